Context: an optimization exercise on an open-source flow, tuned for small area and a short achievable clock period. The choices shown serve that exercise and are no tape-out recipe.
At most, simulation tests tie the RTL to the original design; equivalence was not proved.
Order is by start time. A run may have started before the one above it ended, and the first run may already hold edits.
The series may have gaps, and a smaller design here may also do less where the tests do not look.
Function not checked in runs 1 to 5: the RTL went through the layout flow alone.
No activity file was given, so power comes from the tool's default toggle rates.

### design/flow/config.mk
export PLATFORM = sky130hd
export DESIGN_NAME = fifo_ecc72
export DESIGN_NICKNAME = fifo_ecc72
export VERILOG_FILES = /design/flow/design.v
export SDC_FILE = /design/flow/constraint.sdc
export NUM_CORES = 4
export LEC_CHECK = 0
export CAP_MARGIN = 20
export CORE_MARGIN = 2
export CORE_UTILIZATION = 40
export SLEW_MARGIN = 20
### design/flow/constraint.sdc
create_clock -name core_clock -period 7.0 [get_ports {clk}]
set_input_delay 1.4000 -clock core_clock [delete_from_list [all_inputs] [get_ports {clk}]]
set_output_delay 1.4000 -clock core_clock [all_outputs]
set_load 0.01 [all_outputs]
### design/flow/design.v
module FIFO36E2
#(
    parameter  [64:1] CASCADE_ORDER           = "NONE",
    parameter         CLOCK_DOMAINS           = "INDEPENDENT",
    parameter         EN_ECC_PIPE             = "FALSE",
    parameter         EN_ECC_READ             = "FALSE",
    parameter         EN_ECC_WRITE            = "FALSE",
    parameter         FIRST_WORD_FALL_THROUGH = "FALSE",
    parameter  [71:0] INIT                    = 72'h0,
    parameter   [0:0] IS_RSTREG_INVERTED      = 1'b0,
    parameter   [0:0] IS_RST_INVERTED         = 1'b0,
    parameter   [0:0] IS_RDCLK_INVERTED       = 1'b0,
    parameter   [0:0] IS_RDEN_INVERTED        = 1'b0,
    parameter   [0:0] IS_WRCLK_INVERTED       = 1'b0,
    parameter   [0:0] IS_WREN_INVERTED        = 1'b0,
    parameter integer PROG_EMPTY_THRESH       = 256,
    parameter integer PROG_FULL_THRESH        = 256,
    parameter         RDCOUNT_TYPE            = "RAW_PNTR",
    parameter integer READ_WIDTH              = 4,
    parameter         REGISTER_MODE           = "UNREGISTERED",
    parameter         RSTREG_PRIORITY         = "RSTREG",
    parameter         SLEEP_ASYNC             = "FALSE",
    parameter  [71:0] SRVAL                   = 72'h0,
    parameter         WRCOUNT_TYPE            = "RAW_PNTR",
    parameter integer WRITE_WIDTH             = 4
)
(
    input  [63:0] CASDIN,         
    input   [7:0] CASDINP,        
    input         CASDOMUX,      
    input         CASDOMUXEN,     
    output [63:0] CASDOUT,        
    output  [7:0] CASDOUTP,       
    output        CASNXTEMPTY,    
    input         CASNXTRDEN,     
    input         CASOREGIMUX,   
    input         CASOREGIMUXEN,  
    input         CASPRVEMPTY,    
    output        CASPRVRDEN,     
    input         INJECTDBITERR,  
    input         INJECTSBITERR,  
    output  [7:0] ECCPARITY,
    output        DBITERR,
    output        SBITERR,
    input         RST,
    input         RSTREG,
    input         SLEEP,
    input         RDCLK,
    input         RDEN,
    input         REGCE,
    output [63:0] DOUT,
    output  [7:0] DOUTP,
    output        EMPTY,
    output        FULL,
    output        PROGEMPTY,
    output        PROGFULL,
    output [13:0] RDCOUNT,
    output        RDERR,
    output        RDRSTBUSY,
    output [13:0] WRCOUNT,
    output        WRERR,
    output        WRRSTBUSY,
    input         WRCLK,
    input         WREN,
    input  [63:0] DIN,
    input   [7:0] DINP
);
    /*verilator lint_off WIDTH*/
    localparam [0:0] _CLOCK_DOMAINS   = (CLOCK_DOMAINS == "COMMON" ) ? 1'b1 : 1'b0;
    localparam [0:0] _EN_ECC_PIPE     = (EN_ECC_PIPE   == "TRUE"   ) ? 1'b1 : 1'b0;
    localparam [0:0] _EN_ECC_READ     = (EN_ECC_READ   == "TRUE"   ) ? 1'b1 : 1'b0;
    localparam [0:0] _EN_ECC_WRITE    = (EN_ECC_WRITE  == "TRUE"   ) ? 1'b1 : 1'b0;
    localparam [0:0] _RSTREG_PRIORITY = (RSTREG_PRIORITY == "REGCE") ? 1'b1 : 1'b0;
    localparam [0:0] _FWFT_MODE       = (FIRST_WORD_FALL_THROUGH == "TRUE") ? 1'b1 : 1'b0;
    localparam [4:0] _CASCADE_ORDER   = (CASCADE_ORDER == "PARALLEL") ? 5'b10001
                                      : (CASCADE_ORDER == "FIRST"   ) ? 5'b00010
                                      : (CASCADE_ORDER == "MIDDLE"  ) ? 5'b00100
                                      : (CASCADE_ORDER == "LAST"    ) ? 5'b01000
                                      : 5'b00000;
    localparam [1:0] _REGISTER_MODE   = (REGISTER_MODE == "UNREGISTERED") ? 2'b00
                                      : (REGISTER_MODE == "DO_PIPELINED") ? 2'b01
                                      : (REGISTER_MODE == "REGISTERED"  ) ? 2'b10
                                      : 2'b00;
    localparam [2:0] _RDCOUNT_TYPE    = (RDCOUNT_TYPE == "SYNC_PNTR"         ) ? 3'b001
                                      : (RDCOUNT_TYPE == "SIMPLE_DATACOUNT"  ) ? 3'b010
                                      : (RDCOUNT_TYPE == "EXTENDED_DATACOUNT") ? 3'b100
                                      : 3'b000;
    localparam [2:0] _WRCOUNT_TYPE    = (WRCOUNT_TYPE == "SYNC_PNTR"         ) ? 3'b001
                                      : (WRCOUNT_TYPE == "SIMPLE_DATACOUNT"  ) ? 3'b010
                                      : (WRCOUNT_TYPE == "EXTENDED_DATACOUNT") ? 3'b100
                                      : 3'b000;
    /*verilator lint_on WIDTH*/
    localparam integer _DEPTH_LOG2    = 5;
    localparam integer _DEPTH         = 1 << _DEPTH_LOG2;
    localparam integer _PW            = _DEPTH_LOG2 + 5;
    localparam [_PW:0] _FULL_SPAN     = 1 << _PW;
    localparam        _RD_ADDR_INC    = (READ_WIDTH ==  4) ? 2
                                      : (READ_WIDTH ==  9) ? 4
                                      : (READ_WIDTH == 18) ? 8
                                      : (READ_WIDTH == 36) ? 16
                                      : (READ_WIDTH == 72) ? 32
                                      : 2;
    localparam        _WR_ADDR_INC    = (WRITE_WIDTH ==  4) ? 2
                                      : (WRITE_WIDTH ==  9) ? 4
                                      : (WRITE_WIDTH == 18) ? 8
                                      : (WRITE_WIDTH == 36) ? 16
                                      : (WRITE_WIDTH == 72) ? 32
                                      : 2;
    localparam [13:0] _WR_ADDR_MSK    = (WRITE_WIDTH ==  4) ? 14'b11111111111110
                                      : (WRITE_WIDTH ==  9) ? 14'b11111111111100
                                      : (WRITE_WIDTH == 18) ? 14'b11111111111000
                                      : (WRITE_WIDTH == 36) ? 14'b11111111110000
                                      : (WRITE_WIDTH == 72) ? 14'b11111111100000
                                      : 14'b11111111111110;
    localparam  [7:0] _INITP          = (READ_WIDTH <= 9)  ? {8{INIT[    8]}}
                                      : (READ_WIDTH == 18) ? {4{INIT[17:16]}}
                                      : (READ_WIDTH == 36) ? {2{INIT[35:32]}}
                                      :                      {1{INIT[71:64]}};
    localparam [63:0] _INIT           = (READ_WIDTH <= 9)  ? {8{INIT[ 7: 0]}}
                                      : (READ_WIDTH == 18) ? {4{INIT[15: 0]}}
                                      : (READ_WIDTH == 36) ? {2{INIT[31: 0]}}
                                      :                      {1{INIT[63: 0]}};
    localparam  [7:0] _SRVALP         = (READ_WIDTH <= 9)  ? {8{SRVAL[    8]}}
                                      : (READ_WIDTH == 18) ? {4{SRVAL[17:16]}}
                                      : (READ_WIDTH == 36) ? {2{SRVAL[35:32]}}
                                      :                      {1{SRVAL[71:64]}};
    localparam [63:0] _SRVAL          = (READ_WIDTH <= 9)  ? {8{SRVAL[ 7: 0]}}
                                      : (READ_WIDTH == 18) ? {4{SRVAL[15: 0]}}
                                      : (READ_WIDTH == 36) ? {2{SRVAL[31: 0]}}
                                      :                      {1{SRVAL[63: 0]}};
    localparam        pipe_dly        = { 31'b0, _EN_ECC_PIPE }
                                      + { 31'b0, _REGISTER_MODE[1] }
                                      + { 31'b0, _FWFT_MODE };
    localparam wr_adj      = (_RD_ADDR_INC >= _WR_ADDR_INC) ? _RD_ADDR_INC / _WR_ADDR_INC
                           : 1;
    localparam rdcount_adj = (_RDCOUNT_TYPE[2]) ? pipe_dly
                           : 0;
    localparam wrcount_adj = (((_WR_ADDR_INC >= _RD_ADDR_INC) && (pipe_dly == 0)) ||
                              ((_WR_ADDR_INC >= pipe_dly * _RD_ADDR_INC) && (pipe_dly > 0))) ? 1
                           : ((pipe_dly > 1) || (_FWFT_MODE)) ? pipe_dly * wr_adj
                           : 0;
    function [7:0] fn_ecc
    (
        input        encode,
        input [63:0] d_i,
        input  [7:0] dp_i
    );
    begin
        fn_ecc[0] = ^{ dp_i[0] & ~encode, d_i & 64'b1010101_1010101010101010101010101010101_101010101010101_1010101_101_1 };
        fn_ecc[1] = ^{ dp_i[1] & ~encode, d_i & 64'b1100110_1100110011001100110011001100110_110011001100110_1100110_110_1 };
        fn_ecc[2] = ^{ dp_i[2] & ~encode, d_i & 64'b1111000_1111000011110000111100001111000_111100001111000_1111000_111_0 };
        fn_ecc[3] = ^{ dp_i[3] & ~encode, d_i & 64'b0000000_1111111100000000111111110000000_111111110000000_1111111_000_0 };
        fn_ecc[4] = ^{ dp_i[4] & ~encode, d_i & 64'b0000000_1111111111111111000000000000000_111111111111111_0000000_000_0 };
        fn_ecc[5] = ^{ dp_i[5] & ~encode, d_i & 64'b0000000_1111111111111111111111111111111_000000000000000_0000000_000_0 };
        fn_ecc[6] = ^{ dp_i[6] & ~encode, d_i & 64'b1111111_0000000000000000000000000000000_000000000000000_0000000_000_0 };
        fn_ecc[7] = (encode) ? ^{ fn_ecc[6:0], d_i } : ^{ dp_i[7:0], d_i };
    end
    endfunction
    function [71:0] fn_cor_bit
    (
        input  [6:0] error_bit,
        input [63:0] d_i,
        input  [7:0] dp_i
    );
    reg [71:0] _d;
    begin
        _d = { d_i[63:57], dp_i[6], d_i[56:26], dp_i[5], d_i[25:11], dp_i[4],
               d_i[10:4], dp_i[3], d_i[3:1], dp_i[2], d_i[0], dp_i[1:0], dp_i[7] };
        _d[error_bit] = ~_d[error_bit];
        fn_cor_bit = { _d[0], _d[64], _d[32], _d[16], _d[8], _d[4], _d[2], _d[1],
                       _d[71:65], _d[63:33], _d[31:17], _d[15:9], _d[7:5], _d[3] };
    end
    endfunction
    wire        _w_GSR = 1'b0;
    wire        _w_RDCLK;
    wire        _w_WRCLK;
    assign _w_RDCLK = (IS_RDCLK_INVERTED[0]) ? ~RDCLK : RDCLK;
    assign _w_WRCLK = (IS_WRCLK_INVERTED[0]) ? ~WRCLK : WRCLK;
    wire        _w_RST    = RST ^ IS_RST_INVERTED[0];
    wire        _w_RSTREG = (!_REGISTER_MODE[0]) ? _w_RDRST
                          : (!_RSTREG_PRIORITY) ? RSTREG ^ IS_RSTREG_INVERTED[0]
                          : (RSTREG ^ IS_RSTREG_INVERTED[0]) & REGCE;
    reg         _r_WRRST;
    reg   [1:0] _r_WRRST_busy;
    reg   [2:0] _r_WRRST_done;
    wire        _w_RDRST;
    reg   [1:0] _r_RDRST_cdc;
    reg   [2:0] _r_RDRST_busy;
    reg   [2:0] _r_RDRST_done;
    always @ (posedge _w_WRCLK) begin : P_WR_RESET
        if (_w_RST & ~WRRSTBUSY) begin
            _r_WRRST <= 1'b1;
        end
        else begin
            if (_CLOCK_DOMAINS) begin
                if (_r_WRRST) _r_WRRST <= 1'b0;
            end
            else begin
                if (_r_WRRST_done[2]) _r_WRRST <= 1'b0;
            end
        end
    end
generate
    if (_CLOCK_DOMAINS) begin
        assign _w_RDRST  = _r_WRRST;
        assign RDRSTBUSY = _r_WRRST;
        assign WRRSTBUSY = _r_WRRST;
    end
    else begin
        always @ (posedge _w_RDCLK) begin : P_RD_RESET_CDC
            if (_w_GSR) begin
                _r_RDRST_cdc <= 2'b00;
            end
            else begin
                _r_RDRST_cdc <= { _r_RDRST_cdc[0], _r_WRRST };
            end
        end
        always @ (posedge _w_RDCLK) begin : P_RD_RESET_DONE
            if (_w_GSR | ~_r_RDRST_cdc[1]) begin
                _r_RDRST_done <= 3'b000;
            end
            else begin
                _r_RDRST_done <= { _r_RDRST_done[1:0], _r_RDRST_cdc[1] };
            end
        end
        always @ (posedge _w_RDCLK) begin : P_RD_RESET_BUSY
            if (_w_GSR) begin
                _r_RDRST_busy <= 3'b000;
            end
            else begin
                _r_RDRST_busy <= { _r_RDRST_busy[1:0], _r_RDRST_cdc[1] };
            end
        end
        always @ (posedge _w_WRCLK) begin : P_WR_RESET_DONE
            if (_w_GSR | _r_WRRST_done[2]) begin
                _r_WRRST_done <= 3'b000;
            end
            else if (_r_WRRST) begin
                _r_WRRST_done <= { _r_WRRST_done[1:0], _r_RDRST_done[2] };
            end
        end
        always @ (posedge _w_WRCLK) begin : P_WR_RESET_BUSY
            if (_w_GSR) begin
                _r_WRRST_busy <= 2'b00;
            end
            else begin
                _r_WRRST_busy <= { _r_WRRST_busy[0], _r_RDRST_busy[2] };
            end
        end
        assign _w_RDRST  = _r_RDRST_cdc[1];
        assign RDRSTBUSY = _r_RDRST_cdc[1];
        assign WRRSTBUSY = _r_WRRST | _r_WRRST_busy[1];
    end
endgenerate
    reg   [1:0] _r_SLEEP_RD;  
    wire        _w_SLEEP_RD;
    reg   [1:0] _r_SLEEP_WR;  
    wire        _w_SLEEP_WR;
    always @ (posedge _w_RDCLK) begin : P_SLEEP_RD_CLK
        if (_w_GSR) begin
            _r_SLEEP_RD <= 2'b0;
        end
        else begin
            _r_SLEEP_RD <= { _r_SLEEP_RD[0], SLEEP };
        end
    end
    assign _w_SLEEP_RD = |{ _r_SLEEP_RD, SLEEP };
    always @ (posedge _w_WRCLK) begin : P_SLEEP_WR_CLK
        if (_w_GSR) begin
            _r_SLEEP_WR <= 2'b0;
        end
        else begin
            _r_SLEEP_WR <= { _r_SLEEP_WR[0], SLEEP };
        end
    end
    assign _w_SLEEP_WR = |{ _r_SLEEP_WR, SLEEP };
    wire        _w_RDEN = (|_CASCADE_ORDER[2:1])               
                        ? CASNXTRDEN & ~_w_SLEEP_RD            
                        : RDEN ^ IS_RDEN_INVERTED[0];          
    wire        _w_WREN = (|_CASCADE_ORDER[3:2])               
                        ? ~(CASPRVEMPTY | FULL | _w_SLEEP_WR)  
                        : WREN ^ IS_WREN_INVERTED[0];          
    wire  [7:0] _w_DINP = (|_CASCADE_ORDER[3:2])               
                        ? CASDINP                              
                        : DINP;                                
    wire [63:0] _w_DIN  = (|_CASCADE_ORDER[3:2])               
                        ? CASDIN                               
                        : DIN;                                 
    assign CASDOUT      = (|_CASCADE_ORDER[2:0])               
                        ? DOUT                                 
                        : 64'b0;                               
    assign CASDOUTP     = (|_CASCADE_ORDER[2:0])               
                        ? DOUTP                                
                        : 8'b0;                                
    assign CASNXTEMPTY  = (|_CASCADE_ORDER[2:1])               
                        ? EMPTY | _w_SLEEP_RD                  
                        : 1'b0;                                
    assign CASPRVRDEN   = (|_CASCADE_ORDER[3:2])               
                        ? ~(CASPRVEMPTY | FULL | _w_SLEEP_WR)  
                        : 1'b0;                                
    reg         _r_CASDOMUX;
    reg         _r_CASOREGIMUX;
    always @ (posedge _w_RDCLK) begin
        if (_w_GSR) begin
            _r_CASDOMUX    <= 1'b0;
            _r_CASOREGIMUX <= 1'b0;
        end
        else begin
            _r_CASDOMUX    <= (|_CASCADE_ORDER[4:2]) ? CASDOMUX    : 1'b0;
            _r_CASOREGIMUX <= (|_CASCADE_ORDER[4:2]) ? CASOREGIMUX : 1'b0;
        end
    end
    /*verilator lint_off MULTIDRIVEN*/
    reg   [7:0] _mem_blk_p [0:_DEPTH-1];  
    reg  [63:0] _mem_blk   [0:_DEPTH-1];  
    /*verilator lint_on MULTIDRIVEN*/
    wire        _w_wr_ena = _w_WREN & ~FULL & ~WRRSTBUSY;
    reg   [7:0] _r_ecc_reg_p1;
    reg  [_PW-1:0] _r_wr_addr_p0;
    reg  [_PW-1:0] _r_wr_addr_p1;
    wire [_PW-1:0] _w_wr_addr_nxt_p0;
    reg  [_PW-1:0] _r_rd_addr_cc1;
    reg  [_PW-1:0] _r_rd_addr_cc2;
    reg  [_PW-1:0] _r_rd_addr_cc3;
    wire [_PW-1:0] _w_rd_addr_cc;
    always @ (posedge _w_WRCLK) begin : P_FIFO_WRITE
        reg [63:0] _v_data;  
        reg  [7:0] _v_ecc;   
        reg  [_DEPTH_LOG2-1:0] _v_word;  
        reg  [5:0] _v_bit;   
        if (_w_GSR) begin
            _r_ecc_reg_p1  <= 8'h00;
            _r_wr_addr_p0  <= 14'd0;
            _r_wr_addr_p1  <= 14'd0;
            _r_rd_addr_cc1 <= 14'd0;
            _r_rd_addr_cc2 <= 14'd0;
            _r_rd_addr_cc3 <= 14'd0;
        end
        else if (WRRSTBUSY) begin
            _r_wr_addr_p0  <= 14'd0;
            _r_wr_addr_p1  <= 14'd0;
            _r_rd_addr_cc1 <= 14'd0;
            _r_rd_addr_cc2 <= 14'd0;
            _r_rd_addr_cc3 <= 14'd0;
        end
        else begin
            if (_w_wr_ena) begin
                if (_w_SLEEP_WR) begin
                    $display("Error: WRITE on port B attempted while in SLEEP mode");
                    _r_ecc_reg_p1 <= 8'h00;
                end
                else begin
                    if (_EN_ECC_WRITE) begin
                        if (INJECTDBITERR) begin
                            _v_data = _w_DIN ^ 64'h4000000040000000;
                        end
                        else if (INJECTSBITERR) begin
                            _v_data = _w_DIN ^ 64'h0000000040000000;
                        end
                        else begin
                            _v_data = _w_DIN;
                        end
                        _v_ecc         = fn_ecc(1'b1, _w_DIN, _w_DINP);
                        _r_ecc_reg_p1 <= _v_ecc;
                    end
                    else begin
                        _v_data        = _w_DIN;
                        _v_ecc         = _w_DINP;
                        _r_ecc_reg_p1 <= 8'h00;
                    end
                    _v_word = _r_wr_addr_p0[_PW-1:5];
                    _v_bit  = { _r_wr_addr_p0[4:0], 1'b0 };
                    if (WRITE_WIDTH == 4) begin
                        _mem_blk  [_v_word][_v_bit+:4]      <= _v_data[3:0];
                    end
                    else if (WRITE_WIDTH == 9) begin
                        _mem_blk_p[_v_word][_v_bit[5:3]]    <= _v_ecc[0];
                        _mem_blk  [_v_word][_v_bit+:8]      <= _v_data[7:0];
                    end
                    else if (WRITE_WIDTH == 18) begin
                        _mem_blk_p[_v_word][_v_bit[5:3]+:2] <= _v_ecc[1:0];
                        _mem_blk  [_v_word][_v_bit+:16]     <= _v_data[15:0];
                    end
                    else if (WRITE_WIDTH == 36) begin
                        _mem_blk_p[_v_word][_v_bit[5:3]+:4] <= _v_ecc[3:0];
                        _mem_blk  [_v_word][_v_bit+:32]     <= _v_data[31:0];
                    end
                    else if (WRITE_WIDTH == 72) begin
                        _mem_blk_p[_v_word]                 <= _v_ecc;
                        _mem_blk  [_v_word]                 <= _v_data;
                    end
                end
            end
            _r_wr_addr_p0 <= _w_wr_addr_nxt_p0;
            if (!_CLOCK_DOMAINS) begin
                _r_wr_addr_p1  <= _r_wr_addr_p0;
                _r_rd_addr_cc1 <= _r_rd_addr_p1;
                _r_rd_addr_cc2 <= _r_rd_addr_cc1;
                _r_rd_addr_cc3 <= _r_rd_addr_cc2;
            end
        end
    end
    assign _w_wr_addr_nxt_p0 = (_w_wr_ena) ? _r_wr_addr_p0 + _WR_ADDR_INC[_PW-1:0] : _r_wr_addr_p0;
    assign _w_rd_addr_cc     = (_CLOCK_DOMAINS) ? _r_rd_addr_p0 : _r_rd_addr_cc3;
    assign ECCPARITY         = _r_ecc_reg_p1;
    reg  [13:0] _r_wr_count;
    always @ (posedge _w_WRCLK) begin
        reg [_PW:0] v_wr_count;
        if (_w_GSR || WRRSTBUSY) begin
            _r_wr_count <= 14'd0;
        end
        else begin
            v_wr_count = { 1'b0, _r_wr_addr_p0 - _w_rd_addr_cc };
            if (v_wr_count == 0) v_wr_count[_PW] = FULL;
            v_wr_count = v_wr_count / _WR_ADDR_INC;
            if (_WRCOUNT_TYPE[2])
                _r_wr_count <= { 3'b0, v_wr_count } + wrcount_adj[13:0];
            else
                _r_wr_count <= { 3'b0, v_wr_count };
        end
    end
    assign WRCOUNT = (_WRCOUNT_TYPE[0]) ? _w_wr_addr_cc / _WR_ADDR_INC
                   : (|_WRCOUNT_TYPE[2:1]) ? _r_wr_count
                   : _r_wr_addr_p0 / _WR_ADDR_INC;
    wire        _w_rd_ena;
  assign _w_rd_ena = (_w_RDEN ||
                        ((fill_lat || fill_reg || fill_ecc) && ~_w_SLEEP_RD)) &&
                        ~ram_empty && ~_w_RDRST;
    reg  [_PW-1:0] _r_rd_addr_p0;
    reg  [_PW-1:0] _r_rd_addr_p1;
    wire [_PW-1:0] _w_rd_addr_nxt_p0;
    reg  [_PW-1:0] _r_wr_addr_cc1;
    reg  [_PW-1:0] _r_wr_addr_cc2;
    reg  [_PW-1:0] _r_wr_addr_cc3;
    wire [_PW-1:0] _w_wr_addr_cc;
    reg   [7:0] _r_rd_ecc_p1;
    reg  [63:0] _r_rd_data_p1;
    reg         _r_sbiterr_p1;
    reg         _r_dbiterr_p1;
    always @ (posedge _w_RDCLK) begin : P_FIFO_READ_P1
        reg [63:0] _v_data;  
        reg  [7:0] _v_ecc;   
        reg  [7:0] _v_synd;  
        reg        _v_sbit;  
        reg        _v_dbit;  
        reg  [_DEPTH_LOG2-1:0] _v_word;  
        reg  [5:0] _v_bit;   
        if (_w_GSR) begin
            _r_rd_addr_p0  <= 14'd0;
            _r_rd_addr_p1  <= 14'd0;
            _r_wr_addr_cc1 <= 14'd0;
            _r_wr_addr_cc2 <= 14'd0;
            _r_wr_addr_cc3 <= 14'd0;
            _r_rd_ecc_p1   <= _INITP;
            _r_rd_data_p1  <= _INIT;
            first_read     <= 1'b0;
            rdcount_en     <= 1'b0;
        end
        else if (_w_RDRST) begin
            _r_rd_addr_p0  <= 14'd0;
            _r_rd_addr_p1  <= 14'd0;
            _r_wr_addr_cc1 <= 14'd0;
            _r_wr_addr_cc2 <= 14'd0;
            _r_wr_addr_cc3 <= 14'd0;
            _r_rd_ecc_p1   <= _SRVALP;
            _r_rd_data_p1  <= _SRVAL;
            _r_sbiterr_p1  <= 1'b0;
            _r_dbiterr_p1  <= 1'b0;
            first_read     <= 1'b0;
            rdcount_en     <= 1'b0;
        end
        else begin
            if (_w_rd_ena) begin
                if (_w_SLEEP_RD) begin
                    $display("Error: READ on port A attempted while in SLEEP mode");
                    _r_rd_ecc_p1  <= 8'h00;
                    _r_rd_data_p1 <= 64'hDEADDEAD;
                end
                else begin
                    _v_word = _r_rd_addr_p0[_PW-1:5];
                    _v_bit  = { _r_rd_addr_p0[4:0], 1'b0 };
                    if (READ_WIDTH == 4) begin
                        _v_ecc  =   8'b0;
                        _v_data = { 60'b0, _mem_blk  [_v_word][_v_bit+:4] };
                    end
                    else if (READ_WIDTH == 9) begin
                        _v_ecc  = { 7'b0,  _mem_blk_p[_v_word][_v_bit[5:3]] };
                        _v_data = { 56'b0, _mem_blk  [_v_word][_v_bit+:8] };
                    end
                    else if (READ_WIDTH == 18) begin
                        _v_ecc  = { 6'b0,  _mem_blk_p[_v_word][_v_bit[5:3]+:2] };
                        _v_data = { 48'b0, _mem_blk  [_v_word][_v_bit+:16] };
                    end
                    else if (READ_WIDTH == 36) begin
                        _v_ecc  = { 4'b0,  _mem_blk_p[_v_word][_v_bit[5:3]+:4] };
                        _v_data = { 32'b0, _mem_blk  [_v_word][_v_bit+:32] };
                    end
                    else if (READ_WIDTH == 72) begin
                        _v_ecc  =          _mem_blk_p[_v_word];
                        _v_data =          _mem_blk  [_v_word];
                    end
                    if (_EN_ECC_READ) begin
                        _v_synd = fn_ecc(1'b0, _v_data, _v_ecc);
                        _v_sbit = (|_v_synd) &  _v_synd[7];
                        _v_dbit = (|_v_synd) & ~_v_synd[7];
                        if (_v_sbit) begin
                            { _r_rd_ecc_p1, _r_rd_data_p1 } <= fn_cor_bit(_v_synd[6:0], _v_data, _v_ecc);
                        end
                        else begin
                            { _r_rd_ecc_p1, _r_rd_data_p1 } <= { _v_ecc, _v_data };
                        end
                        _r_sbiterr_p1 <= _v_sbit;
                        _r_dbiterr_p1 <= _v_dbit;
                    end
                    else begin
                        _r_rd_ecc_p1  <= _v_ecc;
                        _r_rd_data_p1 <= _v_data;
                        _r_sbiterr_p1 <= 1'b0;
                        _r_dbiterr_p1 <= 1'b0;
                    end
                    first_read <= 1'b1;
                    rdcount_en <= 1'b1;
                end
            end
            else if (_w_RDEN) begin
                rdcount_en <= 1'b1;
            end
            _r_rd_addr_p0 <= _w_rd_addr_nxt_p0;
            if (!_CLOCK_DOMAINS) begin
                _r_rd_addr_p1  <= _r_rd_addr_p0;
                _r_wr_addr_cc1 <= _r_wr_addr_p1;
                _r_wr_addr_cc2 <= _r_wr_addr_cc1;
                _r_wr_addr_cc3 <= _r_wr_addr_cc2;
            end
        end
    end
    assign _w_rd_addr_nxt_p0 = (_w_rd_ena) ? _r_rd_addr_p0 + _RD_ADDR_INC[_PW-1:0] : _r_rd_addr_p0;
    assign _w_wr_addr_cc     = (_CLOCK_DOMAINS) ? _r_wr_addr_p0 : _r_wr_addr_cc3;
    reg   [7:0] _r_rd_ecc_p2;
    reg  [63:0] _r_rd_data_p2;
    reg         _r_sbiterr_p2;
    reg         _r_dbiterr_p2;
    always @ (posedge _w_RDCLK) begin : P_DATA_PIPE_P2
        if (_w_GSR) begin
            _r_rd_ecc_p2  <= _INITP;
            _r_rd_data_p2 <= _INIT;
            _r_sbiterr_p2 <= 1'b0;
            _r_dbiterr_p2 <= 1'b0;
        end
        else if (_w_RDRST) begin
            _r_rd_ecc_p2  <= _SRVALP;
            _r_rd_data_p2 <= _SRVAL;
            _r_sbiterr_p2 <= 1'b0;
            _r_dbiterr_p2 <= 1'b0;
        end
        else if (WREN_ecc) begin
            _r_rd_ecc_p2  <= _r_rd_ecc_p1;
            _r_rd_data_p2 <= _r_rd_data_p1;
            _r_sbiterr_p2 <= _r_sbiterr_p1;
            _r_dbiterr_p2 <= _r_dbiterr_p1;
        end
    end
    reg   [7:0] _r_rd_ecc_p3;
    reg  [63:0] _r_rd_data_p3;
    reg         _r_sbiterr_p3;
    reg         _r_dbiterr_p3;
    always @ (posedge _w_RDCLK) begin : P_DATA_PIPE_P3
        if (_w_GSR) begin
            _r_rd_ecc_p3  <= _INITP;
            _r_rd_data_p3 <= _INIT;
        end
        else if (_w_RSTREG) begin
            _r_rd_ecc_p3  <= _SRVALP;
            _r_rd_data_p3 <= _SRVAL;
        end
        else if (REGCE_A_int) begin
            if (_r_CASOREGIMUX) begin
                _r_rd_ecc_p3  <= CASDINP;
                _r_rd_data_p3 <= CASDIN;
            end
            else begin
                _r_rd_ecc_p3  <= (_EN_ECC_PIPE) ? _r_rd_ecc_p2  : _r_rd_ecc_p1;
                _r_rd_data_p3 <= (_EN_ECC_PIPE) ? _r_rd_data_p2 : _r_rd_data_p1;
            end
        end
    end
    assign DOUTP = (_r_CASDOMUX) ? CASDINP
                 : (|_REGISTER_MODE) ? _r_rd_ecc_p3
                 : (_EN_ECC_PIPE) ? _r_rd_ecc_p2
                 : _r_rd_ecc_p1;
    assign DOUT  = (_r_CASDOMUX) ? CASDIN
                 : (|_REGISTER_MODE) ? _r_rd_data_p3
                 : (_EN_ECC_PIPE) ? _r_rd_data_p2
                 : _r_rd_data_p1;
    always @ (posedge _w_RDCLK) begin : P_ECC_PIPE_P3
        if (_w_GSR) begin
            _r_sbiterr_p3 <= 1'b0;
            _r_dbiterr_p3 <= 1'b0;
        end
        else if (_w_RDRST) begin
            _r_sbiterr_p3 <= 1'b0;
            _r_dbiterr_p3 <= 1'b0;
        end
        else if (REGCE_A_int) begin
            _r_sbiterr_p3 <= (_EN_ECC_PIPE) ? _r_sbiterr_p2 : _r_sbiterr_p1;
            _r_dbiterr_p3 <= (_EN_ECC_PIPE) ? _r_dbiterr_p2 : _r_dbiterr_p1;
        end
    end
    assign SBITERR = (|_REGISTER_MODE) ? _r_sbiterr_p3
                   : (_EN_ECC_PIPE) ? _r_sbiterr_p2
                   : _r_sbiterr_p1;
    assign DBITERR = (|_REGISTER_MODE) ? _r_dbiterr_p3
                   : (_EN_ECC_PIPE) ? _r_dbiterr_p2
                   : _r_dbiterr_p1;
    reg  [13:0] _r_rd_count;
generate
    if ((_WR_ADDR_INC == _RD_ADDR_INC) && (_CLOCK_DOMAINS) && (_RDCOUNT_TYPE[2])) begin : EXT_RD_COUNT
        always @ (posedge _w_RDCLK) begin
            if (_w_GSR) begin
                _r_rd_count <= 14'd0;
            end
            else if (_w_RDRST) begin
                _r_rd_count <= 14'd0;
            end
            else begin
                case ({ EMPTY, _w_RDEN, _w_wr_ena })
                    3'b000 : _r_rd_count <= _r_rd_count;
                    3'b001 : _r_rd_count <= _r_rd_count + 14'd1;
                    3'b010 : _r_rd_count <= _r_rd_count - 14'd1;
                    3'b011 : _r_rd_count <= _r_rd_count;
                    3'b100 : _r_rd_count <= _r_rd_count;
                    3'b101 : _r_rd_count <= _r_rd_count + 14'd1;
                    3'b110 : _r_rd_count <= _r_rd_count;
                    3'b111 : _r_rd_count <= _r_rd_count;
                endcase
            end
        end
    end
    else begin
        always @ (posedge _w_RDCLK) begin
            reg [_PW:0] v_rd_count;
            if (_w_GSR) begin
                _r_rd_count <= 14'd0;
            end
            else if (_w_RDRST) begin
                _r_rd_count <= 14'd0;
            end
            else if (rdcount_en) begin
                v_rd_count = { 1'b0, _w_wr_addr_cc - _r_rd_addr_p0 };
                if (v_rd_count == 0) v_rd_count[_PW] = FULL;
                v_rd_count = v_rd_count / _RD_ADDR_INC;
                _r_rd_count <= { 3'b0, v_rd_count } + rdcount_adj[13:0];
            end
        end
    end
endgenerate
assign RDCOUNT = (_RDCOUNT_TYPE[0]) ? _w_rd_addr_cc / _RD_ADDR_INC
               : (|_RDCOUNT_TYPE[2:1]) ? _r_rd_count
               : _r_rd_addr_p0 / _RD_ADDR_INC;
  wire RDEN_lat;
  wire WREN_lat;
  wire RDEN_reg;
  reg  fill_lat;
  reg  fill_reg;
  wire WREN_ecc;
  wire RDEN_ecc;
  reg  fill_ecc;
  wire REGCE_A_int;
  wire prog_empty;
  reg prog_empty_cc;
  reg  ram_full_c;
  wire ram_empty;
  reg  ram_empty_i;
  reg  ram_empty_c;
  reg  o_lat_empty;
  reg  o_reg_empty;
  reg  o_ecc_empty;
  wire o_stages_empty;
  wire prog_full;
  reg  prog_full_reg;
  reg  r_RDERR;
  reg  r_WRERR;
  reg first_read;
  reg rdcount_en;
  wire [_PW-1:0] full_count;
  wire [_PW-1:0] next_full_count;
  wire [_PW-1:0] full_count_masked;
  wire [_PW:0] m_full;
  wire [_PW:0] m_full_raw;
  wire [_PW:0] prog_full_val;
  wire [_PW-1:0] prog_empty_val;
  reg ram_full_i;
  wire ram_one_from_full_i;
  wire ram_two_from_full_i;
  wire ram_one_from_full;
  wire ram_two_from_full;
  wire ram_one_read_from_not_full;
  wire [_PW-1:0] empty_count;
  wire [_PW-1:0] next_empty_count;
  wire ram_one_read_from_empty_i;
  wire ram_one_read_from_empty;
  wire ram_one_write_from_not_empty;
  wire ram_one_write_from_not_empty_i;
   assign REGCE_A_int = (_REGISTER_MODE[0]) ? RDEN_reg : REGCE;
   assign RDEN_lat = _w_RDEN || ((fill_reg || fill_ecc || fill_lat) && ~_w_SLEEP_RD);
   assign WREN_lat = _w_rd_ena;
   assign RDEN_ecc = (_w_RDEN || fill_reg) && (_EN_ECC_PIPE);
   assign WREN_ecc = (_w_RDEN || fill_reg || fill_ecc) && ~o_lat_empty &&
                       (_EN_ECC_PIPE) && first_read;
   assign RDEN_reg = _w_RDEN || fill_reg ;
    assign o_stages_empty =
         (pipe_dly == 0) ? ram_empty :
         (pipe_dly == 1) ? o_lat_empty :
         (pipe_dly == 3) ? o_reg_empty :  
        ((pipe_dly == 2) && (!_EN_ECC_PIPE)) ?
          o_reg_empty :  
          o_ecc_empty ;  
   always @ (posedge _w_RDCLK) begin
      if (_w_GSR || _w_RDRST) begin
         o_lat_empty <= 1'b1;
         end
      else if (RDEN_lat) begin
         o_lat_empty <= ram_empty;
      end
      else if (WREN_lat == 1) begin
         o_lat_empty <= 1'b0;
         end
      end
generate
    if (pipe_dly > 0) begin : G_FILL_LAT
   always @ (negedge _w_RDCLK) begin
      if (_w_GSR || _w_RDRST || _w_SLEEP_RD) begin
         fill_lat  <= 0;
         end
      else if (o_lat_empty) begin
         if (pipe_dly>0) begin
            fill_lat  <= ~ram_empty;
         end
      end
      else begin
         fill_lat  <= 0;
         end
      end
    end
    else begin : G_NO_FILL_LAT
        assign fill_lat = 1'b0;
    end
endgenerate
    always @ (posedge _w_RDCLK) begin
        if (_w_GSR) begin
            o_reg_empty <= 1'b1;
        end
        else if (_w_RDRST) begin
            o_reg_empty <= 1'b1;
        end
        else if (RDEN_reg) begin
            o_reg_empty <= (_EN_ECC_PIPE) ? o_ecc_empty : o_lat_empty;
        end
    end
generate
    if (pipe_dly > 0) begin : G_FILL_REG
   always @ (negedge _w_RDCLK) begin
      if (_w_GSR || _w_RDRST || _w_SLEEP_RD) begin
          fill_reg <= 0;
          end
      else if ((o_lat_empty == 0) && (o_reg_empty == 1) &&
               (!_EN_ECC_PIPE) &&
               (pipe_dly==2)) begin
          fill_reg <= 1;
          end
      else if ((o_ecc_empty == 0) && (o_reg_empty == 1) &&
               (pipe_dly==3)) begin
          fill_reg <= first_read;
          end
      else begin
          fill_reg <= 0;
          end
      end
    end
    else begin : G_NO_FILL_REG
        assign fill_reg = 1'b0;
    end
endgenerate
   always @ (posedge _w_RDCLK) begin
      if (_w_GSR || _w_RDRST) begin
          o_ecc_empty <= 1;
         end
      else if (RDEN_ecc || WREN_ecc) begin
          o_ecc_empty <= o_lat_empty;
         end
      end
generate
    if (pipe_dly > 0) begin : G_FILL_ECC
   always @ (negedge _w_RDCLK) begin
      if (_w_GSR || _w_RDRST || _w_SLEEP_RD) begin
          fill_ecc <= 0;
      end
      else if ((o_lat_empty == 0) && (o_ecc_empty == 1) && first_read &&
               (_EN_ECC_PIPE & (_REGISTER_MODE[1] | _FWFT_MODE))) begin
          fill_ecc <= 1;
      end
      else begin
          fill_ecc <= 0;
      end
   end
    end
    else begin : G_NO_FILL_ECC
        assign fill_ecc = 1'b0;
    end
endgenerate
    always @ (posedge _w_RDCLK) begin : READ_ERROR
        if (_w_GSR)
            r_RDERR <= 1'b0;
        else
            r_RDERR <= _w_RDEN & (EMPTY | _w_RDRST);
    end
    assign RDERR = r_RDERR;
    always @ (posedge _w_WRCLK) begin : WRITE_ERROR
        if (_w_GSR)
            r_WRERR <= 1'b0;
        else
            r_WRERR <= _w_WREN & (FULL | WRRSTBUSY);
    end
    assign WRERR = r_WRERR;
   assign prog_full = ((full_count_masked <= prog_full_val[_PW-1:0]) && ((full_count > 14'd0) || FULL));
   assign prog_full_val = _FULL_SPAN - (PROG_FULL_THRESH[_PW:0] * _WR_ADDR_INC) + m_full;
   assign m_full = (pipe_dly == 0) ? 15'd0 : (((m_full_raw - 15'd1) / _WR_ADDR_INC) + 15'd1) * _WR_ADDR_INC;
   assign m_full_raw = pipe_dly[_PW:0] * _RD_ADDR_INC;
   assign prog_empty_val = (PROG_EMPTY_THRESH[_PW-1:0] - pipe_dly[_PW-1:0] + 14'd1) * _RD_ADDR_INC;
   assign full_count_masked = full_count & _WR_ADDR_MSK;
   assign full_count        = _w_rd_addr_cc - _r_wr_addr_p0;
   assign next_full_count   = _w_rd_addr_nxt_p0 - _w_wr_addr_nxt_p0;
   assign FULL = (_CLOCK_DOMAINS) ? ram_full_c : ram_full_i;
   assign ram_one_from_full_i = ((full_count < 2*_WR_ADDR_INC) && (full_count > 14'd0));
   assign ram_two_from_full_i = ((full_count < 3*_WR_ADDR_INC) && (full_count > 14'd0));
   assign ram_one_from_full = (next_full_count < _WR_ADDR_INC) && ~ram_full_c;
   assign ram_two_from_full = (next_full_count < 2*_WR_ADDR_INC) && ~ram_full_c;
   assign ram_one_read_from_not_full = (next_full_count >= _WR_ADDR_INC) && ram_full_c;
   always @ (posedge _w_WRCLK) begin
      if (_w_GSR || WRRSTBUSY) begin
         ram_full_c <= 1'b0;
         end
      else if (_w_wr_ena &&
               (_w_rd_ena && (_RD_ADDR_INC < _WR_ADDR_INC)) &&
               ram_one_from_full) begin
         ram_full_c <= 1'b1;
         end
      else if (_w_wr_ena && ~_w_rd_ena && ram_one_from_full) begin
         ram_full_c <= 1'b1;
         end
      else if (_w_rd_ena && ram_one_read_from_not_full) begin
         ram_full_c <= 1'b0;
         end
      else begin
         ram_full_c <= ram_full_c;
         end
      end
   always @ (posedge _w_WRCLK) begin
      if (_w_GSR || WRRSTBUSY) begin
         ram_full_i <= 1'b0;
         end
      else if (_w_wr_ena && ram_two_from_full_i && ~ram_full_i) begin
         ram_full_i <= 1'b1;
         end
      else if (~ram_one_from_full_i) begin
         ram_full_i <= 1'b0;
         end
      else begin
         ram_full_i <= ram_full_i;
         end
      end
   assign PROGFULL = prog_full_reg;
   always @ (posedge _w_WRCLK) begin
      if (_w_GSR || WRRSTBUSY) begin
         prog_full_reg <= 1'b0;
         end
      else begin
         prog_full_reg <= prog_full;
         end
      end
   assign empty_count      = _w_wr_addr_cc - _r_rd_addr_p0;
   assign next_empty_count = _w_wr_addr_nxt_p0 - _w_rd_addr_nxt_p0;
   assign EMPTY = o_stages_empty;
   assign ram_empty = (_CLOCK_DOMAINS) ? ram_empty_c : ram_empty_i;
   assign ram_one_read_from_empty_i = (empty_count < 2*_RD_ADDR_INC) && (empty_count >= _RD_ADDR_INC) && ~ram_empty;
   assign ram_one_read_from_empty = (next_empty_count < _RD_ADDR_INC) && ~ram_empty;
   assign ram_one_write_from_not_empty = (next_empty_count >= _RD_ADDR_INC) && ram_empty;
   assign ram_one_write_from_not_empty_i = (_RD_ADDR_INC < _WR_ADDR_INC) ? EMPTY : ((empty_count + _WR_ADDR_INC) >= _RD_ADDR_INC);
   assign prog_empty = ((empty_count < prog_empty_val) || (_CLOCK_DOMAINS && ram_empty)) && (~FULL | ~_CLOCK_DOMAINS);
   always @ (posedge _w_RDCLK) begin
      if (_w_GSR || _w_RDRST)
         ram_empty_c <= 1'b1;
      else if (~_w_wr_ena &&
               _w_rd_ena  &&
               (ram_one_read_from_empty || ram_empty_c))
         ram_empty_c <= 1'b1;
      else if (_w_wr_ena &&
              (_w_rd_ena && (_RD_ADDR_INC > _WR_ADDR_INC)) &&
              (ram_one_read_from_empty || ram_empty_c))
         ram_empty_c <= 1'b1;
      else if ( _w_wr_ena && (ram_one_write_from_not_empty && ram_empty_c))
         ram_empty_c <= 1'b0;
      else
         ram_empty_c <= ram_empty_c;
      end
   always @ (posedge _w_RDCLK) begin
      if (_w_GSR || _w_RDRST)
         ram_empty_i <= 1'b1;
      else if (_w_rd_ena && ram_one_read_from_empty_i)  
         ram_empty_i <= 1'b1;
      else if (empty_count < _RD_ADDR_INC)
         ram_empty_i <= 1'b1;
      else
         ram_empty_i <= 1'b0;
      end
   assign PROGEMPTY = prog_empty_cc;
   always @ (posedge _w_RDCLK) begin
      if (_w_GSR || _w_RDRST)
         prog_empty_cc <= 1'b1;
      else
         prog_empty_cc <= prog_empty;
      end
endmodule
module fifo_ecc72 (
    input         clk,
    input         RST,
    input         WREN,
    input  [63:0] DIN,
    input   [7:0] DINP,
    output        FULL,
    output        PROGFULL,
    output [13:0] WRCOUNT,
    output        WRERR,
    output        WRRSTBUSY,
    input         RDEN,
    output [63:0] DOUT,
    output  [7:0] DOUTP,
    output        EMPTY,
    output        PROGEMPTY,
    output [13:0] RDCOUNT,
    output        RDERR,
    output        RDRSTBUSY,
    output        SBITERR,
    output        DBITERR
);
    FIFO36E2 #(
        .CASCADE_ORDER           ("NONE"),
        .CLOCK_DOMAINS           ("COMMON"),
        .EN_ECC_PIPE             ("FALSE"),
        .EN_ECC_READ             ("TRUE"),
        .EN_ECC_WRITE            ("FALSE"),
        .FIRST_WORD_FALL_THROUGH ("FALSE"),
        .PROG_EMPTY_THRESH       (4),
        .PROG_FULL_THRESH        (24),
        .RDCOUNT_TYPE            ("SIMPLE_DATACOUNT"),
        .READ_WIDTH              (72),
        .REGISTER_MODE           ("UNREGISTERED"),
        .WRCOUNT_TYPE            ("SIMPLE_DATACOUNT"),
        .WRITE_WIDTH             (72)
    ) u_fifo (
        .CASDIN        (64'b0),
        .CASDINP       (8'b0),
        .CASDOMUX      (1'b0),
        .CASDOMUXEN    (1'b0),
        .CASDOUT       (),
        .CASDOUTP      (),
        .CASNXTEMPTY   (),
        .CASNXTRDEN    (1'b0),
        .CASOREGIMUX   (1'b0),
        .CASOREGIMUXEN (1'b0),
        .CASPRVEMPTY   (1'b0),
        .CASPRVRDEN    (),
        .INJECTDBITERR (1'b0),
        .INJECTSBITERR (1'b0),
        .ECCPARITY     (),
        .DBITERR       (DBITERR),
        .SBITERR       (SBITERR),
        .RST           (RST),
        .RSTREG        (1'b0),
        .SLEEP         (1'b0),
        .RDCLK         (clk),
        .RDEN          (RDEN),
        .REGCE         (1'b1),
        .DOUT          (DOUT),
        .DOUTP         (DOUTP),
        .EMPTY         (EMPTY),
        .FULL          (FULL),
        .PROGEMPTY     (PROGEMPTY),
        .PROGFULL      (PROGFULL),
        .RDCOUNT       (RDCOUNT),
        .RDERR         (RDERR),
        .RDRSTBUSY     (RDRSTBUSY),
        .WRCOUNT       (WRCOUNT),
        .WRERR         (WRERR),
        .WRRSTBUSY     (WRRSTBUSY),
        .WRCLK         (clk),
        .WREN          (WREN),
        .DIN           (DIN),
        .DINP          (DINP)
    );
endmodule
### design/flow/run.sh
#!/bin/bash
# synth_recipe.tcl (not shown) runs the flow's synth.tcl, then flattens the netlist and writes it again
# the make line also repeats each setting of config.mk as NAME=value (left out here)
make -C /OpenROAD-flow-scripts/flow DESIGN_CONFIG=/design/flow/config.mk WORK_HOME=/design/flow/orfs CLKGATE_MAP_FILE= SYNTH_SCRIPT=/design/flow/synth_recipe.tcl finish
==> flow_summary.ini, run 1 <==
[cts]
clock_path_buffers = 3
worst_skew_pair.late_latency_ns = 0.87
root_buffer = sky130_fd_sc_hd__clkbuf_16
clk_pin_slew_worst_paths_ns = 0.06
post_cts_resize_count = 0
numClockSinks = 2408
postCtsSetupRepairBufs = 0
tritoncts = built
ctsHoldBuffers = 0
numCtsBuffers = 237
cts.htree.levels = 4

[finish]
largest_register = u_fifo._mem_blk
area_delta_synth_final_pct = 15.12
share_of_post_route_cells_with_drive_strength_above_1_pct = 23.78
nets_final = 5351
finish.cell_count_without_fillers = 8639
fill_cells = 20100
largest_register_ffs = 2048
biggestRegsByFlops = u_fifo._mem_blk x2048, u_fifo._mem_blk_p x256, u_fifo._r_rd_data_p1 x64

[detailed_routing]
per_cell_routed_wire_length_um = 33.57
drt_iter0_drc = 6814
drc = 0
route.antenna.remaining_nets = 0
detail_route.first_pass.iterations = 5
vias = 51610
drt-total-wl_mm = 290.0
post_drt_via_cell_ratio = 5.975

[yosys]
synth-async-reset-ratio_pct = 0
yosys.cell_types.count = 99
synth.avg_cell_area_um2 = 20.04
synthDominantAreaCellType = sky130_fd_sc_hd__edfxtp_1
synthDominantCellAreaShare_pct = 71.57
synth.cells.most_frequent = sky130_fd_sc_hd__edfxtp_1, sky130_fd_sc_hd__mux4_2, sky130_fd_sc_hd__mux2i_1
seq_area_frac_synth_pct = 73.72
post-synth-top-count-cell = sky130_fd_sc_hd__edfxtp_1
synth_seq_cells = 2408
synth_top_cells_by_area = sky130_fd_sc_hd__edfxtp_1, sky130_fd_sc_hd__mux4_2, sky130_fd_sc_hd__mux2i_1, sky130_fd_sc_hd__dfxtp_1, sky130_fd_sc_hd__a22oi_1
synthCells = 4825
synth-main-ff-cell = sky130_fd_sc_hd__edfxtp_1
synth_warnings = 4
post_synth_instance_area_um2 = 96680
post_synth_edffs = 2304

[worst_hold_path]
hold_path.class = flop to flop

[floorplanning]
die_x_um = 495.6
fp-row-count = 180
core-area_um2 = 240500
design.portCount = 186
start_util_pct = 40.19
die-area_um2 = 245600
die_h_um = 495.6

[placed_design]
dp_hpwl_mm = 162.5
place_congestion = 0.9091
place.port_buffers = 169
placed_cells_incl_taps = 8193

[global_route]
first_pass_grt_wire_length_mm = 401.2
grt_pass1_vias = 50290
antenna_found_initial = 29
global_route.usage.total_pct = 23.28
maximum_number_of_pins_on_one_net_before_global_route_repair = 82
grt-ovfl-total = 0

[timing]
finalHoldViolations = 0
clock.fmax_mhz = 147.0
tightest_slew_ns = 1.211
report.final.setup_viol = 0
timing.setup.tns_ns = 0
clock-skew-final_ns = 0.02925
period_minus_slack_ns = 6.803
max-slew-margin-rel_pct = 19.27
rsz0062_at_grt = no
post-route-period-util_pct = 97.19
final-max-slew-violation-count = 0

[critical_path]
worst_ep_arrival_time_ns = 7.53
max_stage_delay_ns = 0.68
critical-path-top-cell-by-count = sky130_fd_sc_hd__buf_4
critical_path.endpoint_type = flop
path_cells = buf_12, buf_4, buf_4, mux4_2, a2111oi_0, a22o_1, xnor2_1, xnor3_1, xnor2_4, xor3_1, buf_4, nand3_1, nor3_1, nand3b_1, a21oi_1, nand3_1, o211ai_1, o311ai_1
startpoint_type = flop
worstPathMaxFanout = 20
timing.setup.critical_path_class = flop to flop
critical-path-slowest-cell = sky130_fd_sc_hd__a22o_1
cp.required_ns = 7.73

[status]
run_status = complete, no violations

[flow_run]
max-cap-violations = 0
## per-stage QoR
stage / hold slack, ns / util [%] / setup slack, ns / cell area [um^2]
after floorplan: 0.4726 / - / 0.1613 / 96730
after global placement: 0.4424 / 43.09 / 0.2761 / 103600
after detailed placement: 0.4496 / 43.11 / 0.3139 / 103700
after CTS: 0.4581 / 46.27 / 0.2859 / 111300
after global routing: 0.4757 / 46.26 / 0.03818 / 111300
final: 0.4556 / 46.27 / 0.1968 / 111300
## layout make-up
cell class,instances,area [um^2],area share [%]
antenna,5,12.51,0.01124
multi-input combinational,2092,23480,21.10
tap,3185,3985,3.581
inverter,47,180.2,0.1619
clock buffer,284,6225,5.593
sequential,2408,71290,64.06
clock inverter,153,1365,1.227
timing repair buffer,465,4756,4.273
## worst max-delay path, delay by kind of cell (launching register included)
kind | cells | cell delay, ns
buffers and inverters | 4 | 1.13
AOI/OAI and AO/OA | 5 | 2.32
and+or+nand+nor | 4 | 0.79
DFF | 1 | 0.52
muxes | 1 | 0.55
xor gates and xnor gates | 4 | 1.31
## cells in the final DEF (no fill, tap or decap), types with 17 or more instances in the layout
cell type                            n
sky130_fd_sc_hd__edfxtp_1         2304
sky130_fd_sc_hd__mux4_2            489
sky130_fd_sc_hd__mux2i_1           313
sky130_fd_sc_hd__clkbuf_16         240
sky130_fd_sc_hd__buf_4             221
sky130_fd_sc_hd__nand2_1           162
sky130_fd_sc_hd__clkdlybuf4s50_1   149
sky130_fd_sc_hd__nor2_1            121
sky130_fd_sc_hd__dfxtp_1            98
sky130_fd_sc_hd__a22oi_1            94
sky130_fd_sc_hd__xnor2_1            72
sky130_fd_sc_hd__buf_12             69
sky130_fd_sc_hd__nand3_1            66
sky130_fd_sc_hd__clkinv_1           62
sky130_fd_sc_hd__a21oi_1            58
sky130_fd_sc_hd__clkinv_2           51
sky130_fd_sc_hd__o22ai_1            48
sky130_fd_sc_hd__inv_1              39
sky130_fd_sc_hd__nand4_1            39
sky130_fd_sc_hd__clkbuf_1           38
sky130_fd_sc_hd__mux2_2             36
sky130_fd_sc_hd__nor2_4             35
sky130_fd_sc_hd__nor3_1             33
sky130_fd_sc_hd__o21ai_0            33
sky130_fd_sc_hd__xor2_1             30
sky130_fd_sc_hd__a211oi_1           26
sky130_fd_sc_hd__xnor3_1            25
sky130_fd_sc_hd__o21ai_1            22
sky130_fd_sc_hd__ha_1               21
sky130_fd_sc_hd__bufinv_16          21
sky130_fd_sc_hd__buf_2              20
sky130_fd_sc_hd__a22o_1             19
sky130_fd_sc_hd__o221ai_1           17
## path summary, 6_finish.rpt
path         depth (start not counted)  slack [ns]                      from                       end
max                                 18        0.20   u_fifo._r_rd_addr_p0[5]  u_fifo._r_rd_data_p1[32]
min                                  2        0.46  u_fifo._r_rd_data_p1[23]  u_fifo._r_rd_data_p1[23]
max reg2reg                         18        0.20   u_fifo._r_rd_addr_p0[5]  u_fifo._r_rd_data_p1[32]
min reg2reg                          2        0.46  u_fifo._r_rd_data_p1[23]  u_fifo._r_rd_data_p1[23]
## cells by family after synthesis
kind of cell	count (synthesis)	synth area share, %
AOI/OAI and AO/OA	475	3.610
xor gates and xnor gates	142	1.837
adders and majority gates	24	0.3339
buffers and inverters	340	2.377
DFF	2408	73.72
muxes	842	15.12
other	1	0.003879
and+or+nand+nor	593	3.003
## metal layers
metal	track usage (%)	routed length (um)	vias up	share of wire, %
li1	-	-	20710	-
met1	33.66	121800	27810	42
met2	36.30	134500	2624	46
met3	4.025	25320	453	8.7
met4	6.895	8282	18	2.9
met5	0	118	-	0.041
Power of run 1 is left out: the tool's default activity adds up to more than one toggle a clock period on the data nets, which glitch-free logic cannot reach.
==> inputs of run 2 (changes only) <==
==> design/flow/design.v (replaced) <==
module fifo_ecc72 (
    input         clk,
    input         RST,
    input         WREN,
    input  [63:0] DIN,
    input   [7:0] DINP,
    output        FULL,
    output        PROGFULL,
    output [13:0] WRCOUNT,
    output        WRERR,
    output        WRRSTBUSY,
    input         RDEN,
    output [63:0] DOUT,
    output  [7:0] DOUTP,
    output        EMPTY,
    output        PROGEMPTY,
    output [13:0] RDCOUNT,
    output        RDERR,
    output        RDRSTBUSY,
    output        SBITERR,
    output        DBITERR
);
    function [73:0] ecc_dec(input [71:0] x);
        reg [63:0] d;
        reg  [7:0] dp;
        reg  [7:0] s;
        reg [71:0] h;
        integer    k;
        begin
            d  = x[63:0];
            dp = x[71:64];
            s[0] = dp[0] ^ ^(d & 64'b1010101_1010101010101010101010101010101_101010101010101_1010101_101_1);
            s[1] = dp[1] ^ ^(d & 64'b1100110_1100110011001100110011001100110_110011001100110_1100110_110_1);
            s[2] = dp[2] ^ ^(d & 64'b1111000_1111000011110000111100001111000_111100001111000_1111000_111_0);
            s[3] = dp[3] ^ ^(d & 64'b0000000_1111111100000000111111110000000_111111110000000_1111111_000_0);
            s[4] = dp[4] ^ ^(d & 64'b0000000_1111111111111111000000000000000_111111111111111_0000000_000_0);
            s[5] = dp[5] ^ ^(d & 64'b0000000_1111111111111111111111111111111_000000000000000_0000000_000_0);
            s[6] = dp[6] ^ ^(d & 64'b1111111_0000000000000000000000000000000_000000000000000_0000000_000_0);
            s[7] = ^x;
            h = { d[63:57], dp[6], d[56:26], dp[5], d[25:11], dp[4],
                  d[10:4], dp[3], d[3:1], dp[2], d[0], dp[1:0], dp[7] };
            for (k = 0; k < 72; k = k + 1)
                h[k] = h[k] ^ (s[7] & (s[6:0] == k));
            ecc_dec = { ~s[7] & (|s[6:0]), s[7],
                        h[0], h[64], h[32], h[16], h[8], h[4], h[2], h[1],
                        h[71:65], h[63:33], h[31:17], h[15:9], h[7:5], h[3] };
        end
    endfunction
    reg busy;
    always @(posedge clk) busy <= RST & ~busy;
    assign WRRSTBUSY = busy;
    assign RDRSTBUSY = busy;
    reg full, empty;
    wire w = WREN & ~full & ~busy;
    wire r = RDEN & ~empty & ~busy;
    reg  [5:0] wcnt;
    reg        w_d, r_d;
    wire [5:0] occ = wcnt + {5'd0, w_d} - {5'd0, r_d};
    wire       occ1  = (occ == 6'd1);
    wire       occ31 = (occ == 6'd31);
    wire       le1   = empty | occ1;
    reg pfull, pempty;
    always @(posedge clk) begin
        w_d    <= w;
        r_d    <= r;
        wcnt   <= busy ? 6'd0 : occ;
        pfull  <= ~busy & (occ >= 6'd24);
        pempty <= busy | (occ <= 6'd4);
        empty  <= busy | (r & ~w & occ1) | (empty & ~w);
        full   <= ~busy & ((w & ~r & occ31) | (full & ~r));
    end
    reg [71:0] M [0:30];
    reg  [4:0] wp, rp;
    wire [4:0] wp_inc = (wp == 5'd30) ? 5'd0 : wp + 5'd1;
    wire [4:0] rp_inc = (rp == 5'd30) ? 5'd0 : rp + 5'd1;
    wire       rp_mv  = le1 ? (w & (empty | r)) : r;
    always @(posedge clk) begin
        if (w) M[wp] <= { DINP, DIN };
        wp <= busy ? 5'd0 : (w ? wp_inc : wp);
        rp <= busy ? 5'd0 : (rp_mv ? rp_inc : rp);
    end
    reg [71:0] H;
    wire       h_en = empty ? WREN : RDEN;
    always @(posedge clk)
        if (h_en) H <= le1 ? { DINP, DIN } : M[rp];
    reg [73:0] dout;
    always @(posedge clk)
        if (busy)   dout <= 74'd0;
        else if (r) dout <= ecc_dec(H);
    assign { DBITERR, SBITERR, DOUTP, DOUT } = dout;
    reg rderr, wrerr, rden_seen, rdv;
    always @(posedge clk) begin
        rderr     <= RDEN & (empty | busy);
        wrerr     <= WREN & (full | busy);
        rden_seen <= ~busy & (rden_seen | RDEN);
        rdv       <= rden_seen;
    end
    assign FULL      = full;
    assign EMPTY     = empty;
    assign PROGFULL  = pfull;
    assign PROGEMPTY = pempty;
    assign WRERR     = wrerr;
    assign RDERR     = rderr;
    assign WRCOUNT   = { 8'd0, wcnt };
    assign RDCOUNT   = { 8'd0, wcnt & {6{rdv}} };
endmodule
==> run 2 against run 1 <==
  * Critical path type unchanged
  * Final area fell by 3.0%
  * Routed wire length fell by 16%
  * Area after synthesis fell by 2.6%
  * Clock skew rose by 0.0027 ns
  * First-iteration DRC count fell by 26%
==> flow_summary.ini, run 2 <==
[status]
run_status = complete, no violations

[global_route]
grt-ovfl-total = 0
global_route.usage.total_pct = 20.36
maximum_number_of_pins_on_one_net_before_global_route_repair = 145
grt_pass1_vias = 45710
first_pass_grt_wire_length_mm = 346.2
antenna_found_initial = 11

[cts]
worst_skew_pair.late_latency_ns = 0.88
numClockSinks = 2410
root_buffer = sky130_fd_sc_hd__clkbuf_16
clk_pin_slew_worst_paths_ns = 0.07
tritoncts = built
numCtsBuffers = 236
postCtsSetupRepairBufs = 0
clock_path_buffers = 3
ctsHoldBuffers = 0
cts.htree.levels = 4
post_cts_resize_count = 0

[finish]
share_of_post_route_cells_with_drive_strength_above_1_pct = 24.61
nets_final = 4750
largest_register_ffs = 2232
largest_register = M
biggestRegsByFlops = M x2232, dout x74, H x72
final_cell_mix = sky130_fd_sc_hd__edfxtp_1, sky130_fd_sc_hd__mux4_2, sky130_fd_sc_hd__clkbuf_16
finish.cell_count_without_fillers = 8008
commonest_non_fill_non_tap_cell_in_the_layout = sky130_fd_sc_hd__edfxtp_1
area_delta_synth_final_pct = 14.62

[critical_path]
path_cells = xnor3_1, xnor3_1, xnor3_1, xnor3_1, xnor3_1, nand4bb_2, or3_1, a31oi_1
max_stage_delay_ns = 0.81
cpLargestDelayFamily = XOR/XNOR gates
timing.setup.critical_path_class = flop to flop
path_buf_inv = 0
critical-path-top-cell-by-count = sky130_fd_sc_hd__xnor3_1
worstPathMaxFanout = 32
startpoint_type = flop
cp.required_ns = 7.78
critical-path-slowest-cell = sky130_fd_sc_hd__nand4bb_2
worst_ep_arrival_time_ns = 4.96
critical_path.endpoint_type = flop

[placed_design]
place_congestion = 0.8524
place.port_buffers = 169
placed_cells_incl_taps = 7571
dp_hpwl_mm = 137.0

[timing]
rsz0062_at_grt = no
max-slew-margin-rel_pct = 25.02
report.final.setup_viol = 0
timing.setup.tns_ns = 0
finalHoldViolations = 0
period_minus_slack_ns = 4.183
tightest_slew_ns = 1.122
clock-skew-final_ns = 0.03191
post-route-period-util_pct = 59.75
clock.fmax_mhz = 239.1
final-max-slew-violation-count = 0

[yosys]
seq_area_frac_synth_pct = 75.73
synth_top_cells_by_area = sky130_fd_sc_hd__edfxtp_1, sky130_fd_sc_hd__mux4_2, sky130_fd_sc_hd__dfxtp_1, sky130_fd_sc_hd__mux2i_1, sky130_fd_sc_hd__o21ai_0
synth_xor_area_share_pct = 1.661
synthCells = 4358
synth-main-ff-cell = sky130_fd_sc_hd__edfxtp_1
post-synth-top-count-cell = sky130_fd_sc_hd__edfxtp_1
synthDominantCellAreaShare_pct = 73.48
post_synth_edffs = 2304
synth_mux_area_share_pct = 17.05
synth_seq_cells = 2410
synthDominantAreaCellType = sky130_fd_sc_hd__edfxtp_1
yosys.cell_types.count = 48
synth.avg_cell_area_um2 = 21.61
synth-async-reset-ratio_pct = 0
synth_top_family_by_area = multiplexers
synth-compound-area-share_pct = 2.561
synthSimpleGateAreaFrac_pct = 1.652
synth_warnings = 1
synth-adder-area-share_pct = 0.1807
post_synth_instance_area_um2 = 94160
synth.cells.most_frequent = sky130_fd_sc_hd__edfxtp_1, sky130_fd_sc_hd__mux4_2, sky130_fd_sc_hd__clkbuf_1

[detailed_routing]
per_cell_routed_wire_length_um = 30.56
route.antenna.remaining_nets = 0
vias = 45530
detail_route.first_pass.iterations = 6
drt_iter0_drc = 5052
drc = 0
post_drt_via_cell_ratio = 5.686
drt-total-wl_mm = 244.7

[floorplanning]
start_util_pct = 40.11
core-area_um2 = 234700
die-area_um2 = 239300
fp-row-count = 178
die_x_um = 489.2
die_h_um = 489.2
design.portCount = 186

[worst_hold_path]
hold_path.class = flop to flop

[pwr]
max-vdd-ir-drop_uv = 1060
leakage_nw = 32.96
power_density_nw_per_um2 = 419.4

[flow_run]
max-cap-violations = 0
## run 2: power breakdown
| group | total (mW) | switching (mW) | internal, mW | leakage, nW |
|---|---|---|---|---|
| combinational | 15.8 | 9.21 | 6.54 | 7.56 |
| clock | 12.4 | 5.37 | 7.07 | 3.73 |
| sequential | 17.1 | 0.749 | 16.3 | 21.7 |
| total | 45.3 | 15.3 | 29.9 | 33.0 |
## run 2: cell families after synthesis
logic type / Yosys count
simple gates: 334
other cells: 1
compound gates: 408
mux: 794
buf+inv: 272
flops: 2410
xor+xnor: 126
fa+ha+maj: 13
## run 2: metrics by stage
stage	util (%)	setup WS (ns)	instance area, um^2	hold WS (ns)	total power [mW]
global placement	42.80	2.198	100500	0.3366	32.63
CTS	46.00	2.414	108000	0.3769	45.35
floorplan	-	1.571	94220	0.3317	28.46
detailed placement	42.79	2.149	100400	0.3406	32.92
global route	45.98	2.600	107900	0.3794	46.92
finish	45.98	2.817	107900	0.3656	45.27
## run 2: layout make-up
type                            instances  area, um^2
Clock inverter                        139        1139
Multi-Input combinational cell       1691       22080
Antenna cell                            3       7.507
Sequential cell                      2410       71330
Inverter                               19       71.32
Clock buffer                          293        6402
Timing Repair Buffer                  303        2962
Tap cell                             3150        3941
Fill cell                           19520      126800
## run 2: worst paths after layout
| check | startpoint | to | slack [ns] | depth (start not counted) |
|---|---|---|---|---|
| setup / recovery | H[31] | dout[37] | 2.82 | 8 |
| hold / removal | rden_seen | rdv | 0.37 | 0 |
| hold reg to reg | rden_seen | rdv | 0.37 | 0 |
| setup reg to reg | H[31] | dout[37] | 2.82 | 8 |
## run 2: routing by layer
metal  share of wire [%]  track usage [%]  vias up
met5               0.014                0        -
met3                 5.7            2.872      358
met2                  50            34.20     1681
li1                    -                -    18790
met1                  40            26.99    24700
met4                 3.9            7.707        6
==> inputs of run 3 (changes only) <==
--- a/design/flow/design.v
+++ b/design/flow/design.v
@@ -70,5 +70,4 @@
         full   <= ~busy & ((w & ~r & occ31) | (full & ~r));
     end
-    reg [71:0] M [0:30];
     reg  [4:0] wp, rp;
     wire [4:0] wp_inc = (wp == 5'd30) ? 5'd0 : wp + 5'd1;
@@ -76,12 +75,29 @@
     wire       rp_mv  = le1 ? (w & (empty | r)) : r;
     always @(posedge clk) begin
-        if (w) M[wp] <= { DINP, DIN };
         wp <= busy ? 5'd0 : (w ? wp_inc : wp);
         rp <= busy ? 5'd0 : (rp_mv ? rp_inc : rp);
+    end
+    wire [71:0] din_w = { DINP, DIN };
+    wire [71:0] mq [0:30];
+    reg  [71:0] h_nxt;
+    integer     j;
+    genvar i;
+    generate
+        for (i = 0; i < 31; i = i + 1) begin : g_word
+            reg [71:0] q;
+            always @(posedge clk)
+                if (w & (wp == i)) q <= din_w;
+            assign mq[i] = q;
+        end
+    endgenerate
+    always @* begin
+        h_nxt = {72{le1}} & din_w;
+        for (j = 0; j < 31; j = j + 1)
+            h_nxt = h_nxt | ({72{~le1 & (rp == j)}} & mq[j]);
     end
     reg [71:0] H;
     wire       h_en = empty ? WREN : RDEN;
     always @(posedge clk)
-        if (h_en) H <= le1 ? { DINP, DIN } : M[rp];
+        if (h_en) H <= h_nxt;
     reg [73:0] dout;
     always @(posedge clk)
--- a/design/flow/config.mk
+++ b/design/flow/config.mk
@@ -6,6 +6,8 @@
 export NUM_CORES = 4
 export LEC_CHECK = 0
+export ABC_CLOCK_PERIOD_IN_PS = 2800
 export CAP_MARGIN = 20
 export CORE_MARGIN = 2
 export CORE_UTILIZATION = 40
+export SETUP_SLACK_MARGIN = 4.2
 export SLEW_MARGIN = 20
==> run 3 against run 2 <==
  * Via count is 43% higher
  * Final area is 8.0% higher
  * Combinational power is 120% higher
  * Largest power group is now combinational logic
  * Clock power hardly changed
  * Register-to-register slack better by 0.07 ns
  * Area after synthesis is 2.5% lower
  * Final cell count is 20% higher
  * Critical path depth is 11 higher
  * Hold slack worse by 0.016 ns
==> flow_summary.ini, run 3 <==
[timing]
clock-skew-final_ns = 0.04832
post-route-period-util_pct = 58.68
hold_slack_ns = 0.3493
report.final.setup_viol = 0
fin_ws_ns = 2.892
max-slew-margin-rel_pct = 23.12
rsz0062_at_grt = yes
tightest_slew_ns = 1.152
final-max-slew-violation-count = 0
period_minus_slack_ns = 4.108
timing.setup.tns_ns = 0
finalHoldViolations = 0
clock.fmax_mhz = 243.4

[floorplanning]
die_x_um = 483.0
die_h_um = 483.0
die-area_um2 = 233300
design.portCount = 186
fp-row-count = 175
core-area_um2 = 227700
start_util_pct = 40.30

[placed_design]
place_congestion = 0.8895
pre_cts_slack_ns = 1.679
dp_hpwl_mm = 200.4
placed_cells_incl_taps = 8633
place.port_buffers = 169

[yosys]
synth-main-ff-cell = sky130_fd_sc_hd__edfxtp_1
synthDominantCellAreaShare_pct = 75.39
post_synth_instance_area_um2 = 91770
post_synth_edffs = 2304
yosys.cell_types.count = 87
synth_seq_cells = 2405
synthCells = 5560
synth_warnings = 1
seq_area_frac_synth_pct = 77.59
synthDominantAreaCellType = sky130_fd_sc_hd__edfxtp_1
synth-async-reset-ratio_pct = 0
post-synth-top-count-cell = sky130_fd_sc_hd__edfxtp_1
synth_top_cells_by_area = sky130_fd_sc_hd__edfxtp_1, sky130_fd_sc_hd__a22oi_1, sky130_fd_sc_hd__dfxtp_1, sky130_fd_sc_hd__xnor2_1, sky130_fd_sc_hd__clkbuf_1
synth.cells.most_frequent = sky130_fd_sc_hd__edfxtp_1, sky130_fd_sc_hd__a22oi_1, sky130_fd_sc_hd__clkbuf_1
synth.avg_cell_area_um2 = 16.51

[critical_path]
critical-path-slowest-cell = sky130_fd_sc_hd__or4_1
worstSetupStartpoint = w_d
worst_ep_arrival_time_ns = 4.75
startpoint_type = flop
max_stage_delay_ns = 0.49
crit-reg2reg-capture = H[19]
critical_path.reg2reg.startpoint = w_d
path_cells = inv_2, ha_4, inv_4, ha_4, inv_2, fa_2, inv_2, a21oi_2, o21bai_2, xnor2_4, and4_4, buf_12, buf_16, buf_12, a31oi_4, buf_12, a221oi_1, nand2_1, or4_1
cpLargestDelayFamily = buffers and inverters
worstPathMaxFanout = 8
cp.required_ns = 7.65
ff2ff_path_depth = 19
critical_path.endpoint_type = flop
timing.setup.critical_path_class = flop to flop
path_buf_inv = 8
r2r_setup_slack_ns = 2.89

[cts]
ctsHoldBuffers = 0
worst_skew_pair.late_latency_ns = 0.92
cts.htree.levels = 4
clock_path_buffers = 3
root_buffer = sky130_fd_sc_hd__clkbuf_16
tritoncts = built
clk_pin_slew_worst_paths_ns = 0.07
numCtsBuffers = 234
numClockSinks = 2405

[detailed_routing]
post_drt_via_cell_ratio = 6.769
per_cell_routed_wire_length_um = 40.89
drc = 0
vias = 65090
detail_route.first_pass.iterations = 9
route.antenna.remaining_nets = 0
drt_iter0_drc = 13680
drt-total-wl_mm = 393.2

[finish]
largest_register = g_word.q
nets_final = 6478
final_cell_mix = sky130_fd_sc_hd__edfxtp_1, sky130_fd_sc_hd__a22oi_1, sky130_fd_sc_hd__buf_4
share_of_post_route_cells_with_drive_strength_above_1_pct = 27.60
final_core_utilization_pct = 51.20
finish.cell_count_without_fillers = 9616
area_delta_synth_final_pct = 27.03
largest_register_ffs = 2232
biggestRegsByFlops = g_word.q x2232, dout x74, H x72
commonest_non_fill_non_tap_cell_in_the_layout = sky130_fd_sc_hd__edfxtp_1

[pwr]
leakage_nw = 37.71
max-vdd-ir-drop_uv = 3147
power_density_nw_per_um2 = 547.9

[global_route]
antenna_found_initial = 30
grt-ovfl-total = 0
grt_pass1_vias = 59800
global_route.usage.total_pct = 32.88
maximum_number_of_pins_on_one_net_before_global_route_repair = 89
first_pass_grt_wire_length_mm = 521.1

[flow_run]
max-cap-violations = 0

[worst_hold_path]
hold_path_depth = 0
hold_path.class = flop to flop
min_delay_worst_endpoint = rdv
min_from = rden_seen

[status]
run_status = complete, no violations
[run 3: power by group]
| group | leakage, nW | switching (mW) | internal (mW) | total [mW] |
|---|---|---|---|---|
| Clock | 3.68 | 5.70 | 6.98 | 12.7 |
| Sequential | 21.6 | 0.374 | 16.3 | 16.7 |
| Combinational | 12.4 | 19.8 | 14.7 | 34.5 |
| Total | 37.7 | 25.8 | 38.0 | 63.9 |
[run 3: kinds of logic after synthesis]
logic type,count (synthesis),synth area share (%)
muxes,43,0.4922
adders and majority gates,17,0.2400
buffers and inverters,435,1.932
and+or+nand+nor,897,4.705
DFF,2405,77.59
AOI/OAI and AO/OA,1563,12.69
other,1,0.004086
xor gates and xnor gates,199,2.345
[run 3: how the worst max path moves through the flow]
stage                          end  slack [ns]  cells after the start
global placement             H[10]        1.70                     17
floorplan           g_word[0].q[0]        2.91                      5
detailed placement           H[19]        1.68                     17
finish                       H[19]        2.89                     19
CTS                          H[23]        3.03                     19
global route                 H[19]        2.88                     19
[run 3: layout make-up]
| type | instances | area [um^2] |
|---|---|---|
| Timing Repair Buffer | 970 | 11040 |
| Multi-Input combinational cell | 2745 | 22690 |
| Fill cell | 18310 | 111100 |
| Sequential cell | 2405 | 71310 |
| Clock inverter | 155 | 1513 |
| Tap cell | 3009 | 3765 |
| Inverter | 29 | 130.1 |
| Antenna cell | 21 | 52.55 |
| Clock buffer | 282 | 6078 |
[run 3: metal layers]
layer  vias to the layer above  share of wire [%]  global-route usage, %  wire length, um
met5                         -               0.13                 0.8783              515
met3                      1527                 17                  13.77            67070
met1                     32720                 34                  42.53           135300
li1                      24480                  -                      -                -
met4                        26                7.3                  19.58            28830
met2                      6340                 41                  45.91           161500
[run 3: timing repair]
item                                     CTS  global route
setup buffers                            405            75
gates resized for setup                 1102           244
endpoints found under the setup margin  1959           568
pin swaps                                207           158
gates cloned                              41             4
[run 3: through the flow]
step           power, mW  area, um^2
3_5_place_dp       31.26       99300
3_3_place_gp       31.14       99280
6_report           63.88      116600
5_1_grt            64.77      116500
4_1_cts            58.09      114700
2_1_floorplan      27.58       92160
==> inputs of run 4 (changes only) <==
--- a/design/flow/config.mk
+++ b/design/flow/config.mk
@@ -6,8 +6,8 @@
 export NUM_CORES = 4
 export LEC_CHECK = 0
-export ABC_CLOCK_PERIOD_IN_PS = 2800
+export ABC_CLOCK_PERIOD_IN_PS = 3500
 export CAP_MARGIN = 20
 export CORE_MARGIN = 2
 export CORE_UTILIZATION = 40
-export SETUP_SLACK_MARGIN = 4.2
+export SETUP_SLACK_MARGIN = 3.5
 export SLEW_MARGIN = 20
==> run 4 against run 3 <==
  * Critical path depth is 9 lower
  * Combinational power is 41% lower
  * Fmax is 1.0% lower
  * First-iteration DRC count is 8.1% lower
==> flow_summary.ini, run 4 <==
[placed_design]
pre_cts_slack_ns = 1.785
dp_hpwl_mm = 205.1
place.port_buffers = 169
place_congestion = 0.9159
placed_cells_incl_taps = 8635

[cts]
clock_path_buffers = 3
cts.htree.levels = 4
ctsHoldBuffers = 0
worst_skew_pair.late_latency_ns = 0.93
tritoncts = built
numClockSinks = 2405
clk_pin_slew_worst_paths_ns = 0.06
root_buffer = sky130_fd_sc_hd__clkbuf_16
numCtsBuffers = 232

[yosys]
post_synth_instance_area_um2 = 91770
synth_top_cells_by_area = sky130_fd_sc_hd__edfxtp_1, sky130_fd_sc_hd__a22oi_1, sky130_fd_sc_hd__dfxtp_1, sky130_fd_sc_hd__xnor2_1, sky130_fd_sc_hd__clkbuf_1
synth.avg_cell_area_um2 = 16.51
synth-main-ff-cell = sky130_fd_sc_hd__edfxtp_1
seq_area_frac_synth_pct = 77.59
synth-async-reset-ratio_pct = 0
synth.cells.most_frequent = sky130_fd_sc_hd__edfxtp_1, sky130_fd_sc_hd__a22oi_1, sky130_fd_sc_hd__clkbuf_1
synthDominantCellAreaShare_pct = 75.39
synthDominantAreaCellType = sky130_fd_sc_hd__edfxtp_1
synth_seq_cells = 2405
post-synth-top-count-cell = sky130_fd_sc_hd__edfxtp_1
post_synth_edffs = 2304
synth_warnings = 1
synthCells = 5560
yosys.cell_types.count = 87

[detailed_routing]
drt-total-wl_mm = 387.1
detail_route.first_pass.iterations = 11
route.antenna.remaining_nets = 0
drt_iter0_drc = 12570
drc = 0
vias = 63900
per_cell_routed_wire_length_um = 41.06
post_drt_via_cell_ratio = 6.777

[finish]
share_of_post_route_cells_with_drive_strength_above_1_pct = 20.41
finish.cell_count_without_fillers = 9429
commonest_non_fill_non_tap_cell_in_the_layout = sky130_fd_sc_hd__edfxtp_1
final_cell_mix = sky130_fd_sc_hd__edfxtp_1, sky130_fd_sc_hd__a22oi_1, sky130_fd_sc_hd__buf_4
sequential_cell_area_um2 = 71230
final_core_utilization_pct = 49.80
largest_register = g_word.q
multi_input_gate_area_um2 = 21150
nets_final = 6305
fill_cells = 18550
largest_register_ffs = 2232
area_delta_synth_final_pct = 23.57
biggestRegsByFlops = g_word.q x2232, dout x74, H x72

[global_route]
global_route.usage.total_pct = 32.25
grt_pass1_vias = 58520
first_pass_grt_wire_length_mm = 510.9
antenna_found_initial = 21
maximum_number_of_pins_on_one_net_before_global_route_repair = 74
grt-ovfl-total = 0

[floorplanning]
die-area_um2 = 233300
core-area_um2 = 227700
die_h_um = 483.0
fp-row-count = 175
start_util_pct = 40.30
die_x_um = 483.0
design.portCount = 186

[status]
run_status = complete, no violations

[worst_hold_path]
hold_path.class = flop to flop
min_delay_worst_endpoint = rdv
min_from = rden_seen
hold_path_depth = 0

[timing]
rsz0062_at_grt = yes
post-route-period-util_pct = 59.29
fin_ws_ns = 2.850
period_minus_slack_ns = 4.150
finalHoldViolations = 0
timing.setup.tns_ns = 0
tightest_slew_ns = 1.234
clock-skew-final_ns = 0.06348
hold_slack_ns = 0.3489
report.final.setup_viol = 0
clock.fmax_mhz = 240.9
max-slew-margin-rel_pct = 17.05
final-max-slew-violation-count = 0

[flow_run]
max-cap-violations = 0

[critical_path]
worst_ep_arrival_time_ns = 4.93
crit-reg2reg-capture = H[32]
r2r_setup_slack_ns = 2.85
ff2ff_path_depth = 10
critical_path.reg2reg.startpoint = rp[1]
critical_path.endpoint_type = flop
cp.required_ns = 7.78
timing.setup.critical_path_class = flop to flop
worstPathMaxFanout = 24
startpoint_type = flop

[pwr]
power_density_nw_per_um2 = 439.9
max-vdd-ir-drop_uv = 1725
leakage_nw = 36.02
==> run 4: power breakdown <==
| group | switching (mW) | total (mW) | internal [mW] |
|---|---|---|---|
| clock network | 5.66 | 12.7 | 7.01 |
| logic | 12.7 | 20.3 | 7.53 |
| registers | 0.635 | 16.9 | 16.3 |
| total | 19.0 | 49.9 | 30.8 |
==> run 4: cell type report <==
type | instances | share of cell area (%)
Sequential cell | 2405 | 62.81
Multi-Input combinational cell | 2740 | 18.65
Timing Repair Buffer | 804 | 8.404
Clock buffer | 272 | 5.270
Tap cell | 3009 | 3.320
Clock inverter | 148 | 1.391
Inverter | 29 | 0.1081
Antenna cell | 22 | 0.04855
==> run 4: through the flow <==
step                      power [mW]  instance area (um^2)
final                          49.89                113400
after global routing           50.80                113400
after CTS                      48.31                111500
after detailed placement       31.29                 99250
after global placement         31.20                 99200
after floorplan                27.58                 92080
==> run 4: worst max-delay path, cell delays in order, from the launching register on <==
cell	delay (ns)
sky130_fd_sc_hd__dfxtp_2	0.38
sky130_fd_sc_hd__inv_1	0.16
sky130_fd_sc_hd__ha_4	0.60
sky130_fd_sc_hd__clkinvlp_4	0.49
sky130_fd_sc_hd__nor3_2	0.29
sky130_fd_sc_hd__buf_4	0.71
sky130_fd_sc_hd__a32oi_1	0.11
sky130_fd_sc_hd__o2111ai_1	0.88
sky130_fd_sc_hd__nand2_1	0.12
sky130_fd_sc_hd__nand3_1	0.12
sky130_fd_sc_hd__or4_1	0.10
==> run 4: cells by family (layout without fill, tap and decap cells) <==
| group | count (synthesis) | count (layout) | synth area share (%) |
|---|---|---|---|
| adder cells (fa/ha/maj) | 17 | 17 | 0.2400 |
| XOR/XNOR | 199 | 199 | 2.345 |
| multiplexers | 43 | 43 | 0.4922 |
| AND/OR/NAND/NOR | 897 | 900 | 4.705 |
| other | 1 | 38 | 0.004086 |
| flip-flops | 2405 | 2405 | 77.59 |
| AO/OA/AOI/OAI | 1563 | 1565 | 12.69 |
| buffers and inverters | 435 | 1253 | 1.932 |
==> run 4: how the worst max path moves through the flow <==
stage	from	endpoint	slack, ns	depth (start not counted)
after floorplan	WREN	g_word[18].q[0]	2.81	3
after global placement	w_d	H[32]	1.77	17
after detailed placement	w_d	H[32]	1.79	17
after CTS	w_d	H[48]	2.99	19
after global routing	r_d	H[25]	2.82	20
final	rp[1]	H[32]	2.85	10
==> run 4: timing repair <==
action | CTS | global route
gates cloned | 38 | 6
buffers inserted | 220 | 88
endpoints found under the setup margin | 354 | 329
endpoints found under the hold margin | 0 | 0
pin swaps | 142 | 116
gates resized for setup | 360 | 140
==> run 4: metal layers <==
metal / global-route usage [%] / wire, um / vias to the layer above
met3: 13.12 / 65110 / 1460
met2: 45.45 / 159200 / 6293
met1: 41.34 / 133200 / 32020
met5: 0.5923 / 410 / -
met4: 19.92 / 29220 / 16
li1: - / - / 24110
==> inputs of run 5 (changes only) <==
==> design/flow/design.v (replaced) <==
module fifo_ecc72 (
    input         clk,
    input         RST,
    input         WREN,
    input  [63:0] DIN,
    input   [7:0] DINP,
    output        FULL,
    output        PROGFULL,
    output [13:0] WRCOUNT,
    output        WRERR,
    output        WRRSTBUSY,
    input         RDEN,
    output [63:0] DOUT,
    output  [7:0] DOUTP,
    output        EMPTY,
    output        PROGEMPTY,
    output [13:0] RDCOUNT,
    output        RDERR,
    output        RDRSTBUSY,
    output        SBITERR,
    output        DBITERR
);
    function [71:0] ham(input [71:0] x);
        ham = { x[63:57], x[70], x[56:26], x[69], x[25:11], x[68],
                x[10:4], x[67], x[3:1], x[66], x[0], x[65:64], x[71] };
    endfunction
    function [71:0] unham(input [71:0] h);
        unham = { h[0], h[64], h[32], h[16], h[8], h[4], h[2], h[1],
                  h[71:65], h[63:33], h[31:17], h[15:9], h[7:5], h[3] };
    endfunction
    function [16:0] grp(input [71:0] h);
        reg [7:0] lo;
        reg [8:0] hi;
        integer   k;
        begin
            lo = 8'd0;
            hi = 9'd0;
            for (k = 0; k < 72; k = k + 1) begin
                lo[k % 8] = lo[k % 8] ^ h[k];
                hi[k / 8] = hi[k / 8] ^ h[k];
            end
            grp = { hi, lo };
        end
    endfunction
    function [73:0] ecc_dec(input [71:0] h, input [16:0] g);
        reg  [7:0] lo;
        reg  [8:0] hi;
        reg  [7:0] s;
        reg  [7:0] lsel;
        reg  [8:0] hsel;
        reg [71:0] c;
        integer    k;
        begin
            lo = g[7:0];
            hi = g[16:8];
            s[0] = lo[1] ^ lo[3] ^ lo[5] ^ lo[7];
            s[1] = lo[2] ^ lo[3] ^ lo[6] ^ lo[7];
            s[2] = lo[4] ^ lo[5] ^ lo[6] ^ lo[7];
            s[3] = hi[1] ^ hi[3] ^ hi[5] ^ hi[7];
            s[4] = hi[2] ^ hi[3] ^ hi[6] ^ hi[7];
            s[5] = hi[4] ^ hi[5] ^ hi[6] ^ hi[7];
            s[6] = hi[8];
            s[7] = ^lo;
            for (k = 0; k < 8; k = k + 1)
                lsel[k] = s[7] & (s[2:0] == k);
            for (k = 0; k < 9; k = k + 1)
                hsel[k] = (s[6:3] == k);
            for (k = 0; k < 72; k = k + 1)
                c[k] = h[k] ^ (lsel[k % 8] & hsel[k / 8]);
            ecc_dec = { ~s[7] & (|s[6:0]), s[7], unham(c) };
        end
    endfunction
    reg busy;
    always @(posedge clk) busy <= RST & ~busy;
    assign WRRSTBUSY = busy;
    assign RDRSTBUSY = busy;
    reg full, empty;
    wire w = WREN & ~full & ~busy;
    wire r = RDEN & ~empty & ~busy;
    reg  [5:0] wcnt;
    reg        w_d, r_d;
    wire [5:0] occ = wcnt + {5'd0, w_d} - {5'd0, r_d};
    wire       occ1  = (occ == 6'd1);
    wire       occ31 = (occ == 6'd31);
    reg        le1;
    reg pfull, pempty;
    always @(posedge clk) begin
        w_d    <= w;
        r_d    <= r;
        wcnt   <= busy ? 6'd0 : occ;
        pfull  <= ~busy & (occ >= 6'd24);
        pempty <= busy | (occ <= 6'd4);
        empty  <= busy | (r & ~w & occ1) | (empty & ~w);
        full   <= ~busy & ((w & ~r & occ31) | (full & ~r));
        le1    <= busy | (occ == 6'd0) | (occ1 & ~(w & ~r)) | ((occ == 6'd2) & r & ~w);
    end
    reg [30:0] wsel;
    reg [30:0] rsel;
    wire       rp_mv  = le1 ? (w & (empty | r)) : r;
    always @(posedge clk) begin
        wsel <= busy ? 31'd1 : (w ? { wsel[29:0], wsel[30] } : wsel);
        rsel <= busy ? 31'd1 : (rp_mv ? { rsel[29:0], rsel[30] } : rsel);
    end
    wire [71:0] din_h = ham({ DINP, DIN });
    wire [71:0] mq [0:30];
    reg  [71:0] m_rd;
    integer     j;
    genvar i;
    generate
        for (i = 0; i < 31; i = i + 1) begin : g_word
            reg [71:0] q;
            always @(posedge clk)
                if (wsel[i] & ~full) q <= din_h;
            assign mq[i] = q;
        end
    endgenerate
    always @* begin
        m_rd = 72'd0;
        for (j = 0; j < 31; j = j + 1)
            m_rd = m_rd | ({72{rsel[j]}} & mq[j]);
    end
    wire [71:0] h_nxt = le1 ? din_h : m_rd;
    reg  [71:0] H;
    reg  [16:0] HG;
    wire        h_en = empty | RDEN;
    always @(posedge clk)
        if (h_en) begin
            H  <= h_nxt;
            HG <= grp(h_nxt);
        end
    reg [73:0] dout;
    always @(posedge clk)
        if (busy)   dout <= 74'd0;
        else if (r) dout <= ecc_dec(H, HG);
    assign { DBITERR, SBITERR, DOUTP, DOUT } = dout;
    reg       rderr, wrerr, rden_seen;
    reg [5:0] rcnt;
    always @(posedge clk) begin
        rderr     <= RDEN & (empty | busy);
        wrerr     <= WREN & (full | busy);
        rden_seen <= ~busy & (rden_seen | RDEN);
        if (busy)           rcnt <= 6'd0;
        else if (rden_seen) rcnt <= occ;
    end
    assign FULL      = full;
    assign EMPTY     = empty;
    assign PROGFULL  = pfull;
    assign PROGEMPTY = pempty;
    assign WRERR     = wrerr;
    assign RDERR     = rderr;
    assign WRCOUNT   = { 8'd0, wcnt };
    assign RDCOUNT   = { 8'd0, rcnt };
endmodule
==> design/flow/config.mk (replaced) <==
export PLATFORM = sky130hd
export DESIGN_NAME = fifo_ecc72
export DESIGN_NICKNAME = fifo_ecc72
export VERILOG_FILES = /design/flow/design.v
export SDC_FILE = /design/flow/constraint.sdc
export NUM_CORES = 4
export LEC_CHECK = 0
export ABC_CLOCK_PERIOD_IN_PS = 3000
export CAP_MARGIN = 20
export CORE_MARGIN = 2
export CORE_UTILIZATION = 65
export CTS_BUF_LIST = sky130_fd_sc_hd__clkbuf_8
export CTS_CLUSTER_DIAMETER = 50
export CTS_CLUSTER_SIZE = 12
export PLACE_DENSITY = 0.75
export SETUP_SLACK_MARGIN = 4.1
export SLEW_MARGIN = 20
==> run 5 against run 4 <==
  * Largest cell class unchanged
  * Combinational power shrank 58%
  * Largest power group is now registers
  * Hold slack better by 0.12 ns
  * Flip-flop and latch count rose by 74
  * Still clean
  * Critical path type unchanged
  * Sequential power increased by 8%
==> flow_summary.ini, run 5 <==
[status]
run_status = complete, no violations

[global_route]
maximum_number_of_pins_on_one_net_before_global_route_repair = 121
global_route.usage.total_pct = 45.18
grt-ovfl-total = 0
antenna_found_initial = 17
first_pass_grt_wire_length_mm = 432.3
grt_pass1_vias = 53450

[timing]
rsz0062_at_grt = yes
post-route-period-util_pct = 44.07
period_minus_slack_ns = 3.085
clock.fmax_mhz = 324.2
report.final.setup_viol = 0
clock-skew-final_ns = 0.07093
timing.setup.tns_ns = 0
final-max-slew-violation-count = 0
max-slew-margin-rel_pct = 17.68
tightest_slew_ns = 1.235
finalHoldViolations = 0

[cts]
clock_path_buffers = 3
tritoncts = built
clk_pin_slew_worst_paths_ns = 0.10
numClockSinks = 2479
cts.htree.levels = 4
ctsHoldBuffers = 0
numCtsBuffers = 228
worst_skew_pair.late_latency_ns = 1.06
root_buffer = sky130_fd_sc_hd__clkbuf_8

[finish]
multi_input_gate_area_um2 = 17710
finish.cell_count_without_fillers = 7437
commonest_non_fill_non_tap_cell_in_the_layout = sky130_fd_sc_hd__edfxtp_1
biggestRegsByFlops = g_word.q x2232, dout x74, H x72
fill_cells = 7765
area_delta_synth_final_pct = 13.60
largest_register = g_word.q
sequential_cell_area_um2 = 73090
final_cell_mix = sky130_fd_sc_hd__edfxtp_1, sky130_fd_sc_hd__a22oi_1, sky130_fd_sc_hd__a22o_1
nets_final = 5539
share_of_post_route_cells_with_drive_strength_above_1_pct = 18.53
largest_register_ffs = 2232

[yosys]
synthDominantCellAreaShare_pct = 76.53
seq_area_frac_synth_pct = 80.03
post_synth_instance_area_um2 = 91030
synth_warnings = 1
synth-async-reset-ratio_pct = 0
synthCells = 5018
synth.cells.most_frequent = sky130_fd_sc_hd__edfxtp_1, sky130_fd_sc_hd__a22oi_1, sky130_fd_sc_hd__a22o_1
synthDominantAreaCellType = sky130_fd_sc_hd__edfxtp_1
synth.avg_cell_area_um2 = 18.14
synth_seq_cells = 2479
synth-main-ff-cell = sky130_fd_sc_hd__edfxtp_1
yosys.cell_types.count = 44
post_synth_edffs = 2320
synth_top_cells_by_area = sky130_fd_sc_hd__edfxtp_1, sky130_fd_sc_hd__dfxtp_1, sky130_fd_sc_hd__a22o_1, sky130_fd_sc_hd__a221oi_1, sky130_fd_sc_hd__a22oi_1
post-synth-top-count-cell = sky130_fd_sc_hd__edfxtp_1

[placed_design]
place_congestion = 0.8850
place.port_buffers = 169
dp_hpwl_mm = 142.3
placed_cells_incl_taps = 6904

[floorplanning]
die_h_um = 378.2
die_x_um = 378.2
fp-row-count = 137
start_util_pct = 65.40
die-area_um2 = 143100
design.portCount = 186
core-area_um2 = 139200

[critical_path]
worst_ep_arrival_time_ns = 3.89
critical_path.reg2reg.startpoint = rsel[22]
r2r_setup_slack_ns = 3.92
ff2ff_path_depth = 8
worstPathMaxFanout = 29
crit-reg2reg-capture = HG[5]
cp.required_ns = 7.81
timing.setup.critical_path_class = flop to flop
critical_path.endpoint_type = flop
startpoint_type = flop

[detailed_routing]
vias = 59210
drt-total-wl_mm = 333.9
drt_iter0_drc = 13030
detail_route.first_pass.iterations = 9
per_cell_routed_wire_length_um = 44.89
post_drt_via_cell_ratio = 7.961
route.antenna.remaining_nets = 0
drc = 0

[worst_hold_path]
min_delay_worst_endpoint = wsel[0]
min_from = wsel[30]
hold_path.class = flop to flop
hold_path_depth = 2

[pwr]
power_density_nw_per_um2 = 334.0
total_power_mw = 34.54
leakage_nw = 33.00
max-vdd-ir-drop_uv = 248.2

[flow_run]
max-cap-violations = 0
-- run 5: changes by cell type after synthesis, sizes merged, moves of 75 or more --
cell,previous run,this run
a221oi,97,360
a22o,116,360
a22oi,602,361
a31oi,90,0
buf,126,260
clkbuf,280,72
nand2,273,167
nand3,156,76
nand3b,0,75
nor2,223,32
o22ai,124,0
-- run 5: worst max-delay path by stage --
stage / start / to / slack [ns]
finish: rsel[22] / HG[5] / 3.92
floorplan: full / g_word[29].q[0] / 2.91
detailed placement: DIN[30] / HG[5] / 2.75
global placement: DIN[29] / HG[4] / 2.79
global route: DIN[56] / HG[15] / 3.99
CTS: busy / RDRSTBUSY / 4.01
-- run 5: per-stage QoR --
stage | hold WS [ns] | instance area (um^2) | utilization (%) | setup slack [ns]
final | 0.4678 | 103400 | 74.30 | 3.915
after detailed placement | 0.4513 | 95170 | 68.37 | 2.753
after global placement | 0.4524 | 95150 | 68.36 | 2.790
after CTS | 0.4644 | 101200 | 72.73 | 4.013
after global routing | 0.4834 | 103400 | 74.25 | 3.987
after floorplan | 0.4270 | 91310 | - | 2.915
-- run 5: critical path, stage by stage (launching register included) --
cell	delay, ns
sky130_fd_sc_hd__dfxtp_4	0.39
sky130_fd_sc_hd__buf_16	0.24
sky130_fd_sc_hd__a22o_1	0.27
sky130_fd_sc_hd__a221oi_1	0.29
sky130_fd_sc_hd__nand3_1	0.15
sky130_fd_sc_hd__o32a_4	0.38
sky130_fd_sc_hd__xnor2_4	0.29
sky130_fd_sc_hd__xnor3_2	0.58
sky130_fd_sc_hd__xnor2_2	0.19
-- run 5: kinds of logic (layout without fill, tap and decap cells) --
group,after synthesis,count (layout),synth area share [%]
AO/OA/AOI/OAI,1385,1385,12.13
AND/OR/NAND/NOR,590,590,3.497
adder cells (fa/ha/maj),7,7,0.1045
flip-flops,2479,2479,80.03
other,1,45,0.004119
buffers and inverters,343,842,1.994
XOR/XNOR,209,209,2.198
multiplexers,4,4,0.04398
-- run 5: layout make-up --
cell class	count	share of cell area, %
sequential	2479	70.68
multi-input combinational	2211	17.12
timing repair buffer	525	6.321
clock buffer	235	3.128
tap	1876	2.270
clock inverter	71	0.3618
antenna	29	0.07018
inverter	11	0.04719
-- run 5: what timing repair did --
action	4_1_cts	5_1_grt
setup buffers	96	70
gates resized for setup	708	186
cloned	19	13
setup endpoints to repair	317	265
pin swaps	4	54
-- run 5: power by group --
part	switching [mW]	internal, mW	total [mW]
Sequential	0.819	17.3	18.2
Clock	4.76	3.05	7.81
Combinational	5.22	3.36	8.58
Total	10.8	23.7	34.5
-- run 5: per-layer routing --
layer  vias up  routed length [um]  track usage (%)
met5         -                 869            1.166
met1     28600              100200            58.23
li1      21560                   -                -
met2      7297              137700            63.63
met4        24               26860            27.29
met3      1728               68160            19.74
==> inputs of run 6 (changes only) <==
--- a/design/flow/design.v
+++ b/design/flow/design.v
@@ -95,9 +95,10 @@
         le1    <= busy | (occ == 6'd0) | (occ1 & ~(w & ~r)) | ((occ == 6'd2) & r & ~w);
     end
-    reg [30:0] wsel;
+    reg [30:0] wsel, wseln;    
     reg [30:0] rsel;
     wire       rp_mv  = le1 ? (w & (empty | r)) : r;
     always @(posedge clk) begin
-        wsel <= busy ? 31'd1 : (w ? { wsel[29:0], wsel[30] } : wsel);
+        wsel  <= busy ? 31'd1 : (w ? { wsel[29:0], wsel[30] } : wsel);
+        wseln <= busy ? ~31'd1 : (w ? { wseln[29:0], wseln[30] } : wseln);
         rsel <= busy ? 31'd1 : (rp_mv ? { rsel[29:0], rsel[30] } : rsel);
     end
@@ -110,6 +111,8 @@
         for (i = 0; i < 31; i = i + 1) begin : g_word
             reg [71:0] q;
+            wire       ld   = wsel[i] & ~full;
+            wire       hold = wseln[i] | full;
             always @(posedge clk)
-                if (wsel[i] & ~full) q <= din_h;
+                q <= ({72{ld}} & din_h) | ({72{hold}} & q);
             assign mq[i] = q;
         end
--- a/design/flow/config.mk
+++ b/design/flow/config.mk
@@ -10,8 +10,5 @@
 export CORE_MARGIN = 2
 export CORE_UTILIZATION = 65
-export CTS_BUF_LIST = sky130_fd_sc_hd__clkbuf_8
-export CTS_CLUSTER_DIAMETER = 50
-export CTS_CLUSTER_SIZE = 12
 export PLACE_DENSITY = 0.75
-export SETUP_SLACK_MARGIN = 4.1
+export SETUP_SLACK_MARGIN = 3.9
 export SLEW_MARGIN = 20
==> run 6 against run 5 <==
  * Largest cell class unchanged
  * Total power increased by 17%
  * Sequential share of layout area is 21 points lower
  * Via count is 46% higher
  * Sequential power fell by 8%
  * Non-clock buffer count down 73
  * Global-route usage up 12 points
  * Flip-flop and latch count rose by 31
  * Routed wire length rose by 31%
  * Highest routed layer unchanged
  * Clock power rose by 68%
  * Setup slack worse by 0.19 ns
  * Critical path type unchanged
==> flow_summary.ini, run 6 <==
[detailed_routing]
vias = 86400
detail_route.first_pass.iterations = 12
post_drt_via_cell_ratio = 8.721
drt-total-wl_mm = 436.0
per_cell_routed_wire_length_um = 44.02
drc = 0
route.antenna.remaining_nets = 0
drt_iter0_drc = 18440

[finish]
biggestRegsByFlops = g_word.q x2232, dout x74, H x72
final_cell_mix = sky130_fd_sc_hd__a22o_1, sky130_fd_sc_hd__dfxtp_1, sky130_fd_sc_hd__a22oi_1
final_design_instance_area_without_fill_um2 = 103200
share_of_post_route_cells_with_drive_strength_above_1_pct = 10.23
largest_register = g_word.q
commonest_non_fill_non_tap_cell_in_the_layout = sky130_fd_sc_hd__a22o_1
area_delta_synth_final_pct = 12.12
largest_register_ffs = 2232
finish.cell_count_without_fillers = 9906
nets_final = 7860

[yosys]
synth_top_cells_by_area = sky130_fd_sc_hd__dfxtp_1, sky130_fd_sc_hd__a22o_1, sky130_fd_sc_hd__a221oi_1, sky130_fd_sc_hd__clkbuf_1, sky130_fd_sc_hd__a22oi_1
synth_warnings = 1
synth-main-ff-cell = sky130_fd_sc_hd__dfxtp_1
synth.cells.most_frequent = sky130_fd_sc_hd__a22o_1, sky130_fd_sc_hd__dfxtp_1, sky130_fd_sc_hd__clkbuf_1
seq_area_frac_synth_pct = 55.53
synth_seq_cells = 2510
synthDominantCellAreaShare_pct = 52.66
synthCells = 8130
post_synth_instance_area_um2 = 92080
synth-async-reset-ratio_pct = 0
synthDominantAreaCellType = sky130_fd_sc_hd__dfxtp_1
synth.avg_cell_area_um2 = 11.33
yosys.cell_types.count = 43
post_synth_edffs = 88
post-synth-top-count-cell = sky130_fd_sc_hd__a22o_1

[floorplanning]
fp-row-count = 138
design.portCount = 186
core-area_um2 = 141100
die_h_um = 380.4
die_x_um = 380.4
die-area_um2 = 144700
start_util_pct = 65.28

[global_route]
antenna_found_initial = 35
maximum_number_of_pins_on_one_net_before_global_route_repair = 97
global_route.usage.total_pct = 56.81
grt_pass1_vias = 78030
first_pass_grt_wire_length_mm = 591.9
grt-ovfl-total = 0

[timing]
tightest_slew_ns = 1.340
hold_slack_ns = 0.4211
post-route-period-util_pct = 46.82
report.final.setup_viol = 0
final-max-slew-violation-count = 0
clock-skew-final_ns = 0.04421
max-slew-margin-rel_pct = 10.67
clock.fmax_mhz = 305.1
timing.setup.tns_ns = 0
period_minus_slack_ns = 3.277
finalHoldViolations = 0
rsz0062_at_grt = yes

[cts]
ctsHoldBuffers = 0
worst_skew_pair.late_latency_ns = 0.89
cts.htree.levels = 4
clock_path_buffers = 3
numCtsBuffers = 233
numClockSinks = 2510
clk_pin_slew_worst_paths_ns = 0.07
root_buffer = sky130_fd_sc_hd__clkbuf_16
tritoncts = built

[critical_path]
timing.setup.critical_path_class = flop to flop
worst_ep_arrival_time_ns = 4.09
startpoint_type = flop
r2r_setup_slack_ns = 3.72
critical_path.endpoint_type = flop
worstPathMaxFanout = 40
cp.required_ns = 7.81

[worst_hold_path]
hold_path.class = flop to flop

[pwr]
sequentialPowerShare_pct = 41.4
max-vdd-ir-drop_uv = 307.4
power_switching_mw = 14.29
power_density_nw_per_um2 = 393.0
leakage_nw = 39.37
netSwitchingFraction_pct = 35.22
total_power_mw = 40.57
comb_power_share_pct = 26.4
clock_share_of_power_pct = 32.2
power_report.internal_total_mw = 26.28

[placed_design]
placed_cells_incl_taps = 9373
placed_cell_area_um2 = 93950
place_congestion = 1.007
place.port_buffers = 169
dp_hpwl_mm = 206.8

[flow_run]
max-cap-violations = 0

[status]
run_status = complete, no violations
-- run 6: cell count changes in the layout (fill, tap and decap cells not counted), sizes merged, moves of 56 or more --
| cell | delta |
|---|---|
| inv | -56 |
| edfxtp | -2232 |
| clkbuf | +107 |
| dfxtp | +2263 |
| a22o | +2232 |
| nand2 | +61 |
| dlygate4sd2 | +84 |
| buf | -144 |
-- run 6: final cells by class --
| class | count | area, um^2 |
|---|---|---|
| multi-input cells | 4569 | 37090 |
| inverters | 11 | 53.80 |
| well taps | 1890 | 2365 |
| fillers | 9712 | 37830 |
| clock buffers | 352 | 6980 |
| repair buffers | 452 | 4582 |
| diodes | 49 | 122.6 |
| flip-flops and latches | 2510 | 51260 |
| clock inverters | 73 | 788.3 |
-- run 6: through the flow --
stage                     util (%)  worst slack [ns]
after floorplan                  -             4.081
after global placement       66.58             3.037
after detailed placement     66.60             2.961
after CTS                    72.58             3.749
after global routing         73.10             3.855
final                        73.18             3.723
-- run 6: worst paths after layout --
path,from,end,cells past startpoint
setup reg to reg,full,g_word[21].q[21],6
hold / removal,wseln[1],wseln[2],2
hold reg to reg,wseln[1],wseln[2],2
setup / recovery,full,g_word[21].q[21],6
-- run 6: power by group through the flow --
stage | clock, mW | combinational (mW) | sequential [mW]
after floorplan | 0 | 5.35 | 16.6
after global placement | 0 | 9.28 | 17.0
after detailed placement | 0 | 9.39 | 17.0
after CTS | 12.9 | 9.50 | 16.7
after global routing | 13.4 | 10.3 | 16.8
final | 13.1 | 10.7 | 16.8
-- run 6: layer usage --
metal | share of wire [%] | track usage [%] | routed length [um]
met1 | 32 | 70.16 | 139300
met5 | 0.12 | 0.4299 | 519
met3 | 21 | 29.52 | 89740
met4 | 11 | 42.88 | 47290
met2 | 37 | 74.14 | 159200
-- run 6: kinds of logic (layout without fill, tap and decap cells) --
logic type | after synthesis | after routing | share of synthesized area [%]
AOI/OAI and AO/OA | 3648 | 3648 | 33.32
xor gates and xnor gates | 209 | 209 | 2.173
adders and majority gates | 7 | 7 | 0.1033
buffers and inverters | 1068 | 888 | 4.912
DFF | 2510 | 2510 | 55.53
muxes | 4 | 4 | 0.04348
other | 1 | 65 | 0.004072
and+or+nand+nor | 683 | 685 | 3.923
-- run 6: worst max-delay path, stage by stage (launching register included) --
cell and delay [ns]:
sky130_fd_sc_hd__dfxtp_4 0.36, sky130_fd_sc_hd__buf_12 0.13, sky130_fd_sc_hd__buf_4 0.37, sky130_fd_sc_hd__nor2b_4 0.18, sky130_fd_sc_hd__buf_4 0.84, sky130_fd_sc_hd__buf_4 0.94, sky130_fd_sc_hd__a22o_1 0.25
-- run 6: what timing repair did --
item | 4_1_cts | 5_1_grt
gates cloned | 3 | 3
buffers inserted | 25 | 26
endpoints found under the setup margin | 251 | 55
pin swaps | 3 | 10
resized for setup | 175 | 74
==> inputs of run 7 (changes only) <==
--- a/design/flow/config.mk
+++ b/design/flow/config.mk
@@ -9,6 +9,9 @@
 export CAP_MARGIN = 20
 export CORE_MARGIN = 2
-export CORE_UTILIZATION = 65
-export PLACE_DENSITY = 0.75
-export SETUP_SLACK_MARGIN = 3.9
+export CORE_UTILIZATION = 52
+export CTS_BUF_LIST = sky130_fd_sc_hd__clkbuf_8
+export CTS_CLUSTER_DIAMETER = 50
+export CTS_CLUSTER_SIZE = 12
+export PLACE_DENSITY = 0.62
+export SETUP_SLACK_MARGIN = 4.1
 export SLEW_MARGIN = 20
==> run 7 against run 6 <==
  * Still clean
  * Flip-flop and latch count did not move
  * Register-to-register slack improved by 0.15 ns
  * Clock power fell by 34%
  * Final cell count rose by 4.6%
  * Via count fell by 2.6%
  * Die area rose by 25%
  * Clock skew rose by 0.022 ns
  * Critical path depth fell by 1
  * Setup slack improved by 0.15 ns
  * Sequential share of layout area rose by 0.53 points
  * Critical path type unchanged
  * Critical endpoint is now g_word[2].q[23]
  * Largest cell class unchanged
  * Largest power group unchanged
==> flow_summary.ini, run 7 <==
[finish]
final_cell_mix = sky130_fd_sc_hd__a22o_1, sky130_fd_sc_hd__dfxtp_1, sky130_fd_sc_hd__a22oi_1
largest_register_ffs = 2232
sequential_cell_area_um2 = 51380
share_of_post_route_cells_with_drive_strength_above_1_pct = 13.63
final_core_utilization_pct = 58.14
finish.cell_count_without_fillers = 10360
commonest_non_fill_non_tap_cell_in_the_layout = sky130_fd_sc_hd__a22o_1
fill_cells = 14660
final_design_instance_area_without_fill_um2 = 102400
nets_final = 7985
largest_register = g_word.q
multi_input_gate_area_um2 = 37480
biggestRegsByFlops = g_word.q x2232, dout x74, H x72
area_delta_synth_final_pct = 11.20

[yosys]
synth-async-reset-ratio_pct = 0
post_synth_instance_area_um2 = 92080
synthDominantCellAreaShare_pct = 52.66
synth-adder-area-share_pct = 0.1033
synth.avg_cell_area_um2 = 11.33
synth-main-ff-cell = sky130_fd_sc_hd__dfxtp_1
seq_area_frac_synth_pct = 55.53
synthSimpleGateAreaFrac_pct = 3.923
synth_top_cells_by_area = sky130_fd_sc_hd__dfxtp_1, sky130_fd_sc_hd__a22o_1, sky130_fd_sc_hd__a221oi_1, sky130_fd_sc_hd__clkbuf_1, sky130_fd_sc_hd__a22oi_1
synth_top_family_by_area = compound AO/OA/AOI/OAI gates
post_synth_edffs = 88
yosys.cell_types.count = 43
synthDominantAreaCellType = sky130_fd_sc_hd__dfxtp_1
synth_seq_cells = 2510
synth.cells.most_frequent = sky130_fd_sc_hd__a22o_1, sky130_fd_sc_hd__dfxtp_1, sky130_fd_sc_hd__clkbuf_1
post-synth-top-count-cell = sky130_fd_sc_hd__a22o_1
synth_mux_area_share_pct = 0.04348
synth_xor_area_share_pct = 2.173
synth-compound-area-share_pct = 33.32
synth_warnings = 1
synthCells = 8130

[cts]
worst_skew_pair.late_latency_ns = 1.09
clock_path_buffers = 3
clk_pin_slew_worst_paths_ns = 0.08
ctsHoldBuffers = 0
numCtsBuffers = 236
numClockSinks = 2510
cts.htree.levels = 4
tritoncts = built
root_buffer = sky130_fd_sc_hd__clkbuf_8

[critical_path]
cpLargestDelayFamily = buffers and inverters
ff2ff_path_depth = 5
critical_path.endpoint_type = flop
startpoint_type = flop
timing.setup.critical_path_class = flop to flop
cp.required_ns = 7.97
worst_ep_arrival_time_ns = 4.10
path_cells = buf_4, buf_8, or2_4, buf_4, a22o_1
max_stage_delay_ns = 0.99
critical-path-slowest-cell = sky130_fd_sc_hd__or2_4
worstPathMaxFanout = 42
worstSetupPathDepth = 5
critical-path-top-cell-by-count = sky130_fd_sc_hd__buf_4
path_buf_inv = 3

[pwr]
total_power_mw = 36.80
power_density_nw_per_um2 = 359.4
leakage_nw = 38.66
max-vdd-ir-drop_uv = 333.9

[timing]
max-slew-margin-rel_pct = 10.77
finalHoldViolations = 0
final-max-slew-violation-count = 0
clock.fmax_mhz = 319.7
post-route-period-util_pct = 44.68
fin_ws_ns = 3.872
hold_slack_ns = 0.4257
tightest_slew_ns = 1.338
period_minus_slack_ns = 3.128
rsz0062_at_grt = yes
timing.setup.tns_ns = 0
report.final.setup_viol = 0
clock-skew-final_ns = 0.06617

[placed_design]
place.port_buffers = 169
placed_cell_area_um2 = 94730
placed_cells_incl_taps = 9838
dp_hpwl_mm = 220.0
place_congestion = 0.9288
pre_cts_slack_ns = 3.116

[floorplanning]
die_x_um = 424.8
die-area_um2 = 180500
design.portCount = 186
die_h_um = 424.8
start_util_pct = 52.29
fp-row-count = 154
core-area_um2 = 176100

[detailed_routing]
met1Wirelength_mm = 164.0
per_cell_routed_wire_length_um = 45.51
post_drt_via_cell_ratio = 8.122
topRoutingLayerUsed = met5
drt-total-wl_mm = 471.7
vias = 84180
detail_route.first_pass.iterations = 9
met3WireLength_mm = 84.37
dr_wl_met2_mm = 180.2
drt_iter0_drc = 16430
route.antenna.remaining_nets = 0
drc = 0

[global_route]
global_route.usage.total_pct = 49.76
antenna_found_initial = 37
maximum_number_of_pins_on_one_net_before_global_route_repair = 101
grt_pass1_vias = 76110
grt-ovfl-total = 0
first_pass_grt_wire_length_mm = 633.0

[status]
run_status = complete, no violations

[flow_run]
max-cap-violations = 0

[worst_hold_path]
hold_path_depth = 2
hold_path.class = flop to flop
[run 7: cell types whose count changed in the layout (fill, tap and decap cells not counted), sizes merged, moves of 3 or more]
cell	delta
buf	+208
bufbuf	+5
bufinv	-10
clkbuf	-97
clkdlybuf4s50	+3
clkinv	-39
diode	-10
dlygate4sd2	-94
inv	+41
[run 7: power by group]
group	total (mW)	switching [mW]	internal, mW
Combinational	11.5	7.88	3.65
Sequential	16.7	0.893	15.8
Clock	8.59	5.18	3.42
Total	36.8	13.9	22.9
[run 7: metal layers]
metal  global-route usage [%]  vias to the layer above
li1                         -                    31220
met1                    64.06                    41130
met2                    67.64                     9192
met3                    20.18                     2618
met4                    34.04                       24
met5                        0                        -
[run 7: cell type report]
cell class,instances,area share [%]
clock inverters,67,0.4436
multi-input cells,4568,36.60
flip-flops and latches,2510,50.18
diodes,39,0.09531
well taps,2340,2.859
inverters,11,0.05255
clock buffers,254,3.414
repair buffers,575,6.353
[run 7: timing repair]
| action | CTS | global route |
|---|---|---|
| pin swaps | 2 | 23 |
| cloned | 6 | 5 |
| setup endpoints to repair | 884 | 263 |
| resized for setup | 731 | 104 |
| setup buffers | 109 | 45 |
[run 7: logic make-up after synthesis]
family | Yosys count
and+or+nand+nor | 683
AOI/OAI and AO/OA | 3648
buffers and inverters | 1068
muxes | 4
xor gates and xnor gates | 209
adders and majority gates | 7
DFF | 2510
other | 1
[run 7: path summary, 6_finish.rpt]
path | startpoint | endpoint | slack (ns)
worst min register to register | wseln[8] | wseln[9] | 0.43
worst min-delay path | wseln[8] | wseln[9] | 0.43
worst max-delay path | full | g_word[2].q[23] | 3.87
worst max register to register | full | g_word[2].q[23] | 3.87
[run 7: worst min-delay path, cell delays in order (launching register included)]
cell                      delay [ns]
sky130_fd_sc_hd__dfxtp_1        0.33
sky130_fd_sc_hd__nand2_1        0.06
sky130_fd_sc_hd__nand2_1        0.05
==> inputs of run 8 (changes only) <==
--- a/design/flow/design.v
+++ b/design/flow/design.v
@@ -96,9 +96,13 @@
     end
     reg [30:0] wsel, wseln;    
+    wire       to_full = w & ~r & occ31;
+    wire       unfull  = full & r;
     reg [30:0] rsel;
     wire       rp_mv  = le1 ? (w & (empty | r)) : r;
     always @(posedge clk) begin
-        wsel  <= busy ? 31'd1 : (w ? { wsel[29:0], wsel[30] } : wsel);
-        wseln <= busy ? ~31'd1 : (w ? { wseln[29:0], wseln[30] } : wseln);
+        wsel  <= busy ? 31'd1 : to_full ? 31'd0 : unfull ? rsel :
+                 (w ? { wsel[29:0], wsel[30] } : wsel);
+        wseln <= busy ? ~31'd1 : to_full ? ~31'd0 : unfull ? ~rsel :
+                 (w ? { wseln[29:0], wseln[30] } : wseln);
         rsel <= busy ? 31'd1 : (rp_mv ? { rsel[29:0], rsel[30] } : rsel);
     end
@@ -111,8 +115,6 @@
         for (i = 0; i < 31; i = i + 1) begin : g_word
             reg [71:0] q;
-            wire       ld   = wsel[i] & ~full;
-            wire       hold = wseln[i] | full;
             always @(posedge clk)
-                q <= ({72{ld}} & din_h) | ({72{hold}} & q);
+                q <= ({72{wsel[i]}} & din_h) | ({72{wseln[i]}} & q);
             assign mq[i] = q;
         end
==> run 8 against run 7 <==
  * Still clean
  * Flip-flop and latch count unchanged
  * Setup slack better by 0.053 ns
  * Register-to-register slack better by 0.05 ns
  * Via count grew 2.8%
  * Combinational power is 19% lower
  * Critical path depth rose by 6
  * Non-clock buffer count is 32 higher
  * Total power decreased by 2.1%
  * Global-route usage up 0.83 points
  * Synthesized cell count is 0.41% higher
==> flow_summary.ini, run 8 <==
[status]
run_status = complete, no violations

[finish]
fill_cells = 14620
largest_register_ffs = 2232
nets_final = 8052
area_delta_synth_final_pct = 11.90
final_cell_mix = sky130_fd_sc_hd__a22o_1, sky130_fd_sc_hd__dfxtp_1, sky130_fd_sc_hd__a22oi_1
biggestRegsByFlops = g_word.q x2232, dout x74, H x72
commonest_non_fill_non_tap_cell_in_the_layout = sky130_fd_sc_hd__a22o_1
share_of_post_route_cells_with_drive_strength_above_1_pct = 15.46
final_design_instance_area_without_fill_um2 = 104000
multi_input_gate_area_um2 = 37950
largest_register = g_word.q
sequential_cell_area_um2 = 51630

[pwr]
max-vdd-ir-drop_uv = 278.2
leakage_nw = 39.76
total_power_mw = 36.04
power_density_nw_per_um2 = 346.5

[yosys]
post-synth-top-count-cell = sky130_fd_sc_hd__a22o_1
seq_area_frac_synth_pct = 55.01
post_synth_instance_area_um2 = 92950
synth_top_cells_by_area = sky130_fd_sc_hd__dfxtp_1, sky130_fd_sc_hd__a22o_1, sky130_fd_sc_hd__a22oi_1, sky130_fd_sc_hd__edfxtp_1, sky130_fd_sc_hd__a221oi_1
synth_seq_cells = 2510
synth_warnings = 1
synthCells = 8163
post_synth_edffs = 88
synth.cells.most_frequent = sky130_fd_sc_hd__a22o_1, sky130_fd_sc_hd__dfxtp_1, sky130_fd_sc_hd__clkbuf_1
synth.avg_cell_area_um2 = 11.39
synthDominantAreaCellType = sky130_fd_sc_hd__dfxtp_1
synth-async-reset-ratio_pct = 0
synth-main-ff-cell = sky130_fd_sc_hd__dfxtp_1
yosys.cell_types.count = 52
synthDominantCellAreaShare_pct = 52.16

[floorplanning]
start_util_pct = 52.21
die_h_um = 426.8
core-area_um2 = 178000
die-area_um2 = 182200
fp-row-count = 155
die_x_um = 426.8
design.portCount = 186

[placed_design]
dp_hpwl_mm = 214.3
place_congestion = 0.8936
place.port_buffers = 169
placed_cell_area_um2 = 94980
pre_cts_slack_ns = 2.956

[detailed_routing]
met1Wirelength_mm = 167.0
post_drt_via_cell_ratio = 8.253
drc = 0
route.antenna.remaining_nets = 0
dr_wl_met2_mm = 184.2
detail_route.first_pass.iterations = 16
met3WireLength_mm = 89.65
drt-total-wl_mm = 486.2
topRoutingLayerUsed = met5
drt_iter0_drc = 18020
per_cell_routed_wire_length_um = 46.36
vias = 86550

[critical_path]
path_cells = buf_12, buf_12, buf_16, buf_12, a22o_1, a221oi_1, nand4_1, o32a_4, xnor2_2, xnor3_1, xnor2_1
worst_ep_arrival_time_ns = 3.92
max_stage_delay_ns = 0.43
worstPathMaxFanout = 8
critical-path-slowest-cell = sky130_fd_sc_hd__o32a_4
critical-path-top-cell-by-count = sky130_fd_sc_hd__buf_12
startpoint_type = flop
cpLargestDelayFamily = compound AO/OA/AOI/OAI gates
critical_path.endpoint_type = flop
timing.setup.critical_path_class = flop to flop
path_buf_inv = 4
cp.required_ns = 7.85

[timing]
fin_ws_ns = 3.926
clock.fmax_mhz = 325.3
post-route-period-util_pct = 43.92
finalHoldViolations = 0
final-max-slew-violation-count = 0
period_minus_slack_ns = 3.074
timing.setup.tns_ns = 0
report.final.setup_viol = 0
tightest_slew_ns = 1.437
rsz0062_at_grt = yes
max-slew-margin-rel_pct = 4.188
clock-skew-final_ns = 0.06961

[cts]
tritoncts = built
clock_path_buffers = 3
clk_pin_slew_worst_paths_ns = 0.09
numCtsBuffers = 238
root_buffer = sky130_fd_sc_hd__clkbuf_8
worst_skew_pair.late_latency_ns = 1.09
numClockSinks = 2510
cts.htree.levels = 4

[global_route]
global_route.usage.total_pct = 50.59
grt_pass1_vias = 76170
antenna_found_initial = 33
maximum_number_of_pins_on_one_net_before_global_route_repair = 119
grt-ovfl-total = 0
first_pass_grt_wire_length_mm = 643.0

[worst_hold_path]
hold_path.class = flop to flop

[flow_run]
max-cap-violations = 0
-- run 8: cell count changes in the layout (fill, tap and decap cells not counted), moves of 33 or more --
cell | before | now
sky130_fd_sc_hd__a221oi_1 | 329 | 237
sky130_fd_sc_hd__a221oi_2 | 31 | 116
sky130_fd_sc_hd__dfxtp_1 | 2301 | 2238
sky130_fd_sc_hd__dfxtp_4 | 39 | 108
sky130_fd_sc_hd__nand2b_1 | 34 | 1
sky130_fd_sc_hd__nand3_1 | 75 | 150
sky130_fd_sc_hd__nand3b_1 | 75 | 1
sky130_fd_sc_hd__nor2_1 | 25 | 122
sky130_fd_sc_hd__o21ai_0 | 137 | 104
-- run 8: worst register-to-register path: stages (launching register included) --
cell	delay [ns]
sky130_fd_sc_hd__dfxtp_4	0.38
sky130_fd_sc_hd__buf_12	0.16
sky130_fd_sc_hd__buf_12	0.13
sky130_fd_sc_hd__buf_16	0.16
sky130_fd_sc_hd__buf_12	0.17
sky130_fd_sc_hd__a22o_1	0.22
sky130_fd_sc_hd__a221oi_1	0.24
sky130_fd_sc_hd__nand4_1	0.23
sky130_fd_sc_hd__o32a_4	0.43
sky130_fd_sc_hd__xnor2_2	0.21
sky130_fd_sc_hd__xnor3_1	0.38
sky130_fd_sc_hd__xnor2_1	0.14
-- run 8: power by group --
part | switching, mW | internal [mW] | leakage, nW | total (mW)
clock network | 5.24 | 3.60 | 2.26 | 8.84
registers | 1.59 | 16.3 | 20.6 | 17.9
logic | 5.29 | 4.06 | 16.9 | 9.35
-- run 8: repair_timing --
| action | CTS | global route |
|---|---|---|
| resized for setup | 707 | 139 |
| cloned | 26 | 13 |
| hold buffers | 0 | 0 |
| pin swaps | 18 | 60 |
| endpoints found under the setup margin | 180 | 202 |
| buffers inserted | 108 | 78 |
-- run 8: layout make-up --
cell class                 instances  area share [%]
timing repair buffer             607           6.857
clock buffer                     256           3.388
sequential                      2510           49.64
tap                             2355           2.833
antenna                           70          0.1684
clock inverter                    77          0.5678
multi-input combinational       4600           36.49
inverter                          12         0.05774
-- run 8: final timing paths --
path                                       from         endpoint  slack, ns  depth (start not counted)
worst max-delay path                   rsel[12]            HG[3]       3.93                         11
worst min-delay path            g_word[15].q[0]  g_word[15].q[0]       0.47                          1
worst max register to register         rsel[12]            HG[3]       3.93                         11
worst min register to register  g_word[15].q[0]  g_word[15].q[0]       0.47                          1
-- run 8: stage by stage --
stage | std cells | hold WS, ns | utilization (%)
2_1_floorplan | 8178 | 0.4397 | -
6_report | 10490 | 0.4743 | 58.42
4_1_cts | 10330 | 0.4769 | 57.32
3_3_place_gp | 9859 | 0.4518 | 53.35
3_5_place_dp | 9859 | 0.4529 | 53.35
5_1_grt | 10430 | 0.4820 | 58.34
-- run 8: logic make-up (layout without fill, tap and decap cells) --
kind of cell	count (synthesis)	count (layout)	share of synthesized area [%]
AOI/OAI and AO/OA	3650	3651	33.72
DFF	2510	2510	55.01
buffers and inverters	1069	952	5.314
and+or+nand+nor	711	711	3.552
xor gates and xnor gates	210	210	2.243
adders and majority gates	7	7	0.1023
muxes	5	5	0.05385
other	1	86	0.004034
-- run 8: layer usage --
layer | vias up | GRT usage, %
li1 | 31490 | -
met1 | 42070 | 62.90
met2 | 10050 | 66.62
met3 | 2903 | 25.48
met4 | 32 | 36.20
met5 | - | 2.063
==> inputs of run 9 (changes only) <==
--- a/design/flow/config.mk
+++ b/design/flow/config.mk
@@ -10,8 +10,8 @@
 export CORE_MARGIN = 2
 export CORE_UTILIZATION = 52
-export CTS_BUF_LIST = sky130_fd_sc_hd__clkbuf_8
-export CTS_CLUSTER_DIAMETER = 50
-export CTS_CLUSTER_SIZE = 12
+export CTS_BUF_LIST = sky130_fd_sc_hd__clkbuf_16
+export CTS_CLUSTER_DIAMETER = 60
+export CTS_CLUSTER_SIZE = 20
 export PLACE_DENSITY = 0.62
-export SETUP_SLACK_MARGIN = 4.1
+export SETUP_SLACK_MARGIN = 4.2
 export SLEW_MARGIN = 20
==> run 9 against run 8 <==
  * Sequential share of layout area decreased by 1.0 points
  * Still clean on timing, DRC and antenna
  * Area after synthesis unchanged
  * Final area up 2.1%
  * Flip-flop and latch count is the same
  * Via count fell by 0.18%
  * Synthesized cell count stayed put
  * Die area stayed put
  * Largest cell class unchanged
  * Non-clock buffer count is 74 higher
  * Setup slack worse by 0.0024 ns
  * Hold slack worse by 0.010 ns
  * Register-to-register slack about the same
==> flow_summary.ini, run 9 <==
[critical_path]
worst_ep_arrival_time_ns = 3.71
r2r_setup_slack_ns = 3.92
critical_path.reg2reg.startpoint = le1
worstPathMaxFanout = 39
crit-reg2reg-capture = HG[0]
critical_path.endpoint_type = flop
ff2ff_path_depth = 6
timing.setup.critical_path_class = flop to flop
cp.required_ns = 7.63
startpoint_type = flop

[cts]
cts.htree.levels = 4
clk_pin_slew_worst_paths_ns = 0.08
clock_path_buffers = 3
numCtsBuffers = 168
root_buffer = sky130_fd_sc_hd__clkbuf_16
tritoncts = built
worst_skew_pair.late_latency_ns = 0.89
ctsHoldBuffers = 0
numClockSinks = 2510

[floorplanning]
die_h_um = 426.8
die_x_um = 426.8
core-area_um2 = 178000
start_util_pct = 52.21
design.portCount = 186
fp-row-count = 155
die-area_um2 = 182200

[finish]
largest_register_ffs = 2232
finish.cell_count_without_fillers = 10490
area_delta_synth_final_pct = 14.20
commonest_non_fill_non_tap_cell_in_the_layout = sky130_fd_sc_hd__a22o_1
share_of_post_route_cells_with_drive_strength_above_1_pct = 16.24
final_cell_mix = sky130_fd_sc_hd__a22o_1, sky130_fd_sc_hd__dfxtp_1, sky130_fd_sc_hd__a22oi_1
nets_final = 8058
final_core_utilization_pct = 59.62
biggestRegsByFlops = g_word.q x2232, dout x74, H x72
largest_register = g_word.q

[placed_design]
pre_cts_slack_ns = 2.956
place.port_buffers = 169
place_congestion = 0.8936
dp_hpwl_mm = 214.3
placed_cells_incl_taps = 9859

[yosys]
synth_top_cells_by_area = sky130_fd_sc_hd__dfxtp_1, sky130_fd_sc_hd__a22o_1, sky130_fd_sc_hd__a22oi_1, sky130_fd_sc_hd__edfxtp_1, sky130_fd_sc_hd__a221oi_1
synth-async-reset-ratio_pct = 0
seq_area_frac_synth_pct = 55.01
synth_warnings = 1
synthDominantAreaCellType = sky130_fd_sc_hd__dfxtp_1
post_synth_instance_area_um2 = 92950
synth_seq_cells = 2510
post_synth_edffs = 88
synthDominantCellAreaShare_pct = 52.16
synth.avg_cell_area_um2 = 11.39
yosys.cell_types.count = 52
synth.cells.most_frequent = sky130_fd_sc_hd__a22o_1, sky130_fd_sc_hd__dfxtp_1, sky130_fd_sc_hd__clkbuf_1
post-synth-top-count-cell = sky130_fd_sc_hd__a22o_1
synth-main-ff-cell = sky130_fd_sc_hd__dfxtp_1
synthCells = 8163

[timing]
tightest_slew_ns = 1.378
final-max-slew-violation-count = 0
post-route-period-util_pct = 43.95
clock-skew-final_ns = 0.03588
fin_ws_ns = 3.923
clock.fmax_mhz = 325.0
finalHoldViolations = 0
rsz0062_at_grt = yes
hold_slack_ns = 0.4641
report.final.setup_viol = 0
period_minus_slack_ns = 3.077
max-slew-margin-rel_pct = 8.135
timing.setup.tns_ns = 0

[global_route]
grt-ovfl-total = 0
first_pass_grt_wire_length_mm = 653.8
antenna_found_initial = 36
grt_pass1_vias = 76430
global_route.usage.total_pct = 51.62
maximum_number_of_pins_on_one_net_before_global_route_repair = 119

[pwr]
leakage_nw = 40.81
max-vdd-ir-drop_uv = 300.2
netSwitchingFraction_pct = 33.21
power_switching_mw = 12.65
clock_share_of_power_pct = 27.6
power_density_nw_per_um2 = 358.8
sequentialPowerShare_pct = 46.7
comb_power_share_pct = 25.7
power_report.internal_total_mw = 25.44

[worst_hold_path]
hold_path_depth = 2
min_from = dout[50]
hold_path.class = flop to flop
min_delay_worst_endpoint = dout[50]

[detailed_routing]
per_cell_routed_wire_length_um = 47.05
route.antenna.remaining_nets = 0
drc = 0
detail_route.first_pass.iterations = 13
post_drt_via_cell_ratio = 8.237
drt_iter0_drc = 16920
vias = 86400
drt-total-wl_mm = 493.5

[flow_run]
max-cap-violations = 0

[status]
run_status = complete, no violations
## run 9: cell families after synthesis
group,share of synthesized area (%)
compound gates,33.72
flops,55.01
buf+inv,5.314
simple gates,3.552
xor+xnor,2.243
fa+ha+maj,0.1023
mux,0.05385
other cells,0.004034
## run 9: critical path: stages, from the launching register on
cell	delay [ns]
sky130_fd_sc_hd__dfxtp_4	0.51
sky130_fd_sc_hd__inv_12	0.41
sky130_fd_sc_hd__buf_6	0.49
sky130_fd_sc_hd__o32a_1	0.58
sky130_fd_sc_hd__xnor2_2	0.18
sky130_fd_sc_hd__xnor3_1	0.43
sky130_fd_sc_hd__xnor2_1	0.13
## run 9: power groups by stage
stage | clock [mW] | combinational [mW] | sequential [mW]
CTS | 10.4 | 8.76 | 17.6
finish | 10.5 | 9.79 | 17.8
global placement | 0 | 7.84 | 17.9
floorplan | 0 | 5.28 | 17.3
detailed placement | 0 | 7.95 | 18.0
global route | 10.9 | 9.89 | 17.8
## run 9: cell type report
cell class              instances  area, um^2
well taps                    2355        2947
clock buffers                 177        4429
multi-input cells            4602       38340
repair buffers                681        7717
inverters                      12       62.56
flip-flops and latches       2510       51600
clock inverters               105       934.6
diodes                         47       117.6
fillers                     14330       71880
## run 9: repair_timing
| item | in CTS | in global routing |
|---|---|---|
| endpoints found under the setup margin | 278 | 132 |
| resized for setup | 714 | 122 |
| setup buffers | 184 | 68 |
| pin swaps | 71 | 73 |
| gates cloned | 37 | 11 |
| hold endpoints to repair | 0 | 0 |
## run 9: through the flow
stage	cell area, um^2	total power [mW]
after global routing	106100	38.61
after CTS	104400	36.75
final	106100	38.09
after global placement	94970	25.78
after floorplan	93010	22.56
after detailed placement	94980	25.91
## run 9: worst max path at each step
stage                         from  endpoint  slack, ns
after floorplan               RDEN  dout[60]       4.39
after global placement        WREN  rsel[25]       2.99
after detailed placement      RDEN  wsel[23]       2.96
after CTS                 rsel[12]     HG[0]       4.11
after global routing      rsel[15]     HG[0]       4.01
final                          le1     HG[0]       3.92
## run 9: metal layers
| metal | share of wire (%) | global-route usage (%) |
|---|---|---|
| met2 | 37 | 67.52 |
| met3 | 19 | 26.19 |
| met5 | 0.22 | 1.270 |
| met1 | 34 | 64.01 |
| met4 | 9.9 | 38.24 |

port drivers added, routing unchanged:
Ports are ideal in the flow. The routed layouts listed here were re-timed in OpenROAD. Step 1 assumes that a clkbuf_16 drives the clock port and a buf_2 every other input. Step 2 adds t to the input delays and takes it off the output delays; t is the mean of the earliest and latest rising clock arrival at the registers after step 1. Input paths then give back, and output paths get back, about the clock's delay inside the block. Slacks: ideal / step 1 / step 2; pairs: ideal / step 1.
| run | shift t [ns] | setup slack, ns | worst hold slack (ns) | latest minus earliest clock arrival (ns) |
|---|---|---|---|---|
| run 1 | 0.950 | 0.197 / 0.197 / 0.197 | 0.456 / 0.456 / 0.456 | 0.036 / 0.036 |
| run 2 | 0.937 | 2.817 / 2.817 / 2.121 | 0.366 / 0.366 / 0.366 | 0.048 / 0.048 |
| run 3 | 0.992 | 2.892 / 2.892 / 2.892 | 0.349 / 0.349 / 0.349 | 0.049 / 0.049 |
| run 4 | 0.995 | 2.850 / 2.850 / 2.529 | 0.349 / 0.349 / 0.349 | 0.070 / 0.070 |
| run 5 | 1.108 | 3.915 / 3.915 / 2.845 | 0.468 / 0.468 / 0.468 | 0.083 / 0.082 |
| run 6 | 0.959 | 3.723 / 3.723 / 3.021 | 0.421 / 0.421 / 0.421 | 0.044 / 0.044 |
| run 7 | 1.148 | 3.872 / 3.832 / 3.208 | 0.426 / 0.426 / 0.426 | 0.082 / 0.083 |
| run 8 | 1.155 | 3.926 / 3.848 / 2.988 | 0.474 / 0.474 / 0.474 | 0.078 / 0.078 |
| run 9 | 0.968 | 3.923 / 3.923 / 3.185 | 0.464 / 0.464 / 0.464 | 0.039 / 0.039 |
After both steps every run listed still meets setup and hold. The setup slack of run 5, which loses most, moves by 0.000 ns with the drivers and by -1.070 ns with both steps.
